This is an optimization exercise on Yosys and OpenROAD, whose aim is small area and a short achievable clock period, not a production implementation.
RTL that was checked went through simulation tests only; none was proved equivalent to the original.
Runs are listed by start time; runs that overlapped did not see each other's results, and the first one shown may already differ from the original design.
The series may have gaps, and a smaller design here may also do less where the tests do not look.
For runs 1 and 5 to 8, only the layout was checked, not whether the RTL still works.
Power and IR drop assume default switching activity.

**flow/run.sh**
```bash
#!/bin/bash
# synth_recipe.tcl (not shown) runs the flow's synth.tcl, then flattens the netlist and writes it again
# the make line also repeats each setting of config.mk as NAME=value (left out here)
make -C /OpenROAD-flow-scripts/flow DESIGN_CONFIG=/design/flow/config.mk WORK_HOME=/design/flow/orfs CLKGATE_MAP_FILE= SYNTH_SCRIPT=/design/flow/synth_recipe.tcl finish
```
**flow/config.mk**
```make
export PLATFORM = sky130hd
export DESIGN_NAME = paintr_core
export DESIGN_NICKNAME = paintr_core
export VERILOG_FILES = /design/flow/design.v
export SDC_FILE = /design/flow/constraint.sdc
export NUM_CORES = 4
export LEC_CHECK = 0
export CAP_MARGIN = 20
export CORE_AREA = 5 5 475 475
export DIE_AREA = 0 0 480 480
export SLEW_MARGIN = 20
```
**flow/constraint.sdc**
```tcl
create_clock -name core_clock -period 6.5 [get_ports {clk}]
set_input_delay 1.3000 -clock core_clock [delete_from_list [all_inputs] [get_ports {clk}]]
set_output_delay 1.3000 -clock core_clock [all_outputs]
set_load 0.01 [all_outputs]
```
**flow/design.v**
```verilog
module paintr_core (
	input  logic         clk,
	input  logic         rst,
	input  logic         step,
	input  logic [7:0]   pos_x,
	input  logic [7:0]   pos_y,
	input  logic         sw_save,
	input  logic         sw_load,
	input  logic [639:0] ram_q,
	input  logic         fb_rdata,
	output logic [8:0]   ram_addr,
	output logic [639:0] ram_data,
	output logic         ram_wren,
	output logic [18:0]  fb_waddr,
	output logic         fb_wdata,
	output logic [18:0]  fb_raddr,
	output logic [7:0]   VGA_R,
	output logic [7:0]   VGA_G,
	output logic [7:0]   VGA_B,
	output logic         VGA_BLANK_N,
	output logic         VGA_CLK,
	output logic         VGA_HS,
	output logic         VGA_SYNC_N,
	output logic         VGA_VS
);
	logic [10:0] cx, cy;
	always_ff @(posedge clk) begin
		if (rst) begin
			cx <= 11'd0;
			cy <= 11'd0;
		end else if (step) begin
			if (pos_x > 8'h30) cx <= pos_x[7] ? cx - 11'd1 : cx + 11'd1;
			if (pos_y > 8'h30) cy <= pos_y[7] ? cy + 11'd1 : cy - 11'd1;
		end
	end
	logic [9:0] load_x;
	logic [8:0] load_y;
	logic       color, act, wrap;
	logic [639:0] q_sh;    
	assign q_sh = {1'b0, ram_q[639:1]};
	logic row_end, all_done, upd;
	assign row_end  = act & ~wrap & (load_x == 10'd638);          
	assign all_done = act & wrap & (load_y == 9'd478);            
	assign upd      = ~row_end & ~all_done;
	always_ff @(posedge clk) begin
		if (rst) begin
			load_x <= 10'd0;
			load_y <= 9'd0;
			color  <= 1'b0;
		end else if (sw_load & upd) begin
			load_x <= (act & ~wrap) ? load_x + 10'd1 : 10'd0;
			load_y <= act ? (wrap ? load_y + 9'd1 : load_y) : 9'd0;
			color  <= (act & ~wrap) ? q_sh[load_x] : ram_q[0];
		end
	end
	always_ff @(posedge clk) begin
		if (rst | ~sw_load) begin
			act  <= 1'b0;
			wrap <= 1'b0;
		end else begin
			act  <= 1'b1;
			if (row_end) wrap <= 1'b1;
			else if (upd) wrap <= 1'b0;
		end
	end
	logic [10:0] x, y;
	assign x = sw_load ? {1'b0, load_x} : cx;
	assign y = sw_load ? {2'b0, load_y} : cy;
	logic [8:0]   write_addr;
	logic [639:0] data;
	logic         eq_l, eq_c, en;
	assign eq_l = (write_addr == load_y);
	assign eq_c = ({2'b00, write_addr} == cy);
	assign en   = sw_save & ~rst & (sw_load ? eq_l : eq_c);
	logic [79:0] rsel;
	logic [7:0]  csel;
	always_comb begin
		for (int j = 0; j < 80; j++) rsel[j] = en & (x[10:3] == j);
		for (int k = 0; k < 8; k++)  csel[k] = (x[2:0] == k);
	end
	always_ff @(posedge clk) begin
		for (int i = 0; i < 640; i++)
			data[i] <= (data[i] & en) | (rsel[i >> 3] & csel[i & 7]);
	end
	always_ff @(posedge clk) begin
		if (rst | ~sw_save) write_addr <= 9'd0;
		else                write_addr <= y[8:0];
	end
	assign ram_data = data;
	assign ram_wren = sw_save;
	assign ram_addr = sw_load ? (act ? load_y : 9'd0) : (sw_save ? write_addr : 9'd500);
	logic [18:0] addr_c, addr_l;
	assign addr_c = {cx[10:7] + {cy, 2'b00} + cy, cx[6:0]};
	assign addr_l = {{2'b00, load_x[9:7]} + {1'b0, load_y, 2'b00} + {3'b000, load_y}, load_x[6:0]};
	assign fb_waddr = sw_load ? addr_l : addr_c;
	assign fb_wdata = sw_load ? color : 1'b1;
	logic [10:0] hcount;
	logic [9:0]  vcount;
	logic        eol, eof, blank, pixel;
	assign eol = (hcount == 11'd1599);
	assign eof = (vcount == 10'd524);
	always_ff @(posedge clk) begin
		if (rst | eol) hcount <= 11'd0;
		else           hcount <= hcount + 11'd1;
		if (rst) vcount <= 10'd0;
		else if (eol) vcount <= eof ? 10'd0 : vcount + 10'd1;
	end
	assign VGA_HS = !((hcount[10:7] == 4'b1010) & (hcount[6] | hcount[5]));
	assign VGA_VS = !(vcount[9:1] == 9'd245);
	assign VGA_SYNC_N = 1'b1;
	assign VGA_CLK = hcount[0];
	assign blank = (hcount[10] & (hcount[9] | hcount[8])) | vcount[9] | (vcount[8:5] == 4'b1111);
	assign fb_raddr = {{1'b0, hcount[10:8]} + {vcount, 2'b00} + {2'b00, vcount}, hcount[7:1]};
	always_ff @(posedge clk) begin
		if (rst) begin
			pixel <= 1'b0;
			VGA_BLANK_N <= 1'b0;
		end else if (hcount[0]) begin
			pixel <= fb_rdata;
			VGA_BLANK_N <= ~blank;
		end
	end
	assign VGA_R = {8{pixel}};
	assign VGA_G = {8{pixel}};
	assign VGA_B = {8{pixel}};
endmodule
```
==> impl_metrics.toml, run 1 <==
[status]
status = "complete, no violations"

[detailed_routing]
ant_nets = 0
avgRoutedWirePerCell_um = 29.1
vias = 30900
dr.first_iter.drc_count = 2073
finalWirelength_um = 209000
drc_errors = 0
drt_pass1_iterations = 5
viasPerCell = 4.30

[floorplanning]
die_h_um = 480
rows = 172
dieArea_um2 = 230000
core-area_um2 = 220000
num_io_pins = 1380
die_x_um = 480
initial_core_util = 0.144

[synth]
synth_top_area_cell = "dfxtp_1"
synthTopCellsByArea = "dfxtp_1 (45%), a22o_1 (18%), mux4_2 (10%), ha_1 (3.2%), nor2_1 (3.1%)"
synth_area_per_cell_um2 = 10.9
synthCells = 2886
synthAdderAreaFrac = 0.0374
ys_seq_elements = 716
synth_edf_count = 0
synth_xor_area_frac = 0.0202
synth_top_family_by_area = "compound AO/OA/AOI/OAI gates"
synth_cell_types = 68
yosys_most_used_dff = "dfxtp_1"
netlist.area_leader.share = 0.454
yosysWarnings = 1
synthMuxAreaShare = 0.124
syn-cell-area_um2 = 31600
async_flop_share = 0
seq_area_frac_synth = 0.454
synth_compound_area_frac = 0.232
synthSimpleGateAreaFrac = 0.0856

[worst_setup_path]
cp.arrival_ns = 4.40
r2r_end = "color"
r2r_cells = 9
start_kind = "flip-flop"
crit_start = "cy[0]"
reg2reg_slack_ns = 2.24
path_class = "reg -> out"
critPathMaxFanout = 5
setup.worst_path.end = "fb_waddr[18]"
crit_required_ns = 5.20
crit-reg2reg-launch = "load_x[0]"
setup.worst_path.end_class = "primary output"

[layout]
drive_gt1_frac = 0.102
post-route-cell-area_um2 = 51600
area_delta_synth_final_pct = 63.4
nNetsFinal = 4901

[clocking]
cts_sinks = 716
insertion_delay_ns = 0.70
cts_hold_buf = 0
clk_pin_slew_ns = 0.06
cts_root_buffer = "clkbuf_16"
cts_buffers = 83
h-tree-depth = 3
cts.path.max_buffers = 3
cts_tree = "done"
ctsResizeCount = 0
post_cts_buffers = 0

[timing]
hold_violations = 0
grt_setup_unrepaired = "no"
max_slew.worst_pin.slew_ns = 1.19
setup_viol = 0
relSlewSlack = 0.205
min_period_ns = 5.70
tns_ns = 0
fin_skew_ns = 0.0450
timing.final.crit_share = 0.876
fmax_mhz = 176
final_max_slew_viol_count = 0

[global_routing]
gr-usage-all-layers = 0.171
grt_pass1_vias = 31100
grt_max_degree = 200
use_met1 = 0.204
overflow = 0
grt_pass1_wl_um = 273000
met3_usage = 0.0378
busiest_layer = "met2"
use_met2 = 0.295
antenna_found_initial = 38

[job]
drv_cap = 0

[placement]
numPortBuffers = 1378
place_area_um2 = 48700
gp_congestion = 0.888
dp_hpwl_um = 170000

[power_and_ir_drop]
p_leak_nw = 18.4
power.density_nw_per_um2 = 209
vdd_ir_drop_max_v = 0.000209

[hold_path]
hold_path_class = "reg -> reg"
placed cells by master, fill, tap and decap left out, drive strengths merged, types with 15 or more instances in the layout:
cell type      netlist  routed
mux4               143     143
a22o               643     643
xnor2               42      42
nor2               270     270
nand2              111     111
xor2                31      31
clkdlybuf4s50        0    1376
nor2b               16      16
nand3               38      38
nor4                20      20
inv                 51      59
and3                16      16
dfxtp              716     716
o21ai               41      41
clkbuf             153     113
a21oi               79      79
a22oi               40      40
ha                  80      80
diode                0      15
nor3                16      16
buf                124      80
clkinv               3      22
mux2i               64      64
critical path, stage by stage, from the launching register on:
cell             delay, ns
dfxtp_1               0.47
inv_1                 0.13
fa_1                  0.52
inv_1                 0.07
fa_1                  0.41
a21o_1                0.19
a21oi_1               0.24
o21bai_1              0.11
a21oi_1               0.21
o21ai_0               0.18
a31oi_1               0.22
xnor2_1               0.10
o21ai_0               0.23
clkdlybuf4s50_1       0.59
worst min path at each step:
stage / start / end / slack, ns / depth (start not counted)
2_1_floorplan: cx[3] / cx[3] / 0.48 / 2
3_3_place_gp: data[244] / data[244] / 0.46 / 1
3_5_place_dp: data[114] / data[114] / 0.46 / 1
4_1_cts: data[165] / data[165] / 0.48 / 1
5_1_grt: data[354] / data[354] / 0.49 / 1
6_report: data[456] / data[456] / 0.48 / 1
kinds of logic after synthesis:
kind of cell	Yosys count
AOI/OAI and AO/OA	905
xor gates and xnor gates	73
adders and majority gates	89
buffers and inverters	331
DFF	716
muxes	211
other	1
and+or+nand+nor	560
metal layers:
layer  up-vias  share of wire  wire length, um
met3       282          0.078            16400
met1     15500           0.39            81900
li1      13600              -                -
met5         -       0.000053               11
met4         2          0.050            10600
met2      1528           0.48           100000
stage by stage:
| step | instances | setup WS (ns) | total power, mW | util | hold WS [ns] |
|---|---|---|---|---|---|
| after global placement | 7022 | 1.35 | 5.99 | 0.222 | 0.461 |
| final | 7190 | 0.804 | 10.8 | 0.235 | 0.477 |
| after global routing | 7178 | 0.479 | 11.2 | 0.235 | 0.485 |
| after detailed placement | 7023 | 1.31 | 6.01 | 0.222 | 0.463 |
| after CTS | 7175 | 0.672 | 11.0 | 0.235 | 0.479 |
| after floorplan | 2886 | 1.97 | 5.17 | - | 0.480 |
area by class of cell:
class / count / area (um2)
fill: 23500 / 168000
clock inverter: 39 / 460
inverter: 54 / 203
sequential: 716 / 14400
multi-input combinational: 1839 / 16000
tap: 2958 / 3700
antenna: 15 / 37.5
timing repair buffer: 1456 / 14500
clock buffer: 113 / 2400
state kept, by name, indices dropped and copies added (netlist names), 9 cells and up:
| register | count |
|---|---|
| cx | 11 |
| cy | 11 |
| data | 640 |
| hcount | 11 |
| load_x | 10 |
| load_y | 9 |
| vcount | 10 |
| write_addr | 9 |
synth_stat cells, drive strengths merged (10+ instances only):
master / count
a31oi: 11
nand3: 38
nor3: 16
o21bai: 14
xor2: 31
a21oi: 79
o21ai: 41
a21o: 11
ha: 80
and3: 16
buf: 124
nand4: 13
a22oi: 40
mux4: 143
xnor2: 42
or3: 10
nor2b: 16
dfxtp: 716
mux2i: 64
nand2: 111
nor4: 20
nor2: 270
clkbuf: 153
inv: 51
a22o: 643
power breakdown:
part / total [mW] / switching [mW] / internal (mW)
combinational: 1.44 / 0.742 / 0.700
sequential: 4.46 / 0.0481 / 4.41
clock: 4.90 / 2.08 / 2.83
total: 10.8 / 2.87 / 7.94
==> run 2: changes to the inputs <==
--- a/flow/design.v
+++ b/flow/design.v
@@ -39,4 +39,17 @@
 	logic [639:0] q_sh;    
 	assign q_sh = {1'b0, ram_q[639:1]};
+	logic [7:0]  s0, s1;
+	logic [9:0]  s2;
+	logic [79:0] g1;
+	logic [9:0]  g2;
+	logic        q_mux;
+	always_comb begin
+		for (int k = 0; k < 8; k++)  s0[k] = (load_x[2:0] == k);
+		for (int k = 0; k < 8; k++)  s1[k] = (load_x[5:3] == k);
+		for (int k = 0; k < 10; k++) s2[k] = (load_x[9:6] == k);
+		for (int h = 0; h < 80; h++) g1[h] = |(q_sh[8*h +: 8] & s0);
+		for (int m = 0; m < 10; m++) g2[m] = |(g1[8*m +: 8] & s1);
+		q_mux = |(g2 & s2);
+	end
 	logic row_end, all_done, upd;
 	assign row_end  = act & ~wrap & (load_x == 10'd638);          
@@ -51,5 +64,5 @@
 			load_x <= (act & ~wrap) ? load_x + 10'd1 : 10'd0;
 			load_y <= act ? (wrap ? load_y + 9'd1 : load_y) : 9'd0;
-			color  <= (act & ~wrap) ? q_sh[load_x] : ram_q[0];
+			color  <= (act & ~wrap) ? q_mux : ram_q[0];
 		end
 	end
@@ -90,8 +103,29 @@
 	assign ram_wren = sw_save;
 	assign ram_addr = sw_load ? (act ? load_y : 9'd0) : (sw_save ? write_addr : 9'd500);
-	logic [18:0] addr_c, addr_l;
-	assign addr_c = {cx[10:7] + {cy, 2'b00} + cy, cx[6:0]};
-	assign addr_l = {{2'b00, load_x[9:7]} + {1'b0, load_y, 2'b00} + {3'b000, load_y}, load_x[6:0]};
-	assign fb_waddr = sw_load ? addr_l : addr_c;
+	logic [11:0] ac, al;
+	logic        mx, my, cx_c;
+	assign mx   = step & (pos_x > 8'h30);
+	assign my   = step & (pos_y > 8'h30);
+	assign cx_c = mx & (pos_x[7] ? (cx[6:0] == 7'd0) : (cx[6:0] == 7'h7f));
+	logic [5:0]  dx, dy, dac;
+	logic        cy_w;
+	assign dx   = ~cx_c ? 6'd0 :
+	              pos_x[7] ? ((cx[10:7] == 4'd0)  ? 6'd15 : 6'h3f) :
+	                         ((cx[10:7] == 4'd15) ? 6'h31 : 6'd1);
+	assign dy   = ~my ? 6'd0 : pos_y[7] ? 6'd5 : 6'h3b;
+	assign cy_w = my & (pos_y[7] ? (cy == 11'h7ff) : (cy == 11'd0));
+	assign dac  = dx + dy;
+	always_ff @(posedge clk) begin
+		if (rst) ac <= 12'd0;
+		else     ac <= ac + {cy_w ^ dac[5], {5{dac[5]}}, dac};
+	end
+	always_ff @(posedge clk) begin
+		if (rst) al <= 12'd0;
+		else if (sw_load & upd) begin
+			if (~act) al <= 12'd0;
+			else if (wrap | (load_x[6:0] == 7'h7f)) al <= al + 12'd1;
+		end
+	end
+	assign fb_waddr = sw_load ? {al, load_x[6:0]} : {ac, cx[6:0]};
 	assign fb_wdata = sw_load ? color : 1'b1;
 	logic [10:0] hcount;
@@ -100,16 +134,32 @@
 	assign eol = (hcount == 11'd1599);
 	assign eof = (vcount == 10'd524);
+	logic [10:0] hnext;
+	logic [9:0]  vnext;
+	logic [11:0] ra;       
+	logic        hs, vs;
+	assign hnext = eol ? 11'd0 : hcount + 11'd1;
+	assign vnext = eol ? (eof ? 10'd0 : vcount + 10'd1) : vcount;
 	always_ff @(posedge clk) begin
-		if (rst | eol) hcount <= 11'd0;
-		else           hcount <= hcount + 11'd1;
-		if (rst) vcount <= 10'd0;
-		else if (eol) vcount <= eof ? 10'd0 : vcount + 10'd1;
+		if (rst) begin
+			hcount <= 11'd0;
+			vcount <= 10'd0;
+			ra     <= 12'd0;
+			hs     <= 1'b1;
+			vs     <= 1'b1;
+		end else begin
+			hcount <= hnext;
+			vcount <= vnext;
+			if (eol)                      ra <= eof ? 12'd0 : ra - 12'd1;
+			else if (hcount[7:0] == 8'hff) ra <= ra + 12'd1;
+			hs <= !((hnext[10:7] == 4'b1010) & (hnext[6] | hnext[5]));
+			vs <= !(vnext[9:1] == 9'd245);
+		end
 	end
-	assign VGA_HS = !((hcount[10:7] == 4'b1010) & (hcount[6] | hcount[5]));
-	assign VGA_VS = !(vcount[9:1] == 9'd245);
+	assign VGA_HS = hs;
+	assign VGA_VS = vs;
 	assign VGA_SYNC_N = 1'b1;
 	assign VGA_CLK = hcount[0];
 	assign blank = (hcount[10] & (hcount[9] | hcount[8])) | vcount[9] | (vcount[8:5] == 4'b1111);
-	assign fb_raddr = {{1'b0, hcount[10:8]} + {vcount, 2'b00} + {2'b00, vcount}, hcount[7:1]};
+	assign fb_raddr = {ra, hcount[7:1]};
 	always_ff @(posedge clk) begin
 		if (rst) begin
==> flow/flow/run.sh (new file) <==
#!/bin/bash
# Standard ORFS layout (standard.sh), with two layout choices added to
# config.mk: port buffers use the smallest buffer cell, and pins may sit on
# adjacent routing tracks so that a smaller die still holds all 1370 ports.
set -euo pipefail
cat flow/extra.mk >> config.mk
bash standard.sh > standard.log 2>&1
==> flow/flow/extra.mk (new file) <==
export BUFFER_PORTS_ARGS = -buffer_cell sky130_fd_sc_hd__buf_1
export PLACE_PINS_ARGS = -min_distance 1 -min_distance_in_tracks
==> flow/standard.sh (new file) <==
#!/bin/bash
# synth_recipe.tcl (not shown) runs the flow's synth.tcl, then flattens the netlist and writes it again
# the make line also repeats each setting of config.mk as NAME=value (left out here)
make -C /OpenROAD-flow-scripts/flow DESIGN_CONFIG=/design/flow/config.mk WORK_HOME=/design/flow/orfs CLKGATE_MAP_FILE= SYNTH_SCRIPT=/design/flow/synth_recipe.tcl "${@:-finish}"
--- a/flow/config.mk
+++ b/flow/config.mk
@@ -7,5 +7,7 @@
 export LEC_CHECK = 0
 export CAP_MARGIN = 20
-export CORE_AREA = 5 5 475 475
-export DIE_AREA = 0 0 480 480
+export CORE_AREA = 5 5 355 355
+export DIE_AREA = 0 0 360 360
 export SLEW_MARGIN = 20
+export BUFFER_PORTS_ARGS = -buffer_cell sky130_fd_sc_hd__buf_1
+export PLACE_PINS_ARGS = -min_distance 1 -min_distance_in_tracks
removed: flow/run.sh
==> impl_metrics.toml, run 2 <==
[status]
status = "complete, no violations"

[placement]
place_area_um2 = 37700
numPortBuffers = 1378
dp_cells = 5860
gp_congestion = 1.01
dp_hpwl_um = 125000

[clocking]
ctsResizeCount = 0
cts_buffers = 79
clk_pin_slew_ns = 0.05
cts_tree = "done"
insertion_delay_ns = 0.66
cts_sinks = 754
cts_root_buffer = "clkbuf_16"
cts.path.max_buffers = 3
h-tree-depth = 3
post_cts_buffers = 0
cts_hold_buf = 0

[synth]
yosys_most_used_dff = "dfxtp_1"
yosysWarnings = 1
seq_area_frac_synth = 0.483
ys_seq_elements = 754
synthCells = 3098
synth_edf_count = 0
synth_top_area_cell = "dfxtp_1"
synthTopCellsByArea = "dfxtp_1 (48%), a22o_1 (18%), a222oi_1 (6.7%), nor2_1 (3.4%), nand2_1 (2.6%)"
synth_cell_types = 71
synthTopCellsByCount = "dfxtp_1 (754), a22o_1 (641), nor2_1 (283)"
synth_most_common_cell = "dfxtp_1"
async_flop_share = 0
syn-cell-area_um2 = 31200
synth_area_per_cell_um2 = 10.1
netlist.area_leader.share = 0.483

[timing]
fmax_mhz = 213
max_slew.worst_pin.slew_ns = 1.08
fin_skew_ns = 0.0525
tns_ns = 0
min_period_ns = 4.70
relSlewSlack = 0.277
hold_violations = 0
grt_setup_unrepaired = "no"
setup_viol = 0
timing.final.crit_share = 0.723
final_max_slew_viol_count = 0

[power_and_ir_drop]
p_sw_frac = 0.261
power_frac_comb = 0.102
vdd_ir_drop_max_v = 0.000189
power_frac_clock = 0.442
intPower_mw = 7.65
p_switching_mw = 2.71
p_leak_nw = 14.7
seqPwrFrac = 0.456
power.density_nw_per_um2 = 256

[layout]
nNetsFinal = 5029
layout_commonest_cell = "buf_1"
drive_gt1_frac = 0.0631
fin_cells = 6025
layout_common_cells = "buf_1 (1376), dfxtp_1 (753), a22o_1 (641), nor2_1 (263), nand2_1 (214)"
finish.utilization = 0.332
largest_register_ffs = 640
area_delta_synth_final_pct = 29.4
regMostFlops = "data"
post-route-cell-area_um2 = 40400

[worst_setup_path]
crit_required_ns = 5.20
reg2reg_slack_ns = 1.90
cp.arrival_ns = 3.40
critPathMaxFanout = 33
setup.worst_path.end_class = "primary output"
start_kind = "input port"
crit-reg2reg-launch = "load_x[0]"
crit_start = "sw_load"
path_class = "in -> out"

[global_routing]
antenna_found_initial = 27
gr-usage-all-layers = 0.240
overflow = 0
grt_pass1_vias = 31500
grt_max_degree = 236
grt_pass1_wl_um = 232000

[detailed_routing]
drc_errors = 0
avgRoutedWirePerCell_um = 27.9
ant_nets = 0
dr.first_iter.drc_count = 4331
vias = 33400
viasPerCell = 5.55
drt_pass1_iterations = 14
finalWirelength_um = 168000

[floorplanning]
initial_core_util = 0.257
die_h_um = 360
die_x_um = 360
core-area_um2 = 122000
dieArea_um2 = 130000
rows = 128
num_io_pins = 1380

[hold_path]
hold_path_class = "reg -> reg"
hp-start = "data[201]"

[job]
drv_cap = 0
-- run 2: power by group through the flow --
stage                     Clock [mW]  Combinational (mW)  Sequential [mW]
after global placement             0                1.04             4.82
after global routing            4.85                1.15             4.73
after floorplan                    0               0.644             4.80
final                           4.58                1.06             4.72
after CTS                       4.67                1.05             4.72
after detailed placement           0                1.04             4.82
-- run 2: final cells by class --
class                      count  area [um2]
fill                       12900       81300
sequential                   754       15100
multi-input combinational   1995       14700
timing repair buffer        1445        5800
clock buffer                 113        2290
tap                         1625        2030
clock inverter                28         340
inverter                      41         154
antenna                       24        60.1
-- run 2: final timing paths --
kind	cells past startpoint	to
worst max-delay path	5	fb_waddr[2]
worst min-delay path	1	data[201]
worst max register to register	12	color
worst min register to register	1	data[201]
-- run 2: worst max-delay path, cell delays in order --
cell and delay (ns):
buf_2 0.57, buf_4 0.45, mux2i_1 0.58, inv_1 0.27, buf_1 0.19
-- run 2: kinds of logic (layout without fill, tap and decap cells) --
kind of cell | after synthesis | after routing | share of synthesized area
other cells | 1 | 25 | 0.000120
fa+ha+maj | 51 | 51 | 0.0214
compound gates | 1090 | 1090 | 0.296
buf+inv | 349 | 1627 | 0.0519
mux | 60 | 60 | 0.0206
flops | 754 | 754 | 0.483
simple gates | 714 | 714 | 0.104
xor+xnor | 79 | 79 | 0.0222
-- run 2: metal layers --
layer  up-vias  share of wire  GRT usage
li1      14400              -          -
met1     16100           0.39      0.294
met2      2153           0.40      0.336
met3       720           0.10     0.0812
met4        10           0.10      0.202
met5         -        0.00040          0
-- run 2: per-stage QoR --
stage / power, mW / worst slack [ns] / hold WS (ns)
3_3_place_gp: 5.86 / 1.35 / 0.459
2_1_floorplan: 5.45 / 1.64 / 0.471
4_1_cts: 10.4 / 1.83 / 0.478
6_report: 10.4 / 1.80 / 0.476
3_5_place_dp: 5.87 / 1.28 / 0.462
5_1_grt: 10.7 / 1.64 / 0.487
==> run 3: changes to the inputs <==
--- a/flow/config.mk
+++ b/flow/config.mk
@@ -8,4 +8,6 @@
 export CAP_MARGIN = 20
 export CORE_AREA = 5 5 355 355
+export CTS_BUF_LIST = sky130_fd_sc_hd__clkbuf_8
+export CTS_CLUSTER_SIZE = 24
 export DIE_AREA = 0 0 360 360
 export SLEW_MARGIN = 20
==> impl_metrics.toml, run 3 <==
[timing]
timing.final.crit_share = 0.718
worst_slack_ns = 1.84
final_max_slew_viol_count = 0
relSlewSlack = 0.245
max_slew.worst_pin.slew_ns = 1.13
tns_ns = 0
hold_violations = 0
fmax_mhz = 214
fin_skew_ns = 0.0596
grt_setup_unrepaired = "no"
setup_viol = 0
min_period_ns = 4.66

[worst_setup_path]
critPathMaxFanout = 33
start_kind = "input port"
cp.arrival_ns = 3.36
crit_start = "sw_load"
crit_required_ns = 5.20
path_class = "in -> out"
setup.worst_path.end_class = "primary output"
crit-reg2reg-launch = "load_x[0]"

[detailed_routing]
dr.first_iter.drc_count = 4284
drc_errors = 0
finalWirelength_um = 168000
avgRoutedWirePerCell_um = 27.6
ant_nets = 0
vias = 33800
viasPerCell = 5.54
drt_pass1_iterations = 13

[global_routing]
grt_pass1_wl_um = 233000
grt_pass1_vias = 31800
gr-usage-all-layers = 0.241
antenna_found_initial = 28
overflow = 0
grt_max_degree = 236

[power_and_ir_drop]
power.density_nw_per_um2 = 246
p_leak_nw = 14.8
p_total_mw = 9.88
vdd_ir_drop_max_v = 0.000169

[layout]
layout_common_cells = "buf_1 (1376), dfxtp_1 (753), a22o_1 (641), nor2_1 (263), nand2_1 (214)"
nNetsFinal = 5069
area_delta_synth_final_pct = 28.8
layout_commonest_cell = "buf_1"
largest_register_ffs = 640
drive_gt1_frac = 0.0735
finish.utilization = 0.331
regMostFlops = "data"

[floorplanning]
die_x_um = 360
die_h_um = 360
rows = 128
initial_core_util = 0.257
core-area_um2 = 122000
dieArea_um2 = 130000
num_io_pins = 1380

[placement]
place_ws_ns = 1.28
dp_hpwl_um = 125000
numPortBuffers = 1378
gp_congestion = 1.01

[clocking]
cts_hold_buf = 0
cts_buffers = 119
ctsResizeCount = 0
insertion_delay_ns = 0.79
clk_pin_slew_ns = 0.06
cts_tree = "done"
cts.path.max_buffers = 3
cts_sinks = 754
post_cts_buffers = 0
cts_root_buffer = "clkbuf_8"
h-tree-depth = 3

[synth]
seq_area_frac_synth = 0.483
netlist.area_leader.share = 0.483
synth_edf_count = 0
synthTopCellsByArea = "dfxtp_1 (48%), a22o_1 (18%), a222oi_1 (6.7%), nor2_1 (3.4%), nand2_1 (2.6%)"
synthTopCellsByCount = "dfxtp_1 (754), a22o_1 (641), nor2_1 (283)"
synth_top_area_cell = "dfxtp_1"
syn-cell-area_um2 = 31200
async_flop_share = 0
synthCells = 3098
synth_area_per_cell_um2 = 10.1
yosys_most_used_dff = "dfxtp_1"
synth_most_common_cell = "dfxtp_1"
synth_cell_types = 71
ys_seq_elements = 754
yosysWarnings = 1

[status]
status = "complete, no violations"

[hold_path]
hp-start = "data[365]"
hold_path_class = "reg -> reg"

[job]
drv_cap = 0
[run 3: cell counts after synthesis]
No cell type changed its count.
[run 3: layer usage]
metal,share of wire,vias to the layer above,GRT usage
li1,-,14600,-
met1,0.40,16300,0.292
met2,0.39,2200,0.333
met3,0.10,748,0.0890
met4,0.11,8,0.211
met5,0.00036,-,0
[run 3: power by group]
| part | leakage, nW | switching (mW) | internal [mW] |
|---|---|---|---|
| sequential | 6.08 | 0.0562 | 4.67 |
| clock | 1.40 | 1.97 | 2.13 |
| combinational | 7.33 | 0.675 | 0.381 |
| total | 14.8 | 2.70 | 7.18 |
[run 3: cell type report]
class / count / area (um2)
clock buffers: 144 / 1980
repair buffers: 1445 / 5800
clock inverters: 71 / 437
flip-flops and latches: 754 / 15100
fillers: 12900 / 81500
inverters: 41 / 154
multi-input cells: 1995 / 14700
well taps: 1625 / 2030
diodes: 29 / 72.6
[run 3: cell families (layout without fill, tap and decap cells)]
family                   after synthesis  count (layout)  synth area share
AO/OA/AOI/OAI                       1090            1090             0.296
XOR/XNOR                              79              79            0.0222
adder cells (fa/ha/maj)               51              51            0.0214
buffers and inverters                349            1701            0.0519
flip-flops                           754             754             0.483
multiplexers                          60              60            0.0206
other                                  1              30          0.000120
AND/OR/NAND/NOR                      714             714             0.104
[run 3: through the flow]
| step | hold WS [ns] | cell area, um2 | std cells |
|---|---|---|---|
| after global routing | 0.489 | 40200 | 6096 |
| final | 0.475 | 40200 | 6104 |
| after floorplan | 0.471 | 31200 | 3098 |
| after CTS | 0.480 | 40200 | 6075 |
| after global placement | 0.459 | 37700 | 5860 |
| after detailed placement | 0.462 | 37700 | 5860 |
[run 3: worst max-delay path, cell delays in order]
cell and delay [ns]:
buf_2 0.56, buf_4 0.46, mux2i_1 0.58, inv_1 0.24
buf_1 0.19
[run 3: worst paths after layout]
path                 end  slack [ns]  cells past startpoint
min reg2reg    data[365]        0.48                      1
max          fb_waddr[2]        1.84                      5
max reg2reg        color        1.97                     12
min            data[365]        0.48                      1
==> run 4: changes to the inputs <==
--- a/flow/config.mk
+++ b/flow/config.mk
@@ -11,4 +11,5 @@
 export CTS_CLUSTER_SIZE = 24
 export DIE_AREA = 0 0 360 360
+export SETUP_SLACK_MARGIN = 3.0
 export SLEW_MARGIN = 20
 export BUFFER_PORTS_ARGS = -buffer_cell sky130_fd_sc_hd__buf_1
==> impl_metrics.toml, run 4 <==
[worst_setup_path]
cp.arrival_ns = 4.33
reg2reg_slack_ns = 3.04
crit_required_ns = 7.18
crit_family = "compound AO/OA/AOI/OAI gates"
cp_common_cell = "a21o_1"
cp_num_buf_inv = 3
crit_chain = "buf_6 -> nor4_4 -> nor2_2 -> o31ai_4 -> clkinvlp_4 -> ha_4 -> inv_2 -> fa_2 -> xnor2_1 -> ha_1 -> a21o_1 -> a21o_1 -> a21o_1 -> a21oi_2 -> o21a_1 -> o21ai_1 -> xnor2_1 -> nor2_1"
path_class = "in -> reg"
start_kind = "input port"
slowest_stage = "ha_1"
critical-path-max-stage-delay_ns = 0.29
critPathMaxFanout = 3
setup.worst_path.end_class = "flip-flop"

[detailed_routing]
drt_pass1_iterations = 17
drc_errors = 0
finalWirelength_um = 177000
ant_nets = 0
avgRoutedWirePerCell_um = 28.5
vias = 34700
dr.first_iter.drc_count = 4911
viasPerCell = 5.60

[layout]
nNetsFinal = 5156
drive_gt1_frac = 0.113
regMostFlops = "data"
layout_common_cells = "buf_1 (1357), dfxtp_1 (746), a22o_1 (641), nor2_1 (258), nand2_1 (213)"
area_delta_synth_final_pct = 35.8
largest_register_ffs = 640
layout_commonest_cell = "buf_1"

[global_routing]
antenna_found_initial = 39
grt_pass1_wl_um = 241000
gr-usage-all-layers = 0.251
grt_pass1_vias = 32400
grt_max_degree = 214
overflow = 0

[power_and_ir_drop]
p_sw_frac = 0.273
power_frac_comb = 0.115
power_frac_clock = 0.435
vdd_ir_drop_max_v = 0.000189
p_total_mw = 10.5
p_leak_nw = 15.7
intPower_mw = 7.66
seqPwrFrac = 0.450
p_switching_mw = 2.87
power.density_nw_per_um2 = 248

[synth]
ys_seq_elements = 754
synthCells = 3098
synth_cell_types = 71
async_flop_share = 0
syn-cell-area_um2 = 31200
synth_edf_count = 0
synth_area_per_cell_um2 = 10.1
synthTopCellsByCount = "dfxtp_1 (754), a22o_1 (641), nor2_1 (283)"
yosys_most_used_dff = "dfxtp_1"
synthTopCellsByArea = "dfxtp_1 (48%), a22o_1 (18%), a222oi_1 (6.7%), nor2_1 (3.4%), nand2_1 (2.6%)"
yosysWarnings = 1
seq_area_frac_synth = 0.483
synth_most_common_cell = "dfxtp_1"
synth_top_area_cell = "dfxtp_1"
netlist.area_leader.share = 0.483

[floorplanning]
num_io_pins = 1380
die_x_um = 360
rows = 128
core-area_um2 = 122000
initial_core_util = 0.257
die_h_um = 360
dieArea_um2 = 130000

[timing]
timing.final.crit_share = 0.562
fmax_mhz = 274
relSlewSlack = 0.319
hold_violations = 0
max_slew.worst_pin.slew_ns = 1.02
tns_ns = 0
setup_viol = 0
final_max_slew_viol_count = 0
fin_skew_ns = 0.0479
min_period_ns = 3.66
grt_setup_unrepaired = "yes"

[clocking]
cts_tree = "done"
cts.path.max_buffers = 3
h-tree-depth = 4
cts_root_buffer = "clkbuf_8"
clk_pin_slew_ns = 0.05
cts_buffers = 131
insertion_delay_ns = 0.83
cts_sinks = 754

[placement]
numPortBuffers = 1378
dp_hpwl_um = 125000
gp_congestion = 0.999

[status]
status = "complete, no violations"

[job]
drv_cap = 0

[hold_path]
hold_path_class = "reg -> reg"
-- run 4: logic make-up after synthesis --
family,after synthesis,share of synthesized area
AOI/OAI and AO/OA,1090,0.296
DFF,754,0.483
and+or+nand+nor,714,0.104
buffers and inverters,349,0.0519
xor gates and xnor gates,79,0.0222
muxes,60,0.0206
adders and majority gates,51,0.0214
other,1,0.000120
-- run 4: worst paths after layout --
kind	from	endpoint	cells after the start
setup / recovery	pos_y[3]	ac[10]	18
hold / removal	data[309]	data[309]	1
setup reg to reg	cx[4]	ac[10]	15
hold reg to reg	data[309]	data[309]	1
-- run 4: power groups by stage --
stage               sequential, mW  combinational, mW  clock, mW
floorplan                     4.80              0.674          0
global placement              4.83               1.05          0
detailed placement            4.84               1.06          0
CTS                           4.74               1.14       4.69
global route                  4.74               1.31       4.91
finish                        4.74               1.22       4.58
-- run 4: cell type report --
type,count,area [um2]
fillers,12700,79300
multi-input cells,1996,15200
flip-flops and latches,754,15100
repair buffers,1519,7070
clock buffers,156,2150
well taps,1625,2030
clock inverters,71,591
inverters,41,171
diodes,34,85.1
-- run 4: per-layer routing --
metal | track usage | vias up | routed length [um] | share of wire
met5 | 0.00254 | - | 104 | 0.00059
met4 | 0.212 | 12 | 16300 | 0.092
met3 | 0.0864 | 709 | 18700 | 0.11
met2 | 0.347 | 2484 | 71700 | 0.41
met1 | 0.309 | 16700 | 70100 | 0.40
li1 | - | 14800 | - | -
-- run 4: through the flow --
stage / area (um2) / util / worst slack, ns / instances / hold slack, ns
CTS: 41700 / 0.342 / 2.89 / 6130 / 0.479
finish: 42400 / 0.349 / 2.84 / 6196 / 0.475
global route: 42400 / 0.348 / 2.71 / 6193 / 0.484
detailed placement: 38000 / 0.312 / 1.23 / 5860 / 0.462
floorplan: 31600 / - / 2.19 / 3098 / 0.472
global placement: 37900 / 0.312 / 1.28 / 5859 / 0.460
-- run 4: repair_timing --
| item | in CTS | in global routing |
|---|---|---|
| endpoints found under the setup margin | 682 | 513 |
| pin swaps | 21 | 33 |
| buffers inserted | 35 | 24 |
| gates resized for setup | 105 | 45 |
| hold buffers | 0 | 0 |
| cloned | 8 | 7 |
==> run 5: changes to the inputs <==
--- a/flow/design.v
+++ b/flow/design.v
@@ -86,13 +86,13 @@
 	assign eq_c = ({2'b00, write_addr} == cy);
 	assign en   = sw_save & ~rst & (sw_load ? eq_l : eq_c);
-	logic [79:0] rsel;
-	logic [7:0]  csel;
+	logic [19:0] rsel;
+	logic [31:0] csel;
 	always_comb begin
-		for (int j = 0; j < 80; j++) rsel[j] = en & (x[10:3] == j);
-		for (int k = 0; k < 8; k++)  csel[k] = (x[2:0] == k);
+		for (int j = 0; j < 20; j++) rsel[j] = en & (x[10:5] == j);
+		for (int k = 0; k < 32; k++) csel[k] = (x[4:0] == k);
 	end
 	always_ff @(posedge clk) begin
 		for (int i = 0; i < 640; i++)
-			data[i] <= (data[i] & en) | (rsel[i >> 3] & csel[i & 7]);
+			data[i] <= (data[i] & en) | (rsel[i >> 5] & csel[i & 31]);
 	end
 	always_ff @(posedge clk) begin
@@ -108,15 +108,36 @@
 	assign my   = step & (pos_y > 8'h30);
 	assign cx_c = mx & (pos_x[7] ? (cx[6:0] == 7'd0) : (cx[6:0] == 7'h7f));
-	logic [5:0]  dx, dy, dac;
+	logic [5:0]  dxr;      
 	logic        cy_w;
-	assign dx   = ~cx_c ? 6'd0 :
-	              pos_x[7] ? ((cx[10:7] == 4'd0)  ? 6'd15 : 6'h3f) :
-	                         ((cx[10:7] == 4'd15) ? 6'h31 : 6'd1);
-	assign dy   = ~my ? 6'd0 : pos_y[7] ? 6'd5 : 6'h3b;
+	assign dxr  = (cx[6:0] == 7'h7f) ? ((cx[10:7] == 4'd15) ? 6'h31 : 6'd1) :
+	              (cx[6:0] == 7'd0)  ? ((cx[10:7] == 4'd0)  ? 6'd15 : 6'h3f) : 6'd0;
 	assign cy_w = my & (pos_y[7] ? (cy == 11'h7ff) : (cy == 11'd0));
-	assign dac  = dx + dy;
+	logic [5:0]  kd [6];   
+	logic [6:0]  ks [6];
+	logic [5:0]  klo [6];
+	logic [5:0]  kup, kdn;
+	always_comb begin
+		kd[0] = 6'd0;        kd[1] = 6'd5;         kd[2] = 6'h3b;
+		kd[3] = dxr;         kd[4] = dxr + 6'd5;   kd[5] = dxr + 6'h3b;
+		for (int k = 0; k < 6; k++) begin
+			ks[k]  = {1'b0, ac[5:0]} + {1'b0, kd[k]};
+			klo[k] = ks[k][5:0];
+			kup[k] = ks[k][6] & ~kd[k][5];
+			kdn[k] = ~ks[k][6] & kd[k][5];
+		end
+	end
+	logic [2:0]  ksel;
+	assign ksel = (cx_c ? 3'd3 : 3'd0) + (~my ? 3'd0 : pos_y[7] ? 3'd1 : 3'd2);
+	logic [5:0]  ac_up, ac_dn, ac_hi, ac_lo;
+	logic        sel_up, sel_dn;
+	assign ac_up  = ac[11:6] + 6'd1;
+	assign ac_dn  = ac[11:6] - 6'd1;
+	assign ac_lo  = klo[ksel];
+	assign sel_up = kup[ksel];
+	assign sel_dn = kdn[ksel];
+	assign ac_hi  = sel_up ? ac_up : sel_dn ? ac_dn : ac[11:6];
 	always_ff @(posedge clk) begin
 		if (rst) ac <= 12'd0;
-		else     ac <= ac + {cy_w ^ dac[5], {5{dac[5]}}, dac};
+		else     ac <= {ac_hi[5] ^ cy_w, ac_hi[4:0], ac_lo};
 	end
 	always_ff @(posedge clk) begin
--- a/flow/config.mk
+++ b/flow/config.mk
@@ -7,8 +7,9 @@
 export LEC_CHECK = 0
 export CAP_MARGIN = 20
-export CORE_AREA = 5 5 355 355
-export CTS_BUF_LIST = sky130_fd_sc_hd__clkbuf_8
-export CTS_CLUSTER_SIZE = 24
-export DIE_AREA = 0 0 360 360
+export CORE_AREA = 12 12 368 368
+export CTS_BUF_LIST = sky130_fd_sc_hd__clkbuf_8 sky130_fd_sc_hd__clkbuf_16
+export CTS_CLUSTER_DIAMETER = 100
+export CTS_CLUSTER_SIZE = 30
+export DIE_AREA = 0 0 380 380
 export SETUP_SLACK_MARGIN = 3.0
 export SLEW_MARGIN = 20
==> impl_metrics.toml, run 5 <==
[synth]
netlist.area_leader.share = 0.469
synth_top_area_cell = "dfxtp_1"
yosysWarnings = 4
synthTopCellsByArea = "dfxtp_1 (47%), a22o_1 (14%), a222oi_1 (6.5%), nor2_1 (3.6%), a21oi_1 (3.0%)"
ys_seq_elements = 754
synth_area_per_cell_um2 = 9.79
seq_area_frac_synth = 0.469
synthCells = 3283
yosys_most_used_dff = "dfxtp_1"
synth_cell_types = 87
syn-cell-area_um2 = 32200
synthTopCellsByCount = "dfxtp_1 (754), a22o_1 (515), nor2_1 (305)"
async_flop_share = 0
synth_edf_count = 0
synth_most_common_cell = "dfxtp_1"

[timing]
hold_violations = 0
final_max_slew_viol_count = 0
setup_viol = 0
max_slew.worst_pin.slew_ns = 1.20
fin_skew_ns = 0.0483
fmax_mhz = 231
timing.final.crit_share = 0.666
tns_ns = 0
grt_setup_unrepaired = "yes"
relSlewSlack = 0.200
whs_ns = 0.479
min_period_ns = 4.33

[floorplanning]
die_h_um = 380
dieArea_um2 = 144000
die_x_um = 380
core-area_um2 = 126000
rows = 130
initial_core_util = 0.256
num_io_pins = 1380

[global_routing]
overflow = 0
use_met2 = 0.347
met3_usage = 0.0830
grt_max_degree = 222
grt_pass1_wl_um = 262000
grt_pass1_vias = 32600
busiest_layer = "met2"
gr-usage-all-layers = 0.247
antenna_found_initial = 29
use_met1 = 0.309

[worst_setup_path]
cp_common_cell = "a222oi_1"
cp_num_buf_inv = 1
crit_required_ns = 6.99
cp.arrival_ns = 4.82
crit_chain = "buf_1 -> a222oi_1 -> nand2_2 -> a222oi_1 -> o22ai_1 -> or4b_1 -> a311oi_2 -> a21oi_1"
crit_start = "ram_q[50]"
reg2reg_slack_ns = 2.17
crit_family = "compound AO/OA/AOI/OAI gates"
critPathMaxFanout = 1
setup.worst_path.end_class = "flip-flop"
path_class = "in -> reg"
r2r_cells = 9
critical-path-max-stage-delay_ns = 1.08
slowest_stage = "a222oi_1"
crit-reg2reg-launch = "load_x[1]"
r2r_end = "color"
start_kind = "input port"

[layout]
layout_commonest_cell = "buf_1"
area_delta_synth_final_pct = 30.6
fin_cells = 6205
drive_gt1_frac = 0.106
regMostFlops = "data"
fill_cells = 13200
post-route-cell-area_um2 = 42000
largest_register_ffs = 640
nNetsFinal = 5243
layout_common_cells = "buf_1 (1355), dfxtp_1 (746), a22o_1 (515), nor2_1 (264), a222oi_1 (209)"

[clocking]
h-tree-depth = 2
cts.path.max_buffers = 3
cts_sinks = 754
cts_tree = "done"
insertion_delay_ns = 0.62
clk_pin_slew_ns = 0.11
cts_buffers = 38
cts_root_buffer = "clkbuf_16"

[detailed_routing]
finalWirelength_um = 193000
ant_nets = 0
drt_pass1_iterations = 15
drc_errors = 0
avgRoutedWirePerCell_um = 31.1
vias = 35000
dr.first_iter.drc_count = 4576
viasPerCell = 5.64

[placement]
dp_cells = 5999
place_area_um2 = 38500
gp_congestion = 0.964
numPortBuffers = 1378
dp_hpwl_um = 136000

[power_and_ir_drop]
power.density_nw_per_um2 = 225
vdd_ir_drop_max_v = 0.000168
seqPwrFrac = 0.504
p_total_mw = 9.44
p_leak_nw = 14.6
intPower_mw = 6.58
p_sw_frac = 0.303
p_switching_mw = 2.86
power_frac_comb = 0.181
power_frac_clock = 0.315

[hold_path]
hold_path_class = "reg -> reg"
holdPathEnd = "data[89]"
hp-start = "data[89]"
holdPathStages = 2

[status]
status = "complete, no violations"

[job]
drv_cap = 0
## run 5: changes by cell type in the layout (fill, tap and decap cells not counted), sizes merged, moves of 13 or more
| cell | previous run | this run |
|---|---|---|
| and3 | 12 | 25 |
| inv | 84 | 55 |
| nor2 | 292 | 331 |
| a22o | 641 | 515 |
| a21oi | 75 | 193 |
| diode | 34 | 21 |
| buf | 1508 | 1539 |
| clkbuf | 165 | 46 |
## run 5: timing repair
item,CTS,global route
gates resized for setup,161,53
pin swaps,47,30
setup endpoints to repair,685,428
cloned,20,2
hold buffers,0,0
buffers inserted,75,34
## run 5: area by class of cell
| class | instances | area, um2 | share of cell area |
|---|---|---|---|
| clock inverters | 14 | 303 | 0.00721 |
| clock buffers | 40 | 990 | 0.0236 |
| repair buffers | 1547 | 7120 | 0.169 |
| inverters | 54 | 229 | 0.00545 |
| diodes | 21 | 52.6 | 0.00125 |
| multi-input cells | 2125 | 16100 | 0.384 |
| well taps | 1650 | 2060 | 0.0491 |
| flip-flops and latches | 754 | 15100 | 0.360 |
## run 5: kinds of logic after synthesis
group,Yosys count,share of synthesized area
adder cells (fa/ha/maj),61,0.0251
AO/OA/AOI/OAI,1137,0.284
other,1,0.000117
multiplexers,59,0.0195
flip-flops,754,0.469
AND/OR/NAND/NOR,773,0.113
buffers and inverters,421,0.0673
XOR/XNOR,77,0.0210
## run 5: worst max path at each step
stage                           end  slack [ns]  cells past startpoint
after floorplan               ac[8]        2.44                     14
after global placement    data[616]        1.38                      8
after detailed placement  data[617]        1.29                      8
after CTS                     color        2.31                      9
after global routing          color        2.23                      9
final                         color        2.17                      8
## run 5: through the flow
| step | util | setup WS, ns |
|---|---|---|
| after floorplan | - | 2.44 |
| after global placement | 0.306 | 1.38 |
| after detailed placement | 0.307 | 1.29 |
| after CTS | 0.329 | 2.31 |
| after global routing | 0.334 | 2.23 |
| final | 0.334 | 2.17 |
## run 5: worst reg2reg max path: cells and delay by family, from the launching register on
| kind | cells | cell delay, ns |
|---|---|---|
| AOI/OAI and AO/OA | 5 | 2.59 |
| buffers and inverters | 1 | 0.14 |
| DFF | 1 | 0.38 |
| and+or+nand+nor | 2 | 0.86 |
| adders and majority gates | 1 | 0.24 |
## run 5: power by group through the flow
stage | combinational (mW) | clock (mW) | sequential, mW
finish | 1.70 | 2.97 | 4.76
global route | 1.84 | 3.18 | 4.77
CTS | 1.60 | 3.03 | 4.76
detailed placement | 1.38 | 0 | 4.86
global placement | 1.36 | 0 | 4.86
floorplan | 0.934 | 0 | 4.82
## run 5: metal layers
layer,part of all wire,wire (um)
met1,0.41,78900
met2,0.40,76400
met3,0.11,20400
met4,0.087,16800
met5,0.0010,198
==> run 6: changes to the inputs <==
--- a/flow/design.v
+++ b/flow/design.v
@@ -127,13 +127,19 @@
 		end
 	end
-	logic [2:0]  ksel;
-	assign ksel = (cx_c ? 3'd3 : 3'd0) + (~my ? 3'd0 : pos_y[7] ? 3'd1 : 3'd2);
+	logic        yu, yd;
+	assign yu = my & pos_y[7];
+	assign yd = my & ~pos_y[7];
+	logic [7:0]  kv [6];   
+	logic [7:0]  kx, k0, kk;
+	always_comb
+		for (int k = 0; k < 6; k++) kv[k] = {klo[k], kup[k], kdn[k]};
+	assign k0 = yu ? kv[1] : yd ? kv[2] : kv[0];
+	assign kx = yu ? kv[4] : yd ? kv[5] : kv[3];
+	assign kk = cx_c ? kx : k0;
 	logic [5:0]  ac_up, ac_dn, ac_hi, ac_lo;
 	logic        sel_up, sel_dn;
 	assign ac_up  = ac[11:6] + 6'd1;
 	assign ac_dn  = ac[11:6] - 6'd1;
-	assign ac_lo  = klo[ksel];
-	assign sel_up = kup[ksel];
-	assign sel_dn = kdn[ksel];
+	assign {ac_lo, sel_up, sel_dn} = kk;
 	assign ac_hi  = sel_up ? ac_up : sel_dn ? ac_dn : ac[11:6];
 	always_ff @(posedge clk) begin
--- a/flow/config.mk
+++ b/flow/config.mk
@@ -7,9 +7,8 @@
 export LEC_CHECK = 0
 export CAP_MARGIN = 20
-export CORE_AREA = 12 12 368 368
-export CTS_BUF_LIST = sky130_fd_sc_hd__clkbuf_8 sky130_fd_sc_hd__clkbuf_16
-export CTS_CLUSTER_DIAMETER = 100
-export CTS_CLUSTER_SIZE = 30
-export DIE_AREA = 0 0 380 380
+export CORE_AREA = 5 5 355 355
+export CTS_BUF_LIST = sky130_fd_sc_hd__clkbuf_8
+export CTS_CLUSTER_SIZE = 24
+export DIE_AREA = 0 0 360 360
 export SETUP_SLACK_MARGIN = 3.0
 export SLEW_MARGIN = 20
==> impl_metrics.toml, run 6 <==
[global_routing]
antenna_found_initial = 75
grt_pass1_wl_um = 243000
use_met2 = 0.366
gr-usage-all-layers = 0.253
use_met1 = 0.306
busiest_layer = "met2"
overflow = 0
grt_max_degree = 233
met3_usage = 0.0921
grt_pass1_vias = 32400

[clocking]
cts_buffers = 121
cts_root_buffer = "clkbuf_8"
h-tree-depth = 3
cts_hold_buf = 0
insertion_delay_ns = 0.83
cts_tree = "done"
clk_pin_slew_ns = 0.06
cts.path.max_buffers = 3
cts_sinks = 754

[hold_path]
hold_path_class = "reg -> reg"
holdPathEnd = "hs"
holdPathStages = 1
hp-start = "hcount[10]"

[worst_setup_path]
critPathMaxFanout = 5
start_kind = "flip-flop"
crit_required_ns = 7.20
setup.worst_path.end_class = "flip-flop"
path_class = "reg -> reg"
crit-reg2reg-launch = "load_x[0]"
cp.arrival_ns = 4.68
r2r_cells = 12
r2r_end = "color"
reg2reg_slack_ns = 2.52

[placement]
place_ws_ns = 1.10
numPortBuffers = 1378
gp_congestion = 1.04
dp_hpwl_um = 123000

[timing]
worst_slack_ns = 2.52
min_period_ns = 3.98
hold_violations = 0
max_slew.worst_pin.slew_ns = 1.18
fmax_mhz = 251
timing.final.crit_share = 0.612
fin_skew_ns = 0.0572
setup_viol = 0
tns_ns = 0
grt_setup_unrepaired = "yes"
final_max_slew_viol_count = 0
whs_ns = 0.455
relSlewSlack = 0.210

[floorplanning]
initial_core_util = 0.257
die_x_um = 360
num_io_pins = 1380
rows = 128
dieArea_um2 = 130000
core-area_um2 = 122000
die_h_um = 360

[detailed_routing]
drt_pass1_iterations = 17
ant_nets = 0
avgRoutedWirePerCell_um = 28.3
finalWirelength_um = 179000
viasPerCell = 5.53
drc_errors = 0
vias = 35000
dr.first_iter.drc_count = 4689

[power_and_ir_drop]
vdd_ir_drop_max_v = 0.000201
power.density_nw_per_um2 = 244
p_leak_nw = 15.0

[synth]
synth_most_common_cell = "dfxtp_1"
synth_area_per_cell_um2 = 9.68
syn-cell-area_um2 = 31300
synthTopCellsByArea = "dfxtp_1 (48%), a22o_1 (14%), a222oi_1 (7.0%), nor2_1 (3.6%), clkbuf_1 (3.3%)"
synthTopCellsByCount = "dfxtp_1 (754), a22o_1 (514), nor2_1 (301)"
seq_area_frac_synth = 0.483
async_flop_share = 0
synth_top_area_cell = "dfxtp_1"
synth_edf_count = 0
synthCells = 3229
yosysWarnings = 5
netlist.area_leader.share = 0.483
synth_cell_types = 73
yosys_most_used_dff = "dfxtp_1"
ys_seq_elements = 754

[layout]
nNetsFinal = 5248
fill_cells = 12700
regMostFlops = "data"
largest_register_ffs = 640
area_delta_synth_final_pct = 34.7
layout_common_cells = "buf_1 (1358), dfxtp_1 (736), a22o_1 (514), nor2_1 (250), a222oi_1 (218)"
drive_gt1_frac = 0.114
layout_commonest_cell = "buf_1"

[job]
drv_cap = 0

[status]
status = "complete, no violations"
## run 6: cell count changes after synthesis, moves of 8 or more
cell,previous run,this run
a222oi_1,209,218
nor2_4,12,0
buf_2,92,17
buf_4,49,33
clkbuf_1,172,278
a21oi_1,193,201
buf_6,38,12
nor2b_1,22,14
or4_1,4,14
buf_1,16,26
## run 6: what timing repair did
action                                  in CTS  in global routing
gates cloned                                10                  6
gates resized for setup                     96                 95
pin swaps                                   32                 25
endpoints found under the setup margin     628                445
setup buffers                               61                 27
endpoints found under the hold margin        0                  0
## run 6: how the worst max path moves through the flow
stage / slack, ns / depth (start not counted) / startpoint / endpoint
floorplan: 2.93 / 6 / sw_load / fb_waddr[15]
global placement: 1.17 / 9 / sw_load / data[207]
detailed placement: 1.10 / 9 / sw_load / data[454]
CTS: 2.64 / 11 / load_x[0] / color
global route: 2.48 / 12 / load_x[0] / color
finish: 2.52 / 12 / load_x[0] / color
## run 6: power breakdown
group	internal, mW	switching (mW)	leakage (nW)
sequential	4.66	0.0789	6.09
combinational	0.538	0.799	7.51
clock	2.19	2.02	1.45
total	7.39	2.90	15.0
## run 6: logic make-up after synthesis
logic type / share of synthesized area
and+or+nand+nor: 0.103
AOI/OAI and AO/OA: 0.292
muxes: 0.0158
xor gates and xnor gates: 0.0244
DFF: 0.483
other: 0.000120
adders and majority gates: 0.0244
buffers and inverters: 0.0577
## run 6: worst max-delay path, stage by stage, from the launching register on
cell and delay (ns):
dfxtp_4 0.39, inv_4 0.06, ha_4 0.17, buf_12 0.14, buf_4 0.15, a222oi_1 0.64
nand2_1 0.14, a222oi_1 0.57, o22ai_1 0.14, or4_1 0.54, mux4_2 0.50, a311oi_2 0.26
o22ai_1 0.12
## run 6: area by class of cell
type	count	area [um2]	share of cell area
multi-input combinational	2070	15200	0.362
sequential	754	15100	0.359
timing repair buffer	1529	6860	0.163
tap	1625	2030	0.0483
clock buffer	144	1980	0.0470
clock inverter	74	493	0.0117
inverter	52	204	0.00484
antenna	75	188	0.00445
## run 6: per-stage QoR
step / power (mW) / cells / cell area, um2 / util
floorplan: 5.54 / 3230 / 31400 / -
global route: 10.7 / 6316 / 42100 / 0.346
CTS: 10.3 / 6214 / 41300 / 0.340
detailed placement: 5.99 / 5925 / 37800 / 0.310
global placement: 5.97 / 5923 / 37700 / 0.310
finish: 10.3 / 6323 / 42100 / 0.346
## run 6: routing by layer
metal,vias up,part of all wire
li1,15000,-
met5,-,0.00026
met1,16800,0.38
met4,8,0.090
met2,2418,0.42
met3,693,0.11
==> run 7: changes to the inputs <==
--- a/flow/config.mk
+++ b/flow/config.mk
@@ -8,8 +8,9 @@
 export CAP_MARGIN = 20
 export CORE_AREA = 5 5 355 355
-export CTS_BUF_LIST = sky130_fd_sc_hd__clkbuf_8
-export CTS_CLUSTER_SIZE = 24
+export CTS_BUF_LIST = sky130_fd_sc_hd__clkbuf_8 sky130_fd_sc_hd__clkbuf_16
+export CTS_CLUSTER_DIAMETER = 60
+export CTS_CLUSTER_SIZE = 20
 export DIE_AREA = 0 0 360 360
-export SETUP_SLACK_MARGIN = 3.0
+export SETUP_SLACK_MARGIN = 3.3
 export SLEW_MARGIN = 20
 export BUFFER_PORTS_ARGS = -buffer_cell sky130_fd_sc_hd__buf_1
==> impl_metrics.toml, run 7 <==
[detailed_routing]
avgRoutedWirePerCell_um = 28.4
drt_pass1_iterations = 14
finalWirelength_um = 175000
ant_nets = 0
viasPerCell = 5.63
vias = 34700
drc_errors = 0
dr.first_iter.drc_count = 5022

[power_and_ir_drop]
p_leak_nw = 15.0
power.density_nw_per_um2 = 237
p_total_mw = 10.1
vdd_ir_drop_max_v = 0.000260

[layout]
regMostFlops = "data"
largest_register_ffs = 640
layout_common_cells = "buf_1 (1350), dfxtp_1 (737), a22o_1 (514), nor2_1 (253), a222oi_1 (218)"
drive_gt1_frac = 0.115
layout_commonest_cell = "buf_1"
nNetsFinal = 5208
fill_cells = 12600
finish.utilization = 0.350
post-route-cell-area_um2 = 42600
area_delta_synth_final_pct = 36.2

[synth]
seq_area_frac_synth = 0.483
ys_seq_elements = 754
netlist.area_leader.share = 0.483
synthTopCellsByArea = "dfxtp_1 (48%), a22o_1 (14%), a222oi_1 (7.0%), nor2_1 (3.6%), clkbuf_1 (3.3%)"
synth_edf_count = 0
synth_cell_types = 73
synth_area_per_cell_um2 = 9.68
synthCells = 3229
yosysWarnings = 5
yosys_most_used_dff = "dfxtp_1"
synth_most_common_cell = "dfxtp_1"
synth_top_area_cell = "dfxtp_1"
syn-cell-area_um2 = 31300
async_flop_share = 0
synthTopCellsByCount = "dfxtp_1 (754), a22o_1 (514), nor2_1 (301)"

[worst_setup_path]
r2r_end = "ac[11]"
crit_chain = "nor4_4 -> nand2_2 -> a221o_2 -> inv_2 -> ha_4 -> inv_1 -> ha_4 -> o211a_1 -> o21ai_1 -> nand4_1 -> o21ai_2 -> o21ai_4 -> buf_6 -> or4_4 -> a21oi_2 -> nor3_2"
slowest_stage = "a221o_2"
start_kind = "flip-flop"
setup.worst_path.end = "ac[11]"
critPathMaxFanout = 4
critical-path-max-stage-delay_ns = 0.51
crit_start = "cx[6]"
path_class = "reg -> reg"
cp_common_cell = "ha_4"
crit_required_ns = 7.06
reg2reg_slack_ns = 2.85
r2r_cells = 16
cp.arrival_ns = 4.21
setup.worst_path.end_class = "flip-flop"
crit-reg2reg-launch = "cx[6]"

[timing]
fin_skew_ns = 0.0940
min_period_ns = 3.65
tns_ns = 0
fmax_mhz = 274
timing.final.crit_share = 0.561
setup_viol = 0
final_max_slew_viol_count = 0
max_slew.worst_pin.slew_ns = 1.22
relSlewSlack = 0.185
grt_setup_unrepaired = "yes"
whs_ns = 0.468
hold_violations = 0

[status]
status = "complete, no violations"

[global_routing]
grt_max_degree = 122
overflow = 0
antenna_found_initial = 9
grt_pass1_wl_um = 234000
grt_pass1_vias = 31800
gr-usage-all-layers = 0.243

[clocking]
clk_pin_slew_ns = 0.08
cts_hold_buf = 0
cts_sinks = 754
cts_root_buffer = "clkbuf_16"
cts_tree = "done"
cts.path.max_buffers = 3
h-tree-depth = 2
insertion_delay_ns = 0.74
cts_buffers = 61

[floorplanning]
num_io_pins = 1380
dieArea_um2 = 130000
die_x_um = 360
initial_core_util = 0.257
rows = 128
core-area_um2 = 122000
die_h_um = 360

[hold_path]
hold_path_class = "reg -> reg"
hp-start = "data[19]"

[placement]
place_area_um2 = 37900
dp_hpwl_um = 118000
numPortBuffers = 1378
gp_congestion = 0.974

[job]
drv_cap = 0
run 7: kinds of logic after synthesis:
family / synth area share
compound gates: 0.292
flops: 0.483
simple gates: 0.103
buf+inv: 0.0577
xor+xnor: 0.0244
fa+ha+maj: 0.0244
mux: 0.0158
other cells: 0.000120
run 7: metrics by stage:
step / setup WS (ns) / cells
floorplan: 2.93 / 3230
global placement: 1.36 / 5929
detailed placement: 1.36 / 5930
CTS: 2.95 / 6116
global route: 2.75 / 6156
finish: 2.85 / 6159
run 7: critical path, delay by kind of cell, from the launching register on:
kind / cells / cell delay [ns]
flops: 1 / 0.37
simple gates: 5 / 1.15
fa+ha+maj: 2 / 0.41
buf+inv: 3 / 0.31
compound gates: 6 / 1.25
run 7: cell type report:
| type | instances | area (um2) | area share |
|---|---|---|---|
| Clock inverter | 42 | 551 | 0.0129 |
| Inverter | 52 | 210 | 0.00493 |
| Multi-Input combinational cell | 2069 | 15500 | 0.364 |
| Sequential cell | 754 | 15100 | 0.355 |
| Timing Repair Buffer | 1550 | 7620 | 0.179 |
| Antenna cell | 4 | 10.0 | 0.000235 |
| Tap cell | 1625 | 2030 | 0.0477 |
| Clock buffer | 63 | 1550 | 0.0365 |
run 7: worst min-delay path by stage:
stage	endpoint	slack [ns]	cells past startpoint
CTS	hs	0.47	1
detailed placement	data[113]	0.45	2
floorplan	hs	0.40	1
finish	data[19]	0.47	2
global route	data[108]	0.49	2
global placement	data[10]	0.45	2
run 7: what timing repair did:
item | 4_1_cts | 5_1_grt
buffers inserted | 66 | 23
cloned | 15 | 16
resized for setup | 190 | 94
setup endpoints to repair | 713 | 536
pin swaps | 42 | 39
run 7: layer usage:
layer / wire, um / up-vias / global-route usage
li1: - / 14800 / -
met4: 17200 / 8 / 0.190
met2: 71500 / 2332 / 0.346
met5: 189 / - / 0.00944
met1: 67500 / 16800 / 0.300
met3: 18500 / 723 / 0.0785
run 7: report_power, final:
part | total, mW | internal, mW | leakage [nW] | switching (mW)
Sequential | 4.73 | 4.65 | 6.09 | 0.0805
Combinational | 1.40 | 0.583 | 7.91 | 0.814
Clock | 3.96 | 1.95 | 1.03 | 2.01
Total | 10.1 | 7.19 | 15.0 | 2.90
==> run 8: changes to the inputs <==
--- a/flow/design.v
+++ b/flow/design.v
@@ -34,4 +34,26 @@
 		end
 	end
+	logic f_l1, f_l0, f_h1, f_h0;
+	logic cx_inc, cx_dec;
+	assign cx_inc = step & (pos_x > 8'h30) & ~pos_x[7];
+	assign cx_dec = step & (pos_x > 8'h30) & pos_x[7];
+	always_ff @(posedge clk) begin
+		if (rst) begin
+			f_l1 <= 1'b0;
+			f_l0 <= 1'b1;
+			f_h1 <= 1'b0;
+			f_h0 <= 1'b1;
+		end else if (cx_inc) begin
+			f_l1 <= (cx[6:0] == 7'h7e);
+			f_l0 <= f_l1;
+			f_h1 <= f_l1 ? (cx[10:7] == 4'd14) : f_h1;
+			f_h0 <= f_l1 ? (cx[10:7] == 4'd15) : f_h0;
+		end else if (cx_dec) begin
+			f_l1 <= f_l0;
+			f_l0 <= (cx[6:0] == 7'd1);
+			f_h1 <= f_l0 ? (cx[10:7] == 4'd0) : f_h1;
+			f_h0 <= f_l0 ? (cx[10:7] == 4'd1) : f_h0;
+		end
+	end
 	logic [9:0] load_x;
 	logic [8:0] load_y;
@@ -107,9 +129,8 @@
 	assign mx   = step & (pos_x > 8'h30);
 	assign my   = step & (pos_y > 8'h30);
-	assign cx_c = mx & (pos_x[7] ? (cx[6:0] == 7'd0) : (cx[6:0] == 7'h7f));
+	assign cx_c = (cx_dec & f_l0) | (cx_inc & f_l1);
 	logic [5:0]  dxr;      
 	logic        cy_w;
-	assign dxr  = (cx[6:0] == 7'h7f) ? ((cx[10:7] == 4'd15) ? 6'h31 : 6'd1) :
-	              (cx[6:0] == 7'd0)  ? ((cx[10:7] == 4'd0)  ? 6'd15 : 6'h3f) : 6'd0;
+	assign dxr  = f_l1 ? (f_h1 ? 6'h31 : 6'd1) : f_l0 ? (f_h0 ? 6'd15 : 6'h3f) : 6'd0;
 	assign cy_w = my & (pos_y[7] ? (cy == 11'h7ff) : (cy == 11'd0));
 	logic [5:0]  kd [6];   
@@ -119,5 +140,7 @@
 	always_comb begin
 		kd[0] = 6'd0;        kd[1] = 6'd5;         kd[2] = 6'h3b;
-		kd[3] = dxr;         kd[4] = dxr + 6'd5;   kd[5] = dxr + 6'h3b;
+		kd[3] = dxr;
+		kd[4] = f_l1 ? (f_h1 ? 6'h36 : 6'd6)  : f_l0 ? (f_h0 ? 6'd20 : 6'd4)  : 6'd5;
+		kd[5] = f_l1 ? (f_h1 ? 6'h2c : 6'h3c) : f_l0 ? (f_h0 ? 6'd10 : 6'h3a) : 6'h3b;
 		for (int k = 0; k < 6; k++) begin
 			ks[k]  = {1'b0, ac[5:0]} + {1'b0, kd[k]};
==> impl_metrics.toml, run 8 <==
[status]
status = "complete, no violations"

[layout]
fin_cells = 6290
drive_gt1_frac = 0.117
largest_register_ffs = 640
regMostFlops = "data"
layout_common_cells = "buf_1 (1348), dfxtp_1 (751), a22o_1 (518), nor2_1 (261), a21oi_1 (202)"
area_delta_synth_final_pct = 34.9
post-route-cell-area_um2 = 43200
nNetsFinal = 5308
layout_commonest_cell = "buf_1"

[timing]
tns_ns = 0
grt_setup_unrepaired = "yes"
whs_ns = 0.468
hold_violations = 0
relSlewSlack = 0.362
final_max_slew_viol_count = 0
setup_viol = 0
fmax_mhz = 283
fin_skew_ns = 0.0386
min_period_ns = 3.54
timing.final.crit_share = 0.544
worst_slack_ns = 2.96
max_slew.worst_pin.slew_ns = 0.957

[detailed_routing]
viasPerCell = 5.65
drt_pass1_iterations = 13
drc_errors = 0
finalWirelength_um = 192000
dr.first_iter.drc_count = 5120
vias = 35500
avgRoutedWirePerCell_um = 30.5
ant_nets = 0

[floorplanning]
initial_core_util = 0.263
die_x_um = 360
rows = 128
dieArea_um2 = 130000
num_io_pins = 1380
core-area_um2 = 122000
die_h_um = 360

[synth]
synth_cell_types = 90
synth_area_per_cell_um2 = 9.77
synth_most_common_cell = "dfxtp_1"
seq_area_frac_synth = 0.474
async_flop_share = 0
synthTopCellsByCount = "dfxtp_1 (758), a22o_1 (518), nor2_1 (300)"
synth_edf_count = 0
syn-cell-area_um2 = 32000
yosysWarnings = 5
yosys_most_used_dff = "dfxtp_1"
ys_seq_elements = 758
synthCells = 3275
netlist.area_leader.share = 0.474
synthTopCellsByArea = "dfxtp_1 (47%), a22o_1 (14%), a222oi_1 (5.4%), nor2_1 (3.5%), a21oi_1 (3.2%)"
synth_top_area_cell = "dfxtp_1"

[placement]
place_ws_ns = 1.68
dp_cells = 5979
dp_hpwl_um = 128000
place_area_um2 = 38400
gp_congestion = 1.04
numPortBuffers = 1378

[worst_setup_path]
slowest_stage = "a31oi_1"
r2r_cells = 9
path_class = "reg -> reg"
crit_chain = "ha_1 -> ha_4 -> buf_4 -> a222oi_1 -> a31oi_1 -> nor3_1 -> a211oi_1 -> o31ai_1 -> nand4_1"
crit_required_ns = 7.08
reg2reg_slack_ns = 2.96
r2r_end = "color"
crit-reg2reg-launch = "load_x[0]"
crit_family = "compound AO/OA/AOI/OAI gates"
cp_num_buf_inv = 1
start_kind = "flip-flop"
cp.arrival_ns = 4.12
setup.worst_path.end_class = "flip-flop"
critPathMaxFanout = 52
critical-path-max-stage-delay_ns = 0.71

[hold_path]
hp-start = "data[21]"
holdPathStages = 2
holdPathEnd = "data[21]"
hold_path_class = "reg -> reg"

[clocking]
cts_sinks = 758
cts_hold_buf = 0
h-tree-depth = 2
cts.path.max_buffers = 3
clk_pin_slew_ns = 0.07
insertion_delay_ns = 0.65
cts_root_buffer = "clkbuf_16"
cts_tree = "done"
cts_buffers = 58

[global_routing]
grt_max_degree = 115
antenna_found_initial = 46
overflow = 0
grt_pass1_wl_um = 258000
gr-usage-all-layers = 0.272
grt_pass1_vias = 32600

[power_and_ir_drop]
p_leak_nw = 15.3
power.density_nw_per_um2 = 229
vdd_ir_drop_max_v = 0.000225

[job]
drv_cap = 0
-- run 8: cell types whose count changed in the layout (fill, tap and decap cells not counted), moves of 20 or more --
cell,change
nor2_4,+33
a221oi_1,+27
diode_2,+32
a222oi_1,-44
buf_4,+37
o22ai_1,-20
buf_12,+20
-- run 8: cells by family after synthesis --
family	share of synthesized area
mux	0.0210
other cells	0.000117
compound gates	0.291
flops	0.474
xor+xnor	0.0216
buf+inv	0.0632
simple gates	0.107
fa+ha+maj	0.0219
-- run 8: per-layer routing --
layer / track usage / vias to the layer above / part of all wire
li1: - / 15100 / -
met5: 0.00799 / - / 0.00087
met4: 0.202 / 8 / 0.091
met2: 0.392 / 2381 / 0.41
met1: 0.343 / 17400 / 0.39
met3: 0.0820 / 687 / 0.11
-- run 8: power by group --
part | switching (mW) | internal, mW
sequential | 0.0737 | 4.68
clock | 1.92 | 1.91
combinational | 0.792 | 0.520
total | 2.79 | 7.11
-- run 8: cell type report --
| cell class | instances | area (um2) |
|---|---|---|
| antenna | 36 | 90.1 |
| clock buffer | 61 | 1500 |
| clock inverter | 35 | 462 |
| fill | 12600 | 78500 |
| inverter | 61 | 246 |
| multi-input combinational | 2121 | 15800 |
| sequential | 758 | 15200 |
| tap | 1625 | 2030 |
| timing repair buffer | 1593 | 7870 |
-- run 8: how the worst max path moves through the flow --
| stage | slack [ns] | start | to | depth (start not counted) |
|---|---|---|---|---|
| finish | 2.96 | load_x[0] | color | 9 |
| global route | 2.99 | load_x[0] | color | 11 |
| CTS | 2.88 | load_x[1] | color | 10 |
| detailed placement | 1.68 | sw_load | data[476] | 9 |
| global placement | 1.68 | sw_load | data[476] | 9 |
| floorplan | 3.03 | sw_load | fb_waddr[12] | 5 |
-- run 8: per-stage QoR --
| step | power [mW] | utilization |
|---|---|---|
| floorplan | 5.53 | - |
| global placement | 5.95 | 0.316 |
| detailed placement | 5.96 | 0.316 |
| CTS | 9.88 | 0.349 |
| global route | 10.2 | 0.355 |
| finish | 9.90 | 0.355 |
-- run 8: what timing repair did --
| item | 4_1_cts | 5_1_grt |
|---|---|---|
| setup buffers | 95 | 41 |
| endpoints found under the setup margin | 691 | 620 |
| pin swaps | 59 | 35 |
| gates cloned | 39 | 2 |
| resized for setup | 159 | 51 |
-- run 8: tightest hold or removal path, cell delays in order (launching register included) --
cell	delay [ns]
dfxtp_1	0.32
a21oi_1	0.04
nor2_1	0.07
==> run 9: changes to the inputs <==
--- a/flow/design.v
+++ b/flow/design.v
@@ -67,5 +67,4 @@
 	logic        q_mux;
 	always_comb begin
-		for (int k = 0; k < 8; k++)  s0[k] = (load_x[2:0] == k);
 		for (int k = 0; k < 8; k++)  s1[k] = (load_x[5:3] == k);
 		for (int k = 0; k < 10; k++) s2[k] = (load_x[9:6] == k);
@@ -78,4 +77,8 @@
 	assign all_done = act & wrap & (load_y == 9'd478);            
 	assign upd      = ~row_end & ~all_done;
+	always_ff @(posedge clk) begin
+		if (rst) s0 <= 8'd1;
+		else if (sw_load & upd) s0 <= (act & ~wrap) ? {s0[6:0], s0[7]} : 8'd1;
+	end
 	always_ff @(posedge clk) begin
 		if (rst) begin
@@ -105,6 +108,13 @@
 	logic [639:0] data;
 	logic         eq_l, eq_c, en;
-	assign eq_l = (write_addr == load_y);
-	assign eq_c = ({2'b00, write_addr} == cy);
+	logic [8:0]   wa_nx, ly_nx;
+	logic [10:0]  cy_nx;
+	assign wa_nx = (rst | ~sw_save) ? 9'd0 : y[8:0];
+	assign ly_nx = rst ? 9'd0 : (sw_load & upd) ? (act ? (wrap ? load_y + 9'd1 : load_y) : 9'd0) : load_y;
+	assign cy_nx = rst ? 11'd0 : (step & (pos_y > 8'h30)) ? (pos_y[7] ? cy + 11'd1 : cy - 11'd1) : cy;
+	always_ff @(posedge clk) begin
+		eq_l <= (wa_nx == ly_nx);
+		eq_c <= ({2'b00, wa_nx} == cy_nx);
+	end
 	assign en   = sw_save & ~rst & (sw_load ? eq_l : eq_c);
 	logic [19:0] rsel;
==> impl_metrics.toml, run 9 <==
[status]
status = "complete, no violations"

[timing]
max_slew.worst_pin.slew_ns = 1.11
whs_ns = 0.454
setup_viol = 0
worst_slack_ns = 3.03
final_max_slew_viol_count = 0
tns_ns = 0
fmax_mhz = 288
fin_skew_ns = 0.0665
relSlewSlack = 0.258
timing.final.crit_share = 0.534
grt_setup_unrepaired = "yes"
hold_violations = 0
min_period_ns = 3.47

[global_routing]
grt_max_degree = 117
gr-usage-all-layers = 0.249
grt_pass1_wl_um = 240000
overflow = 0
antenna_found_initial = 51
grt_pass1_vias = 32800

[clocking]
cts_hold_buf = 0
cts_buffers = 72
cts_sinks = 768
clk_pin_slew_ns = 0.07
cts.path.max_buffers = 3
insertion_delay_ns = 0.66
cts_tree = "done"
cts_root_buffer = "clkbuf_16"
h-tree-depth = 3

[layout]
largest_register_ffs = 640
layout_common_cells = "buf_1 (1346), dfxtp_1 (756), a22o_1 (528), a22oi_1 (304), nand2_1 (276)"
layout_commonest_cell = "buf_1"
nNetsFinal = 5353
drive_gt1_frac = 0.100
fin_cells = 6374
area_delta_synth_final_pct = 34.8
finish.utilization = 0.354
regMostFlops = "data"
post-route-cell-area_um2 = 43100

[floorplanning]
dieArea_um2 = 130000
die_h_um = 360
core-area_um2 = 122000
initial_core_util = 0.263
die_x_um = 360
num_io_pins = 1380
rows = 128

[worst_setup_path]
crit_chain = "clkbuf_16 -> buf_12 -> buf_16 -> a32o_2 -> buf_6"
path_class = "in -> out"
critPathMaxFanout = 8
r2r_end = "color"
start_kind = "input port"
cp.arrival_ns = 2.17
crit_family = "buffers and inverters"
slowest_stage = "a32o_2"
cp_num_buf_inv = 4
setup.worst_path.end_class = "primary output"
critical-path-max-stage-delay_ns = 0.27
reg2reg_slack_ns = 3.40
crit_required_ns = 5.20
crit-reg2reg-launch = "s0[3]"
r2r_cells = 8

[synth]
yosysWarnings = 5
synth_xor_area_frac = 0.0221
synth_edf_count = 0
synth_compound_area_frac = 0.305
synthSimpleGateAreaFrac = 0.111
synth_cell_types = 81
async_flop_share = 0
syn-cell-area_um2 = 32000
synthTopCellsByArea = "dfxtp_1 (48%), a22o_1 (14%), a22oi_1 (7.2%), nand2_1 (3.4%), clkbuf_1 (2.9%)"
synthAdderAreaFrac = 0.0203
synth_most_common_cell = "dfxtp_1"
ys_seq_elements = 768
synthCells = 3380
synth_area_per_cell_um2 = 9.47
synth_top_family_by_area = "compound AO/OA/AOI/OAI gates"
synthTopCellsByCount = "dfxtp_1 (768), a22o_1 (528), a22oi_1 (306)"
yosys_most_used_dff = "dfxtp_1"
seq_area_frac_synth = 0.480
synthMuxAreaShare = 0.0107
netlist.area_leader.share = 0.480
synth_top_area_cell = "dfxtp_1"

[placement]
dp_cells = 6115
place_ws_ns = 1.93
numPortBuffers = 1378
dp_hpwl_um = 126000
gp_congestion = 1.03
place_area_um2 = 38700

[detailed_routing]
ant_nets = 0
vias = 35000
dr.first_iter.drc_count = 3667
viasPerCell = 5.50
avgRoutedWirePerCell_um = 27.5
drt_pass1_iterations = 6
drc_errors = 0
finalWirelength_um = 175000

[hold_path]
holdPathStages = 2
holdPathEnd = "data[444]"
hold_path_class = "reg -> reg"
hp-start = "data[444]"

[power_and_ir_drop]
power.density_nw_per_um2 = 246
p_total_mw = 10.6
p_leak_nw = 15.0
vdd_ir_drop_max_v = 0.000264

[job]
drv_cap = 0
-- run 9: cell count changes after synthesis, moves of 38 or more --
cell,change
a21oi_1,-114
a222oi_1,-170
a22oi_1,+287
buf_2,-38
clkbuf_1,+52
nand2_1,+89
nand4_1,+59
nor2_1,-83
o21ai_0,+136
-- run 9: cell families (layout without fill, tap and decap cells) --
kind of cell | Yosys count | after routing
xor gates and xnor gates | 80 | 80
DFF | 768 | 768
muxes | 33 | 33
buffers and inverters | 384 | 1695
and+or+nand+nor | 777 | 786
other | 1 | 49
adders and majority gates | 49 | 49
AOI/OAI and AO/OA | 1288 | 1289
-- run 9: cell type report --
type,count,area [um2]
clock buffers,75,1840
diodes,48,120
fillers,12700,78600
flip-flops and latches,768,15400
multi-input cells,2238,15900
inverters,57,248
clock inverters,58,796
repair buffers,1505,6790
well taps,1625,2030
-- run 9: layer usage --
metal,share of wire,track usage
met2,0.43,0.374
met3,0.085,0.0686
met4,0.091,0.197
met1,0.39,0.300
met5,0.00031,0
-- run 9: tightest hold or removal path, stage by stage (launching register included) --
cell and delay [ns]:
dfxtp_1 0.33, nand2_1 0.04, o21ai_0 0.05
-- run 9: power breakdown --
group	internal (mW)	total, mW	leakage, nW	switching, mW
clock	2.52	4.67	1.28	2.15
combinational	0.446	1.13	7.49	0.680
sequential	4.74	4.83	6.20	0.0871
-- run 9: what timing repair did --
item	4_1_cts	5_1_grt
hold endpoints to repair	0	0
setup buffers	20	38
cloned	15	4
endpoints found under the setup margin	606	428
pin swaps	13	22
resized for setup	151	69
-- run 9: how the worst max path moves through the flow --
| stage | start | endpoint | slack, ns | depth (start not counted) |
|---|---|---|---|---|
| floorplan | sw_load | fb_waddr[15] | 2.90 | 6 |
| global placement | sw_load | data[196] | 1.91 | 8 |
| detailed placement | sw_load | data[132] | 1.93 | 8 |
| CTS | sw_load | ram_addr[0] | 3.02 | 5 |
| global route | sw_load | ram_addr[3] | 3.01 | 5 |
| finish | sw_load | ram_addr[3] | 3.03 | 5 |
==> run 10: changes to the inputs <==
--- a/flow/config.mk
+++ b/flow/config.mk
@@ -8,5 +8,5 @@
 export CAP_MARGIN = 20
 export CORE_AREA = 5 5 355 355
-export CTS_BUF_LIST = sky130_fd_sc_hd__clkbuf_8 sky130_fd_sc_hd__clkbuf_16
+export CTS_BUF_LIST = sky130_fd_sc_hd__clkbuf_8
 export CTS_CLUSTER_DIAMETER = 60
 export CTS_CLUSTER_SIZE = 20
==> impl_metrics.toml, run 10 <==
[placement]
gp_congestion = 1.03
dp_hpwl_um = 126000
numPortBuffers = 1378

[synth]
synth_edf_count = 0
netlist.area_leader.share = 0.480
seq_area_frac_synth = 0.480
synthTopCellsByCount = "dfxtp_1 (768), a22o_1 (528), a22oi_1 (306)"
synth_most_common_cell = "dfxtp_1"
synthCells = 3380
syn-cell-area_um2 = 32000
async_flop_share = 0
synth_area_per_cell_um2 = 9.47
synthTopCellsByArea = "dfxtp_1 (48%), a22o_1 (14%), a22oi_1 (7.2%), nand2_1 (3.4%), clkbuf_1 (2.9%)"
ys_seq_elements = 768
yosysWarnings = 5
synth_cell_types = 81
yosys_most_used_dff = "dfxtp_1"
synth_top_area_cell = "dfxtp_1"

[layout]
regMostFlops = "data"
seqCellArea_um2 = 15400
layout_commonest_cell = "buf_1"
largest_register_ffs = 640
multi_input_area_um2 = 15900
fill_cells = 12800
area_delta_synth_final_pct = 31.5
nNetsFinal = 5333
layout_common_cells = "buf_1 (1346), dfxtp_1 (752), a22o_1 (528), a22oi_1 (305), nand2_1 (278)"
drive_gt1_frac = 0.0963

[floorplanning]
die_h_um = 360
dieArea_um2 = 130000
num_io_pins = 1380
rows = 128
initial_core_util = 0.263
core-area_um2 = 122000
die_x_um = 360

[clocking]
cts_sinks = 768
cts.path.max_buffers = 3
cts_tree = "done"
cts_root_buffer = "clkbuf_8"
insertion_delay_ns = 0.76
clk_pin_slew_ns = 0.06
cts_buffers = 72
h-tree-depth = 3

[timing]
fin_skew_ns = 0.0970
tns_ns = 0
grt_setup_unrepaired = "yes"
hold_violations = 0
relSlewSlack = 0.156
setup_viol = 0
final_max_slew_viol_count = 0
timing.final.crit_share = 0.534
max_slew.worst_pin.slew_ns = 1.26
min_period_ns = 3.47
fmax_mhz = 288
whs_ns = 0.459

[global_routing]
antenna_found_initial = 51
grt_max_degree = 232
grt_pass1_wl_um = 238000
gr-usage-all-layers = 0.246
overflow = 0
grt_pass1_vias = 32600

[status]
status = "complete, no violations"

[worst_setup_path]
critPathMaxFanout = 8
path_class = "in -> out"
start_kind = "input port"
crit_required_ns = 5.20
cp.arrival_ns = 2.17
setup.worst_path.end_class = "primary output"

[power_and_ir_drop]
vdd_ir_drop_max_v = 0.000140
p_leak_nw = 14.5
power.density_nw_per_um2 = 225

[detailed_routing]
ant_nets = 0
drt_pass1_iterations = 6
viasPerCell = 5.51
dr.first_iter.drc_count = 3545
vias = 35000
finalWirelength_um = 175000
avgRoutedWirePerCell_um = 27.6
drc_errors = 0

[job]
drv_cap = 0

[hold_path]
hold_path_class = "reg -> reg"
-- run 10: cell counts after synthesis --
Identical to the previous run, type by type.
-- run 10: path summary, 6_finish.rpt --
check | slack, ns | end | from | cells past startpoint
setup / recovery | 3.03 | ram_addr[3] | sw_load | 5
hold / removal | 0.46 | data[506] | data[506] | 2
setup reg to reg | 3.39 | color | s0[0] | 8
hold reg to reg | 0.46 | data[506] | data[506] | 2
-- run 10: final cells by class --
| cell class | instances | share of cell area |
|---|---|---|
| Clock buffer | 75 | 0.0245 |
| Tap cell | 1625 | 0.0483 |
| Clock inverter | 58 | 0.0177 |
| Antenna cell | 46 | 0.00274 |
| Sequential cell | 768 | 0.366 |
| Multi-Input combinational cell | 2238 | 0.377 |
| Timing Repair Buffer | 1485 | 0.157 |
| Inverter | 57 | 0.00592 |
-- run 10: logic make-up (layout without fill, tap and decap cells) --
| group | Yosys count | count (layout) | share of synthesized area |
|---|---|---|---|
| compound gates | 1288 | 1289 | 0.305 |
| xor+xnor | 80 | 80 | 0.0221 |
| fa+ha+maj | 49 | 49 | 0.0203 |
| buf+inv | 384 | 1675 | 0.0500 |
| flops | 768 | 768 | 0.480 |
| mux | 33 | 33 | 0.0107 |
| other cells | 1 | 47 | 0.000117 |
| simple gates | 777 | 786 | 0.111 |
-- run 10: report_power, final --
part,switching (mW),internal [mW],leakage [nW]
Combinational,0.673,0.437,7.38
Sequential,0.0869,4.74,6.20
Clock,1.99,1.54,0.887
-- run 10: through the flow --
stage               worst slack [ns]  instance area (um2)  instances  power [mW]  utilization
floorplan                       2.90                32300       3380        5.53            -
global placement                1.91                38700       6114        5.90        0.318
detailed placement              1.93                38700       6115        5.91        0.318
CTS                             3.03                41300       6276        9.49        0.339
global route                    3.01                42100       6345        9.83        0.346
finish                          3.03                42100       6352        9.47        0.346
-- run 10: critical path, cell delays in order --
cell and delay, ns:
clkbuf_16 0.18, buf_12 0.15, buf_16 0.13, a32o_2 0.27, buf_6 0.13
-- run 10: metal layers --
metal / track usage / wire, um / up-vias
met5: 0 / 51 / -
met4: 0.194 / 15900 / 8
met3: 0.0677 / 15900 / 680
met2: 0.368 / 74900 / 2183
met1: 0.298 / 68800 / 16900
li1: - / - / 15200
-- run 10: what timing repair did --
item,CTS,global route
endpoints found under the setup margin,582,510
resized for setup,129,76
pin swaps,9,15
hold buffers,0,0
buffers inserted,18,20
cloned,10,9
==> run 11: changes to the inputs <==
--- a/flow/config.mk
+++ b/flow/config.mk
@@ -7,9 +7,9 @@
 export LEC_CHECK = 0
 export CAP_MARGIN = 20
-export CORE_AREA = 5 5 355 355
-export CTS_BUF_LIST = sky130_fd_sc_hd__clkbuf_8
+export CORE_AREA = 5 5 325 325
+export CTS_BUF_LIST = sky130_fd_sc_hd__clkbuf_8 sky130_fd_sc_hd__clkbuf_16
 export CTS_CLUSTER_DIAMETER = 60
 export CTS_CLUSTER_SIZE = 20
-export DIE_AREA = 0 0 360 360
+export DIE_AREA = 0 0 330 330
 export SETUP_SLACK_MARGIN = 3.3
 export SLEW_MARGIN = 20
==> impl_metrics.toml, run 11 <==
[timing]
setup_viol = 0
relSlewSlack = 0.245
timing.final.crit_share = 0.521
tns_ns = 0
final_max_slew_viol_count = 0
fin_skew_ns = 0.0496
fmax_mhz = 295
max_slew.worst_pin.slew_ns = 1.13
min_period_ns = 3.39
grt_setup_unrepaired = "yes"
hold_violations = 0

[layout]
drive_gt1_frac = 0.0933
layout_common_cells = "buf_1 (1346), dfxtp_1 (754), a22o_1 (528), a22oi_1 (305), nand2_1 (274)"
nNetsFinal = 5321
regMostFlops = "data"
area_delta_synth_final_pct = 32.3
largest_register_ffs = 640
layout_commonest_cell = "buf_1"
finish.utilization = 0.416
post-route-cell-area_um2 = 42400

[detailed_routing]
avgRoutedWirePerCell_um = 27.8
vias = 35100
viasPerCell = 5.75
drc_errors = 0
ant_nets = 0
dr.first_iter.drc_count = 3376
finalWirelength_um = 169000
drt_pass1_iterations = 6

[clocking]
insertion_delay_ns = 0.67
cts_tree = "done"
cts_sinks = 768
cts_hold_buf = 0
cts.path.max_buffers = 3
clk_pin_slew_ns = 0.06
cts_buffers = 73
cts_root_buffer = "clkbuf_16"
h-tree-depth = 3

[placement]
place_area_um2 = 38400
gp_congestion = 1.09
dp_hpwl_um = 123000
numPortBuffers = 1378

[global_routing]
gr-usage-all-layers = 0.287
antenna_found_initial = 66
overflow = 0
grt_max_degree = 182
grt_pass1_wl_um = 232000
grt_pass1_vias = 32600

[worst_setup_path]
critPathMaxFanout = 7
crit_family = "buffers and inverters"
reg2reg_slack_ns = 3.33
start_kind = "input port"
setup.worst_path.end_class = "primary output"
crit_chain = "clkbuf_16 -> buf_16 -> mux2_4 -> buf_6"
cp_num_buf_inv = 3
cp.arrival_ns = 2.09
crit_required_ns = 5.20
critical-path-max-stage-delay_ns = 0.32
path_class = "in -> out"
slowest_stage = "mux2_4"

[power_and_ir_drop]
power.density_nw_per_um2 = 248
vdd_ir_drop_max_v = 0.000210
p_leak_nw = 14.8

[floorplanning]
die_x_um = 330
core-area_um2 = 102000
rows = 117
initial_core_util = 0.315
die_h_um = 330
dieArea_um2 = 109000
num_io_pins = 1380

[status]
status = "complete, no violations"

[job]
drv_cap = 0

[synth]
synth_edf_count = 0
synth_most_common_cell = "dfxtp_1"
synth_top_area_cell = "dfxtp_1"
async_flop_share = 0
yosysWarnings = 5
synthCells = 3380
netlist.area_leader.share = 0.480
syn-cell-area_um2 = 32000
yosys_most_used_dff = "dfxtp_1"
ys_seq_elements = 768
synth_cell_types = 81
synth_area_per_cell_um2 = 9.47
synthTopCellsByCount = "dfxtp_1 (768), a22o_1 (528), a22oi_1 (306)"
seq_area_frac_synth = 0.480
synthTopCellsByArea = "dfxtp_1 (48%), a22o_1 (14%), a22oi_1 (7.2%), nand2_1 (3.4%), clkbuf_1 (2.9%)"

[hold_path]
hold_path_class = "reg -> reg"
run 11: what timing repair did:
action	in CTS	in global routing
resized for setup	144	66
gates cloned	8	3
buffers inserted	19	13
setup endpoints to repair	661	497
pin swaps	5	14
run 11: where the power goes:
part	switching [mW]	total, mW	internal, mW	leakage, nW
clock	2.19	4.57	2.38	1.24
sequential	0.0811	4.82	4.74	6.20
combinational	0.659	1.10	0.440	7.34
run 11: cell type report:
type	count	area, um2
Multi-Input combinational cell	2229	15700
Clock buffer	76	1880
Tap cell	1368	1710
Fill cell	10300	59400
Timing Repair Buffer	1481	6550
Sequential cell	768	15400
Inverter	57	249
Clock inverter	53	706
Antenna cell	64	160
run 11: worst paths after layout:
check                 start            to  depth (start not counted)
setup / recovery    sw_load  fb_waddr[17]                          4
hold / removal    data[486]     data[486]                          2
setup reg to reg      s0[1]         color                          9
hold reg to reg   data[486]     data[486]                          2
run 11: cells by family after synthesis:
logic type / synth area share
simple gates: 0.111
other cells: 0.000117
mux: 0.0107
flops: 0.480
buf+inv: 0.0500
xor+xnor: 0.0221
compound gates: 0.305
fa+ha+maj: 0.0203
run 11: per-stage QoR:
stage          instances  total power, mW  setup WS [ns]  hold slack (ns)
2_1_floorplan       3380             5.53           2.90            0.406
3_3_place_gp        5858             5.89           1.94            0.433
3_5_place_dp        5860             5.91           1.89            0.440
4_1_cts             6016             10.5           3.12            0.457
5_1_grt             6084             10.9           3.11            0.475
6_report            6096             10.5           3.11            0.450
run 11: routing by layer:
metal | global-route usage | share of wire | up-vias
met1 | 0.336 | 0.37 | 16800
met3 | 0.0898 | 0.097 | 759
met4 | 0.250 | 0.10 | 14
met5 | 0.00710 | 0.00052 | -
met2 | 0.423 | 0.43 | 2247
li1 | - | - | 15300
run 11: worst reg2reg max path, stage by stage, from the launching register on:
cell and delay [ns]:
dfxtp_2 0.45, buf_4 0.30, a22oi_1 0.81, nand4_1 0.51, nand2_1 0.21, a41oi_1 0.14
o21bai_1 0.16, nor3_1 0.06, a32oi_1 0.25, o32ai_1 0.14
==> run 12: changes to the inputs <==
--- a/flow/config.mk
+++ b/flow/config.mk
@@ -7,9 +7,9 @@
 export LEC_CHECK = 0
 export CAP_MARGIN = 20
-export CORE_AREA = 5 5 325 325
+export CORE_AREA = 5 5 295 295
 export CTS_BUF_LIST = sky130_fd_sc_hd__clkbuf_8 sky130_fd_sc_hd__clkbuf_16
 export CTS_CLUSTER_DIAMETER = 60
 export CTS_CLUSTER_SIZE = 20
-export DIE_AREA = 0 0 330 330
+export DIE_AREA = 0 0 300 300
 export SETUP_SLACK_MARGIN = 3.3
 export SLEW_MARGIN = 20
==> impl_metrics.toml, run 12 <==
[status]
status = "complete, no violations"

[synth]
synth_most_common_cell = "dfxtp_1"
syn-cell-area_um2 = 32000
ys_seq_elements = 768
netlist.area_leader.share = 0.480
synth_area_per_cell_um2 = 9.47
synthMuxAreaShare = 0.0107
synthTopCellsByCount = "dfxtp_1 (768), a22o_1 (528), a22oi_1 (306)"
seq_area_frac_synth = 0.480
synthAdderAreaFrac = 0.0203
yosysWarnings = 5
synth_top_area_cell = "dfxtp_1"
synthCells = 3380
yosys_most_used_dff = "dfxtp_1"
synth_edf_count = 0
synth_top_family_by_area = "compound AO/OA/AOI/OAI gates"
synthTopCellsByArea = "dfxtp_1 (48%), a22o_1 (14%), a22oi_1 (7.2%), nand2_1 (3.4%), clkbuf_1 (2.9%)"
synthSimpleGateAreaFrac = 0.111
synth_xor_area_frac = 0.0221
synth_cell_types = 81
synth_compound_area_frac = 0.305
async_flop_share = 0

[placement]
gp_congestion = 1.11
dp_hpwl_um = 114000
dp_cells = 5567
numPortBuffers = 1378
place_ws_ns = 2.08
place_area_um2 = 38000

[worst_setup_path]
critPathMaxFanout = 7
setup.worst_path.end_class = "primary output"
slowest_stage = "a21boi_4"
critical-path-max-stage-delay_ns = 0.22
path_class = "in -> out"
start_kind = "input port"
crit_required_ns = 5.20
r2r_cells = 9
cp.arrival_ns = 2.13
crit_chain = "clkbuf_16 -> buf_4 -> clkinv_8 -> a21boi_4 -> inv_2 -> buf_6"

[floorplanning]
dieArea_um2 = 90000
rows = 106
initial_core_util = 0.383
num_io_pins = 1380
die_x_um = 300
core-area_um2 = 83600
die_h_um = 300

[layout]
post-route-cell-area_um2 = 41600
layout_commonest_cell = "buf_1"
finish.utilization = 0.498
drive_gt1_frac = 0.0895
area_delta_synth_final_pct = 30.1
regMostFlops = "data"
fin_cells = 5775
nNetsFinal = 5331
layout_common_cells = "buf_1 (1346), dfxtp_1 (753), a22o_1 (528), a22oi_1 (305), nand2_1 (277)"
largest_register_ffs = 640

[hold_path]
holdPathStages = 2
hold_path_class = "reg -> reg"

[detailed_routing]
drt_pass1_iterations = 8
drc_errors = 0
ant_nets = 0
dr.first_iter.drc_count = 3520
finalWirelength_um = 156000
avgRoutedWirePerCell_um = 27.1
vias = 34300
viasPerCell = 5.94

[power_and_ir_drop]
seqPwrFrac = 0.485
p_sw_frac = 0.271
p_switching_mw = 2.70
intPower_mw = 7.26
vdd_ir_drop_max_v = 0.000168
power_frac_clock = 0.405
p_total_mw = 9.96
power.density_nw_per_um2 = 239
p_leak_nw = 14.7
power_frac_comb = 0.110

[timing]
fmax_mhz = 292
setup_viol = 0
timing.final.crit_share = 0.527
fin_skew_ns = 0.0531
max_slew.worst_pin.slew_ns = 1.12
min_period_ns = 3.43
worst_slack_ns = 3.07
tns_ns = 0
final_max_slew_viol_count = 0
relSlewSlack = 0.249
hold_violations = 0
whs_ns = 0.454
grt_setup_unrepaired = "yes"

[global_routing]
gr-usage-all-layers = 0.318
antenna_found_initial = 46
grt_max_degree = 219
grt_pass1_wl_um = 219000
grt_pass1_vias = 31500
overflow = 0

[clocking]
cts_hold_buf = 0
cts_sinks = 768
insertion_delay_ns = 0.66
cts_buffers = 59
cts.path.max_buffers = 3
cts_tree = "done"
clk_pin_slew_ns = 0.07
cts_root_buffer = "clkbuf_16"
h-tree-depth = 2

[job]
drv_cap = 0
run 12: power groups by stage:
stage                     sequential, mW  combinational, mW  clock [mW]
after floorplan                     4.89              0.630           0
after global placement              4.93              0.946           0
after detailed placement            4.93              0.952           0
after CTS                           4.82               1.03        4.09
after global routing                4.84               1.19        4.27
final                               4.83               1.10        4.04
run 12: layout make-up:
class | count | area [um2]
flip-flops and latches | 768 | 15400
fillers | 8027 | 41900
repair buffers | 1504 | 6740
diodes | 38 | 95.1
multi-input cells | 2230 | 15700
clock inverters | 36 | 597
clock buffers | 62 | 1520
well taps | 1080 | 1350
inverters | 57 | 253
run 12: cell families (layout without fill, tap and decap cells):
kind of cell	Yosys count	in the layout
compound gates	1288	1288
simple gates	777	779
flops	768	768
buf+inv	384	1659
xor+xnor	80	80
fa+ha+maj	49	49
mux	33	33
other cells	1	39
run 12: final timing paths:
| kind | startpoint | endpoint | slack, ns |
|---|---|---|---|
| min | data[441] | data[441] | 0.45 |
| max reg2reg | s0[6] | color | 3.26 |
| min reg2reg | data[441] | data[441] | 0.45 |
| max | sw_load | fb_waddr[0] | 3.07 |
run 12: layer usage:
| metal | vias up | GRT usage | routed length [um] |
|---|---|---|---|
| met4 | 18 | 0.203 | 12200 |
| li1 | 15300 | - | - |
| met3 | 585 | 0.115 | 18900 |
| met1 | 16100 | 0.404 | 61500 |
| met2 | 2285 | 0.457 | 63500 |
| met5 | - | 0.00758 | 171 |
run 12: critical path, delay by kind of cell:
| family | cells | cell delay, ns |
|---|---|---|
| buffers and inverters | 5 | 0.60 |
| AO/OA/AOI/OAI | 1 | 0.22 |
run 12: what timing repair did:
action	in CTS	in global routing
resized for setup	120	72
setup buffers	30	31
cloned	10	1
pin swaps	17	27
endpoints found under the setup margin	539	465
==> run 13: changes to the inputs <==
--- a/flow/config.mk
+++ b/flow/config.mk
@@ -7,11 +7,12 @@
 export LEC_CHECK = 0
 export CAP_MARGIN = 20
-export CORE_AREA = 5 5 295 295
+export CORE_AREA = 5 5 325 325
 export CTS_BUF_LIST = sky130_fd_sc_hd__clkbuf_8 sky130_fd_sc_hd__clkbuf_16
 export CTS_CLUSTER_DIAMETER = 60
 export CTS_CLUSTER_SIZE = 20
-export DIE_AREA = 0 0 300 300
+export DIE_AREA = 0 0 330 330
 export SETUP_SLACK_MARGIN = 3.3
 export SLEW_MARGIN = 20
+export TNS_END_PERCENT = 5
 export BUFFER_PORTS_ARGS = -buffer_cell sky130_fd_sc_hd__buf_1
 export PLACE_PINS_ARGS = -min_distance 1 -min_distance_in_tracks
==> impl_metrics.toml, run 13 <==
[worst_setup_path]
crit_required_ns = 5.20
critPathMaxFanout = 6
crit-reg2reg-launch = "s0[7]"
slowest_stage = "a21boi_4"
cp.arrival_ns = 2.10
critical-path-max-stage-delay_ns = 0.22
cp_num_buf_inv = 4
start_kind = "input port"
r2r_cells = 8
setup.worst_path.end_class = "primary output"
path_class = "in -> out"
crit_chain = "clkbuf_16 -> nand2_1 -> a21boi_4 -> buf_6 -> inv_2 -> buf_6"
crit_family = "buffers and inverters"
reg2reg_slack_ns = 3.31
r2r_end = "color"
cp_common_cell = "buf_6"

[floorplanning]
rows = 117
die_h_um = 330
dieArea_um2 = 109000
core-area_um2 = 102000
die_x_um = 330
num_io_pins = 1380
initial_core_util = 0.315

[power_and_ir_drop]
intPower_mw = 7.13
p_sw_frac = 0.277
power_frac_clock = 0.401
power_frac_comb = 0.109
p_leak_nw = 14.4
p_switching_mw = 2.73
power.density_nw_per_um2 = 237
seqPwrFrac = 0.490
p_total_mw = 9.86
vdd_ir_drop_max_v = 0.000226

[detailed_routing]
ant_nets = 0
dr.first_iter.drc_count = 3387
avgRoutedWirePerCell_um = 29.2
drc_errors = 0
viasPerCell = 5.73
vias = 34800
finalWirelength_um = 177000
drt_pass1_iterations = 8

[timing]
timing.final.crit_share = 0.523
max_slew.worst_pin.slew_ns = 1.20
whs_ns = 0.453
final_max_slew_viol_count = 0
fmax_mhz = 294
min_period_ns = 3.40
relSlewSlack = 0.199
tns_ns = 0
worst_slack_ns = 3.10
setup_viol = 0
grt_setup_unrepaired = "yes"
fin_skew_ns = 0.0667
hold_violations = 0

[placement]
dp_cells = 5857
gp_congestion = 1.05
dp_hpwl_um = 131000
place_area_um2 = 38300
numPortBuffers = 1378
place_ws_ns = 1.79

[clocking]
clk_pin_slew_ns = 0.07
cts_root_buffer = "clkbuf_16"
cts_tree = "done"
cts_hold_buf = 0
cts.path.max_buffers = 3
insertion_delay_ns = 0.70
cts_sinks = 768
h-tree-depth = 2
cts_buffers = 61

[global_routing]
grt_max_degree = 237
grt_pass1_vias = 32300
grt_pass1_wl_um = 240000
antenna_found_initial = 65
overflow = 0
gr-usage-all-layers = 0.301

[status]
status = "complete, no violations"

[layout]
post-route-cell-area_um2 = 41500
drive_gt1_frac = 0.0806
largest_register_ffs = 640
regMostFlops = "data"
layout_commonest_cell = "buf_1"
fill_cells = 10400
multi_input_area_um2 = 15600
seqCellArea_um2 = 15400
fin_cells = 6063
area_delta_synth_final_pct = 29.8
layout_common_cells = "buf_1 (1347), dfxtp_1 (757), a22o_1 (528), a22oi_1 (305), nand2_1 (278)"
finish.utilization = 0.408
nNetsFinal = 5309

[synth]
synth_cell_types = 81
synth_top_area_cell = "dfxtp_1"
yosys_most_used_dff = "dfxtp_1"
async_flop_share = 0
synth_edf_count = 0
seq_area_frac_synth = 0.480
synth_area_per_cell_um2 = 9.47
synthCells = 3380
syn-cell-area_um2 = 32000
ys_seq_elements = 768
synthTopCellsByCount = "dfxtp_1 (768), a22o_1 (528), a22oi_1 (306)"
yosysWarnings = 5
netlist.area_leader.share = 0.480
synthTopCellsByArea = "dfxtp_1 (48%), a22o_1 (14%), a22oi_1 (7.2%), nand2_1 (3.4%), clkbuf_1 (2.9%)"
synth_most_common_cell = "dfxtp_1"

[job]
drv_cap = 0

[hold_path]
hp-start = "data[432]"
hold_path_class = "reg -> reg"
holdPathStages = 2
holdPathEnd = "data[432]"
==> run 13: cell counts after synthesis <==
No cell type changed its count.
==> run 13: metal layers <==
layer  vias up  global-route usage  wire (um)
met4        18               0.286      20600
met5         -                   0        131
li1      15200                   -          -
met2      2039               0.438      74400
met3       787              0.0790      15200
met1     16700               0.357      66900
==> run 13: layout make-up <==
cell class,count,share of cell area
clock buffers,64,0.0377
diodes,55,0.00331
well taps,1368,0.0412
multi-input cells,2231,0.375
inverters,57,0.00602
repair buffers,1479,0.152
flip-flops and latches,768,0.371
clock inverters,41,0.0132
==> run 13: how the worst max path moves through the flow <==
stage,endpoint,slack [ns],start,depth (start not counted)
2_1_floorplan,fb_waddr[15],2.90,sw_load,6
3_3_place_gp,data[369],1.79,sw_load,7
3_5_place_dp,data[625],1.79,sw_load,7
4_1_cts,fb_waddr[11],3.13,sw_load,4
5_1_grt,fb_waddr[0],3.08,sw_load,6
6_report,fb_waddr[0],3.10,sw_load,6
==> run 13: kinds of logic (layout without fill, tap and decap cells) <==
kind of cell	Yosys count	after routing	synth area share
buffers and inverters	384	1641	0.0500
other	1	56	0.000117
xor gates and xnor gates	80	80	0.0221
and+or+nand+nor	777	779	0.111
AOI/OAI and AO/OA	1288	1289	0.305
muxes	33	33	0.0107
adders and majority gates	49	49	0.0203
DFF	768	768	0.480
==> run 13: worst reg2reg max path: cells and delay by family, from the launching register on <==
| kind | cells | cell delay, ns |
|---|---|---|
| AO/OA/AOI/OAI | 5 | 1.71 |
| AND/OR/NAND/NOR | 3 | 0.79 |
| flip-flops | 1 | 0.55 |
==> run 13: repair_timing <==
action	CTS	global route
endpoints found under the setup margin	623	406
pin swaps	9	16
buffers inserted	16	21
cloned	7	1
gates resized for setup	128	42
==> run 13: power groups by stage <==
stage	Sequential (mW)	Clock, mW	Combinational (mW)
after floorplan	4.89	0	0.616
after global placement	4.93	0	0.957
after detailed placement	4.93	0	0.963
after CTS	4.83	4.03	1.03
after global routing	4.84	4.21	1.17
final	4.83	3.95	1.08
==> run 14: changes to the inputs <==
--- a/flow/config.mk
+++ b/flow/config.mk
@@ -12,5 +12,5 @@
 export CTS_CLUSTER_SIZE = 20
 export DIE_AREA = 0 0 330 330
-export SETUP_SLACK_MARGIN = 3.3
+export SETUP_SLACK_MARGIN = 3.5
 export SLEW_MARGIN = 20
 export TNS_END_PERCENT = 5
==> impl_metrics.toml, run 14 <==
[status]
status = "complete, no violations"

[timing]
timing.final.crit_share = 0.523
fmax_mhz = 294
tns_ns = 0
setup_viol = 0
final_max_slew_viol_count = 0
min_period_ns = 3.40
grt_setup_unrepaired = "yes"
relSlewSlack = 0.0586
hold_violations = 0
fin_skew_ns = 0.0610
max_slew.worst_pin.slew_ns = 1.40

[synth]
synth_xor_area_frac = 0.0221
synth_most_common_cell = "dfxtp_1"
synth_top_family_by_area = "compound AO/OA/AOI/OAI gates"
synthTopCellsByArea = "dfxtp_1 (48%), a22o_1 (14%), a22oi_1 (7.2%), nand2_1 (3.4%), clkbuf_1 (2.9%)"
synthMuxAreaShare = 0.0107
yosys_most_used_dff = "dfxtp_1"
yosysWarnings = 5
synth_area_per_cell_um2 = 9.47
netlist.area_leader.share = 0.480
synth_edf_count = 0
synthAdderAreaFrac = 0.0203
synth_top_area_cell = "dfxtp_1"
seq_area_frac_synth = 0.480
synth_cell_types = 81
synthCells = 3380
synth_compound_area_frac = 0.305
async_flop_share = 0
synthTopCellsByCount = "dfxtp_1 (768), a22o_1 (528), a22oi_1 (306)"
synthSimpleGateAreaFrac = 0.111
ys_seq_elements = 768
syn-cell-area_um2 = 32000

[detailed_routing]
ant_nets = 0
dr.first_iter.drc_count = 3499
avgRoutedWirePerCell_um = 27.7
drt_pass1_iterations = 8
vias = 35000
drc_errors = 0
finalWirelength_um = 169000
viasPerCell = 5.74

[worst_setup_path]
path_class = "in -> out"
setup.worst_path.end_class = "primary output"
reg2reg_slack_ns = 3.39
r2r_cells = 9
start_kind = "input port"
crit-reg2reg-launch = "load_y[0]"
critPathMaxFanout = 8
crit_start = "sw_load"
crit_required_ns = 5.20
setup.worst_path.end = "ram_addr[3]"
r2r_end = "al[10]"
cp.arrival_ns = 2.10

[floorplanning]
core-area_um2 = 102000
num_io_pins = 1380
initial_core_util = 0.315
dieArea_um2 = 109000
die_h_um = 330
rows = 117
die_x_um = 330

[layout]
largest_register_ffs = 640
fill_cells = 10200
regMostFlops = "data"
layout_commonest_cell = "buf_1"
multi_input_area_um2 = 16000
fin_cells = 6086
nNetsFinal = 5365
drive_gt1_frac = 0.0994
area_delta_synth_final_pct = 32.9
seqCellArea_um2 = 15400
layout_common_cells = "buf_1 (1345), dfxtp_1 (756), a22o_1 (528), a22oi_1 (303), nand2_1 (272)"

[clocking]
cts_buffers = 66
insertion_delay_ns = 0.66
cts_tree = "done"
cts_root_buffer = "clkbuf_16"
cts_hold_buf = 0
clk_pin_slew_ns = 0.07
h-tree-depth = 3
cts_sinks = 768
cts.path.max_buffers = 3

[global_routing]
overflow = 0
gr-usage-all-layers = 0.281
antenna_found_initial = 21
grt_pass1_wl_um = 228000
grt_max_degree = 215
grt_pass1_vias = 31800

[power_and_ir_drop]
p_switching_mw = 2.78
p_sw_frac = 0.274
power_frac_clock = 0.411
seqPwrFrac = 0.476
power.density_nw_per_um2 = 239
p_leak_nw = 14.9
intPower_mw = 7.37
vdd_ir_drop_max_v = 0.000222
power_frac_comb = 0.113

[job]
drv_cap = 0

[placement]
gp_congestion = 1.03
dp_hpwl_um = 121000
numPortBuffers = 1378
dp_cells = 5865

[hold_path]
hold_path_class = "reg -> reg"
[run 14: cell counts after synthesis]
Identical to the previous run, type by type.
[run 14: how the worst min path moves through the flow]
stage	startpoint	end	slack, ns	depth (start not counted)
floorplan	hcount[10]	hs	0.41	1
global placement	data[402]	data[402]	0.43	2
detailed placement	data[399]	data[399]	0.44	2
CTS	data[429]	data[429]	0.46	2
global route	data[476]	data[476]	0.48	2
finish	data[432]	data[432]	0.45	2
[run 14: area by class of cell]
type                    instances  area share
well taps                    1368      0.0402
multi-input cells            2236       0.375
repair buffers               1525       0.162
flip-flops and latches        768       0.362
inverters                      57     0.00618
clock inverters                40      0.0119
clock buffers                  72      0.0413
diodes                         20     0.00118
[run 14: per-stage QoR]
| step | hold slack (ns) | total power, mW | setup WS (ns) | area, um2 | util |
|---|---|---|---|---|---|
| 3_3_place_gp | 0.432 | 5.90 | 1.92 | 38400 | 0.377 |
| 3_5_place_dp | 0.440 | 5.91 | 1.89 | 38400 | 0.377 |
| 5_1_grt | 0.476 | 10.5 | 3.08 | 42500 | 0.418 |
| 6_report | 0.452 | 10.1 | 3.10 | 42500 | 0.418 |
| 4_1_cts | 0.458 | 10.1 | 3.02 | 41600 | 0.409 |
| 2_1_floorplan | 0.406 | 5.53 | 2.90 | 32300 | - |
[run 14: logic make-up after synthesis]
logic type / count (synthesis)
compound gates: 1288
simple gates: 777
flops: 768
buf+inv: 384
xor+xnor: 80
fa+ha+maj: 49
mux: 33
other cells: 1
[run 14: power groups by stage]
stage / clock network [mW] / registers [mW] / logic (mW)
after CTS: 4.23 / 4.83 / 1.06
after global routing: 4.43 / 4.84 / 1.24
final: 4.17 / 4.83 / 1.15
after detailed placement: 0 / 4.93 / 0.980
after floorplan: 0 / 4.89 / 0.631
after global placement: 0 / 4.93 / 0.969
[run 14: what timing repair did]
| item | in CTS | in global routing |
|---|---|---|
| setup buffers | 24 | 48 |
| pin swaps | 11 | 44 |
| setup endpoints to repair | 705 | 689 |
| gates cloned | 10 | 7 |
| gates resized for setup | 127 | 108 |
[run 14: per-layer routing]
layer | up-vias | part of all wire | track usage
met1 | 16800 | 0.39 | 0.349
li1 | 15300 | - | -
met4 | 14 | 0.11 | 0.248
met2 | 2094 | 0.41 | 0.397
met3 | 767 | 0.094 | 0.0763
met5 | - | 0.00056 | 0.0182
[run 14: worst max-delay path, stage by stage]
cell	delay, ns
clkbuf_16	0.15
buf_12	0.13
buf_16	0.14
a32o_1	0.24
buf_2	0.14
==> run 15: changes to the inputs <==
--- a/flow/config.mk
+++ b/flow/config.mk
@@ -12,5 +12,5 @@
 export CTS_CLUSTER_SIZE = 20
 export DIE_AREA = 0 0 330 330
-export SETUP_SLACK_MARGIN = 3.5
+export SETUP_SLACK_MARGIN = 3.1
 export SLEW_MARGIN = 20
 export TNS_END_PERCENT = 5
==> impl_metrics.toml, run 15 <==
[clocking]
clk_pin_slew_ns = 0.08
h-tree-depth = 2
cts.path.max_buffers = 3
cts_buffers = 60
insertion_delay_ns = 0.69
cts_hold_buf = 0
cts_sinks = 768
cts_root_buffer = "clkbuf_16"
cts_tree = "done"

[placement]
place_area_um2 = 38200
numPortBuffers = 1378
dp_hpwl_um = 128000
gp_congestion = 1.04

[synth]
synth_area_per_cell_um2 = 9.47
synthTopCellsByArea = "dfxtp_1 (48%), a22o_1 (14%), a22oi_1 (7.2%), nand2_1 (3.4%), clkbuf_1 (2.9%)"
synthCells = 3380
ys_seq_elements = 768
seq_area_frac_synth = 0.480
netlist.area_leader.share = 0.480
yosysWarnings = 5
syn-cell-area_um2 = 32000
async_flop_share = 0
synth_top_area_cell = "dfxtp_1"
synth_cell_types = 81
synthTopCellsByCount = "dfxtp_1 (768), a22o_1 (528), a22oi_1 (306)"
synth_edf_count = 0
yosys_most_used_dff = "dfxtp_1"
synth_most_common_cell = "dfxtp_1"

[status]
status = "complete, no violations"

[layout]
drive_gt1_frac = 0.0634
fill_cells = 10600
nNetsFinal = 5272
regMostFlops = "data"
largest_register_ffs = 640
area_delta_synth_final_pct = 27.2
layout_common_cells = "buf_1 (1357), dfxtp_1 (758), a22o_1 (528), a22oi_1 (305), nand2_1 (284)"
layout_commonest_cell = "buf_1"
post-route-cell-area_um2 = 40700

[worst_setup_path]
setup.worst_path.end_class = "flip-flop"
cp_num_buf_inv = 3
r2r_cells = 8
critPathMaxFanout = 32
start_kind = "input port"
crit-reg2reg-launch = "load_x[3]"
r2r_end = "al[4]"
crit_required_ns = 7.12
cp.arrival_ns = 4.20
critical-path-max-stage-delay_ns = 0.83
slowest_stage = "nor2_4"
reg2reg_slack_ns = 3.21
path_class = "in -> reg"
crit_family = "simple AND/OR/NAND/NOR gates"
crit_chain = "clkbuf_2 -> clkinv_1 -> buf_4 -> nand2_1 -> nor2_4 -> o21a_1 -> o21ai_0 -> nor2_4 -> a22o_1"
cp_common_cell = "nor2_4"

[power_and_ir_drop]
vdd_ir_drop_max_v = 0.000256
p_total_mw = 9.71
power.density_nw_per_um2 = 239
p_leak_nw = 14.0

[floorplanning]
die_h_um = 330
dieArea_um2 = 109000
die_x_um = 330
initial_core_util = 0.315
core-area_um2 = 102000
rows = 117
num_io_pins = 1380

[timing]
final_max_slew_viol_count = 0
hold_violations = 0
grt_setup_unrepaired = "yes"
relSlewSlack = 0.220
tns_ns = 0
timing.final.crit_share = 0.551
fin_skew_ns = 0.0654
max_slew.worst_pin.slew_ns = 1.17
min_period_ns = 3.58
fmax_mhz = 279
setup_viol = 0

[detailed_routing]
wl_met1_um = 64200
avgRoutedWirePerCell_um = 28.6
finalWirelength_um = 173000
viasPerCell = 5.74
drc_errors = 0
vias = 34600
dr_wl_met2_um = 71700
wl_met3_um = 15800
drt_pass1_iterations = 7
ant_nets = 0
dr.first_iter.drc_count = 3325
top_layer = "met5"

[global_routing]
gr-usage-all-layers = 0.293
grt_max_degree = 251
grt_pass1_vias = 31800
overflow = 0
antenna_found_initial = 57
grt_pass1_wl_um = 235000

[job]
drv_cap = 0

[hold_path]
hp-start = "data[438]"
holdPathEnd = "data[438]"
hold_path_class = "reg -> reg"
holdPathStages = 2
-- run 15: kinds of logic (layout without fill, tap and decap cells) --
group,Yosys count,count (layout),synth area share
xor+xnor,80,80,0.0221
buf+inv,384,1605,0.0500
simple gates,777,779,0.111
other cells,1,55,0.000117
flops,768,768,0.480
mux,33,33,0.0107
compound gates,1288,1289,0.305
fa+ha+maj,49,49,0.0203
-- run 15: final cells by class --
class                   count  area [um2]  area share
clock inverters            43         532      0.0131
multi-input cells        2231       15300       0.377
flip-flops and latches    768       15400       0.378
repair buffers           1443        5820       0.143
inverters                  57         239     0.00587
clock buffers              62        1530      0.0376
well taps                1368        1710      0.0420
diodes                     54         135     0.00332
-- run 15: worst max-delay path by stage --
stage	cells after the start	from	endpoint	slack [ns]
3_3_place_gp	8	sw_load	data[13]	1.95
3_5_place_dp	8	sw_load	data[353]	1.95
4_1_cts	9	pos_x[0]	ac[9]	2.94
6_report	9	rst	data[321]	2.92
2_1_floorplan	6	sw_load	fb_waddr[15]	2.90
5_1_grt	9	rst	data[363]	2.75
-- run 15: power breakdown --
| part | leakage [nW] | internal [mW] | switching [mW] | total, mW |
|---|---|---|---|---|
| sequential | 6.20 | 4.74 | 0.0865 | 4.82 |
| clock | 1.00 | 1.89 | 1.99 | 3.88 |
| combinational | 6.85 | 0.382 | 0.627 | 1.01 |
| total | 14.0 | 7.01 | 2.70 | 9.71 |
-- run 15: metrics by stage --
stage	std cells	hold slack, ns	setup slack, ns	util
4_1_cts	5967	0.456	2.94	0.398
3_3_place_gp	5852	0.434	1.95	0.375
5_1_grt	6018	0.475	2.75	0.400
2_1_floorplan	3380	0.406	2.90	-
6_report	6026	0.453	2.92	0.400
3_5_place_dp	5852	0.440	1.95	0.375
-- run 15: worst register-to-register path, delay by kind of cell, from the launching register on --
family                 cells  cell delay (ns)
AOI/OAI and AO/OA          3             0.92
and+or+nand+nor            4             1.38
buffers and inverters      1             0.40
DFF                        1             0.52
-- run 15: timing repair --
item / CTS / global route
pin swaps: 2 / 3
setup buffers: 6 / 4
cloned: 4 / 1
setup endpoints to repair: 659 / 408
resized for setup: 62 / 10
-- run 15: layer usage --
| layer | global-route usage | vias up |
|---|---|---|
| met4 | 0.286 | 6 |
| li1 | - | 15100 |
| met3 | 0.0854 | 784 |
| met1 | 0.345 | 16600 |
| met5 | 0.00710 | - |
| met2 | 0.420 | 2097 |
==> run 16: changes to the inputs <==
--- a/flow/config.mk
+++ b/flow/config.mk
@@ -7,10 +7,10 @@
 export LEC_CHECK = 0
 export CAP_MARGIN = 20
-export CORE_AREA = 5 5 325 325
+export CORE_AREA = 5 5 295 295
 export CTS_BUF_LIST = sky130_fd_sc_hd__clkbuf_8 sky130_fd_sc_hd__clkbuf_16
 export CTS_CLUSTER_DIAMETER = 60
 export CTS_CLUSTER_SIZE = 20
-export DIE_AREA = 0 0 330 330
-export SETUP_SLACK_MARGIN = 3.1
+export DIE_AREA = 0 0 300 300
+export SETUP_SLACK_MARGIN = 3.3
 export SLEW_MARGIN = 20
 export TNS_END_PERCENT = 5
==> impl_metrics.toml, run 16 <==
[layout]
fill_cells = 8161
layout_commonest_cell = "buf_1"
drive_gt1_frac = 0.0774
regMostFlops = "data"
layout_common_cells = "buf_1 (1364), dfxtp_1 (755), a22o_1 (528), a22oi_1 (305), nand2_1 (281)"
nNetsFinal = 5318
largest_register_ffs = 640
area_delta_synth_final_pct = 29.0

[synth]
synthMuxAreaShare = 0.0107
synth_compound_area_frac = 0.305
synth_cell_types = 81
syn-cell-area_um2 = 32000
ys_seq_elements = 768
synth_xor_area_frac = 0.0221
async_flop_share = 0
synth_top_family_by_area = "compound AO/OA/AOI/OAI gates"
synth_area_per_cell_um2 = 9.47
yosysWarnings = 5
yosys_most_used_dff = "dfxtp_1"
synthCells = 3380
synth_most_common_cell = "dfxtp_1"
synthTopCellsByCount = "dfxtp_1 (768), a22o_1 (528), a22oi_1 (306)"
synth_edf_count = 0
synthTopCellsByArea = "dfxtp_1 (48%), a22o_1 (14%), a22oi_1 (7.2%), nand2_1 (3.4%), clkbuf_1 (2.9%)"
netlist.area_leader.share = 0.480
synthSimpleGateAreaFrac = 0.111
seq_area_frac_synth = 0.480
synth_top_area_cell = "dfxtp_1"
synthAdderAreaFrac = 0.0203

[global_routing]
grt_max_degree = 222
overflow = 0
grt_pass1_wl_um = 227000
antenna_found_initial = 31
gr-usage-all-layers = 0.335
grt_pass1_vias = 32000

[clocking]
cts_tree = "done"
clk_pin_slew_ns = 0.06
cts_sinks = 768
h-tree-depth = 3
cts_root_buffer = "clkbuf_16"
cts.path.max_buffers = 3
cts_buffers = 67
insertion_delay_ns = 0.67

[floorplanning]
initial_core_util = 0.383
num_io_pins = 1380
die_h_um = 300
core-area_um2 = 83600
die_x_um = 300
rows = 106
dieArea_um2 = 90000

[worst_setup_path]
path_class = "in -> out"
r2r_cells = 13
cp.arrival_ns = 2.18
setup.worst_path.end_class = "primary output"
critPathMaxFanout = 6
crit_required_ns = 5.20
start_kind = "input port"

[hold_path]
holdPathStages = 2
hold_path_class = "reg -> reg"

[power_and_ir_drop]
power.density_nw_per_um2 = 246
vdd_ir_drop_max_v = 0.000221
p_leak_nw = 14.5

[timing]
hold_violations = 0
relSlewSlack = 0.247
grt_setup_unrepaired = "yes"
min_period_ns = 3.48
final_max_slew_viol_count = 0
setup_viol = 0
max_slew.worst_pin.slew_ns = 1.12
worst_slack_ns = 3.02
tns_ns = 0
fin_skew_ns = 0.0650
fmax_mhz = 287
timing.final.crit_share = 0.536

[detailed_routing]
avgRoutedWirePerCell_um = 28.5
ant_nets = 0
dr.first_iter.drc_count = 3736
viasPerCell = 6.06
drc_errors = 0
vias = 34900
finalWirelength_um = 164000
drt_pass1_iterations = 6

[placement]
numPortBuffers = 1378
gp_congestion = 1.00
dp_hpwl_um = 118000
place_ws_ns = 1.88

[job]
drv_cap = 0

[status]
status = "complete, no violations"
-- run 16: changes by cell type in the layout (fill, tap and decap cells not counted), moves of 5 or more --
cell       before   now
nor2_2         33    23
o21ai_2         2    10
clkbuf_16      60    69
buf_6           3    14
buf_12          2    12
buf_1        1357  1364
o21ai_0       173   167
buf_4          59    76
diode_2        54    26
o21ai_1        13     8
nor2_4          9    18
dfxtp_2         1     8
buf_2          17     2
-- run 16: worst paths after layout --
| kind | startpoint | to | slack [ns] |
|---|---|---|---|
| setup reg to reg | f_l1 | ac[9] | 3.29 |
| setup / recovery | sw_load | fb_waddr[1] | 3.02 |
| hold reg to reg | data[458] | data[458] | 0.46 |
| hold / removal | data[458] | data[458] | 0.46 |
-- run 16: through the flow --
| step | utilization | instance area (um2) | power [mW] | std cells | hold WS, ns |
|---|---|---|---|---|---|
| after floorplan | - | 32200 | 5.51 | 3380 | 0.406 |
| after global placement | 0.454 | 37900 | 5.89 | 5569 | 0.432 |
| after detailed placement | 0.454 | 38000 | 5.89 | 5570 | 0.441 |
| after CTS | 0.489 | 40900 | 10.2 | 5709 | 0.457 |
| after global routing | 0.494 | 41300 | 10.5 | 5753 | 0.479 |
| final | 0.494 | 41300 | 10.2 | 5757 | 0.456 |
-- run 16: per-layer routing --
layer / vias up / GRT usage / part of all wire
li1: 15200 / - / -
met5: - / 0 / 0.00040
met2: 2262 / 0.456 / 0.39
met1: 16800 / 0.436 / 0.40
met3: 631 / 0.117 / 0.12
met4: 10 / 0.247 / 0.088
-- run 16: worst max-delay path, stage by stage --
cell	delay (ns)
clkbuf_16	0.15
buf_16	0.16
nand2_4	0.06
a21boi_4	0.18
buf_6	0.14
inv_6	0.04
buf_8	0.13
-- run 16: timing repair --
action | in CTS | in global routing
setup endpoints to repair | 673 | 632
cloned | 7 | 3
pin swaps | 10 | 16
resized for setup | 90 | 43
setup buffers | 19 | 19
hold buffers | 0 | 0
-- run 16: final cells by class --
class	instances	area [um2]	area share
multi-input combinational	2234	15500	0.376
sequential	768	15400	0.373
timing repair buffer	1479	6330	0.153
clock buffer	69	1700	0.0413
tap	1080	1350	0.0327
clock inverter	44	651	0.0158
inverter	57	245	0.00594
antenna	26	65.1	0.00158
-- run 16: cells by family (layout without fill, tap and decap cells) --
logic type | after synthesis | count (layout)
xor gates and xnor gates | 80 | 80
and+or+nand+nor | 777 | 782
other | 1 | 27
adders and majority gates | 49 | 49
muxes | 33 | 33
DFF | 768 | 768
buffers and inverters | 384 | 1649
AOI/OAI and AO/OA | 1288 | 1289
-- run 16: report_power, final --
part           leakage, nW  internal (mW)  switching [mW]
Sequential            6.20           4.74          0.0851
Clock                 1.12           2.14            2.13
Combinational         7.13          0.413           0.647
Total                 14.5           7.29            2.86
==> run 17: changes to the inputs <==
--- a/flow/config.mk
+++ b/flow/config.mk
@@ -7,9 +7,9 @@
 export LEC_CHECK = 0
 export CAP_MARGIN = 20
-export CORE_AREA = 5 5 295 295
-export CTS_BUF_LIST = sky130_fd_sc_hd__clkbuf_8 sky130_fd_sc_hd__clkbuf_16
+export CORE_AREA = 5 5 325 325
+export CTS_BUF_LIST = sky130_fd_sc_hd__clkbuf_8
 export CTS_CLUSTER_DIAMETER = 60
 export CTS_CLUSTER_SIZE = 20
-export DIE_AREA = 0 0 300 300
+export DIE_AREA = 0 0 330 330
 export SETUP_SLACK_MARGIN = 3.3
 export SLEW_MARGIN = 20
==> impl_metrics.toml, run 17 <==
[synth]
yosysWarnings = 5
synthSimpleGateAreaFrac = 0.111
synth_top_area_cell = "dfxtp_1"
synth_cell_types = 81
synth_top_family_by_area = "compound AO/OA/AOI/OAI gates"
synthTopCellsByArea = "dfxtp_1 (48%), a22o_1 (14%), a22oi_1 (7.2%), nand2_1 (3.4%), clkbuf_1 (2.9%)"
synth_xor_area_frac = 0.0221
netlist.area_leader.share = 0.480
synthAdderAreaFrac = 0.0203
ys_seq_elements = 768
syn-cell-area_um2 = 32000
synth_edf_count = 0
synthTopCellsByCount = "dfxtp_1 (768), a22o_1 (528), a22oi_1 (306)"
synthMuxAreaShare = 0.0107
synthCells = 3380
synth_most_common_cell = "dfxtp_1"
synth_area_per_cell_um2 = 9.47
yosys_most_used_dff = "dfxtp_1"
seq_area_frac_synth = 0.480
synth_compound_area_frac = 0.305
async_flop_share = 0

[worst_setup_path]
start_kind = "input port"
cp_common_cell = "buf_6"
crit-reg2reg-launch = "s0[7]"
crit_chain = "buf_4 -> buf_6 -> nor2b_4 -> a32o_2 -> buf_6"
slowest_stage = "a32o_2"
cp.arrival_ns = 2.08
crit_family = "buffers and inverters"
cp_num_buf_inv = 3
critPathMaxFanout = 8
crit_cells = 5
crit_required_ns = 5.20
reg2reg_slack_ns = 3.28
setup.worst_path.end_class = "primary output"
r2r_cells = 8
critical-path-max-stage-delay_ns = 0.23
path_class = "in -> out"
r2r_end = "color"

[global_routing]
grt_max_degree = 237
gr-usage-all-layers = 0.300
grt_pass1_vias = 32200
antenna_found_initial = 64
grt_pass1_wl_um = 240000
overflow = 0

[floorplanning]
initial_core_util = 0.315
die_h_um = 330
dieArea_um2 = 109000
die_x_um = 330
num_io_pins = 1380
core-area_um2 = 102000
rows = 117

[timing]
timing.final.crit_share = 0.520
fin_skew_ns = 0.0911
fmax_mhz = 296
setup_viol = 0
tns_ns = 0
min_period_ns = 3.38
hold_violations = 0
relSlewSlack = 0.231
final_max_slew_viol_count = 0
max_slew.worst_pin.slew_ns = 1.15
grt_setup_unrepaired = "yes"

[layout]
drive_gt1_frac = 0.0805
largest_register_ffs = 640
fin_cells = 6057
regMostFlops = "data"
layout_common_cells = "buf_1 (1347), dfxtp_1 (753), a22o_1 (528), a22oi_1 (305), nand2_1 (277)"
layout_commonest_cell = "buf_1"
nNetsFinal = 5305
area_delta_synth_final_pct = 27.3
fill_cells = 10500

[hold_path]
holdPathStages = 2
holdPathEnd = "data[427]"
hold_path_class = "reg -> reg"
hp-start = "data[427]"

[placement]
numPortBuffers = 1378
dp_cells = 5857
dp_hpwl_um = 131000
gp_congestion = 1.05

[power_and_ir_drop]
power_frac_clock = 0.338
p_switching_mw = 2.60
power_frac_comb = 0.120
p_sw_frac = 0.292
seqPwrFrac = 0.542
power.density_nw_per_um2 = 219
vdd_ir_drop_max_v = 0.000181
p_leak_nw = 14.1
intPower_mw = 6.32

[clocking]
cts_tree = "done"
h-tree-depth = 2
cts_hold_buf = 0
cts_buffers = 61
cts_sinks = 768
insertion_delay_ns = 0.81
cts.path.max_buffers = 3
clk_pin_slew_ns = 0.09
cts_root_buffer = "clkbuf_8"

[job]
drv_cap = 0

[detailed_routing]
drt_pass1_iterations = 10
dr.first_iter.drc_count = 3338
avgRoutedWirePerCell_um = 29.1
drc_errors = 0
vias = 34700
ant_nets = 0
finalWirelength_um = 176000
viasPerCell = 5.73

[status]
status = "complete, no violations"
==> run 17: kinds of logic after synthesis <==
kind of cell	Yosys count
fa+ha+maj	49
buf+inv	384
simple gates	777
other cells	1
compound gates	1288
mux	33
flops	768
xor+xnor	80
==> run 17: worst max path at each step <==
stage | startpoint | to | slack [ns]
2_1_floorplan | sw_load | fb_waddr[15] | 2.90
3_3_place_gp | sw_load | data[369] | 1.79
3_5_place_dp | sw_load | data[625] | 1.79
4_1_cts | sw_load | fb_waddr[0] | 3.13
5_1_grt | pos_y[7] | eq_c | 3.08
6_report | sw_save | ram_addr[3] | 3.12
==> run 17: power by group through the flow <==
stage / sequential [mW] / clock (mW) / combinational, mW
floorplan: 4.89 / 0 / 0.616
global placement: 4.93 / 0 / 0.957
detailed placement: 4.93 / 0 / 0.963
CTS: 4.83 / 3.09 / 1.03
global route: 4.84 / 3.27 / 1.17
finish: 4.83 / 3.01 / 1.07
==> run 17: layout make-up <==
class / count / area [um2] / share of cell area
Sequential cell: 768 / 15400 / 0.378
Inverter: 57 / 244 / 0.00599
Multi-Input combinational cell: 2230 / 15500 / 0.381
Clock inverter: 41 / 509 / 0.0125
Antenna cell: 53 / 133 / 0.00325
Tap cell: 1368 / 1710 / 0.0420
Clock buffer: 64 / 881 / 0.0216
Timing Repair Buffer: 1476 / 6330 / 0.155
==> run 17: stage by stage <==
stage                     area [um2]  utilization  hold WS [ns]  setup slack (ns)  total power [mW]
after floorplan                32200            -         0.406              2.90              5.51
after global placement         38200        0.376         0.432              1.79              5.89
after detailed placement       38300        0.376         0.440              1.79              5.90
after CTS                      40400        0.397         0.464              3.13              8.95
after global routing           40800        0.401         0.490              3.08              9.28
final                          40800        0.401         0.460              3.12              8.92
==> run 17: worst register-to-register path, cell delays in order (launching register included) <==
cell and delay, ns:
dfxtp_4 0.56, a22o_1 0.34, a221oi_1 0.76, nand4_1 0.37, nand4_1 0.20, o211ai_1 0.11, and3_1 0.22, a32oi_1 0.38
o32ai_1 0.15
==> run 17: what timing repair did <==
item                       in CTS  in global routing
buffers inserted               22                 12
setup endpoints to repair     452                188
cloned                          6                  1
resized for setup             132                 29
pin swaps                       8                  6
==> run 17: per-layer routing <==
layer  GRT usage  vias to the layer above  wire (um)
li1            -                    15200          -
met1       0.355                    16600      65900
met2       0.437                     2117      73900
met3      0.0794                      806      15400
met4       0.287                       16      20800
met5           0                        -        138

[afterwards: timing with drivers on the ports]
The results above use ideal ports. As a check the final layouts listed here were re-extracted and re-timed, cells and wires unchanged.
Step 1 (the two cells are an assumption about what drives the block):
set clk [get_ports {clk}]
set_driving_cell -lib_cell sky130_fd_sc_hd__clkbuf_16 $clk
set_driving_cell -lib_cell sky130_fd_sc_hd__buf_2 [delete_from_list [all_inputs] $clk]
Step 2 moves the port delays by t, midway between the first and last clock arrival at a register: inputs arrive t later, outputs are due t later. That takes back most of the time a late clock gives input paths.
Slacks: ideal ports / drivers / drivers and shift; pairs: ideal ports / drivers.
| run | t (ns) | setup slack, ns | worst setup path after step 2 | worst slew at a driven data input, ns |
|---|---|---|---|---|
| run 1 | 0.752 | 0.804 / 0.729 / 1.034 | input to register | 0.56 |
| run 2 | 0.694 | 1.801 / 1.723 / 1.122 | input to register | 0.20 |
| run 3 | 0.812 | 1.836 / 1.760 / 1.076 | input to register | 0.21 |
| run 4 | 0.874 | 2.844 / 2.783 / 1.965 | input to register | 0.21 |
| run 5 | 0.663 | 2.170 / 2.173 / 1.517 | input to register | 0.27 |
| run 6 | 0.865 | 2.522 / 2.522 / 1.900 | input to register | 0.19 |
| run 7 | 0.750 | 2.850 / 2.709 / 2.004 | input to register | 0.33 |
| run 8 | 0.694 | 2.961 / 2.644 / 2.444 | input to register | 0.34 |
| run 9 | 0.689 | 3.030 / 2.821 / 2.434 | input to register | 0.24 |
| run 10 | 0.773 | 3.029 / 2.816 / 2.317 | input to register | 0.25 |
| run 11 | 0.709 | 3.113 / 2.869 / 2.415 | input to register | 0.25 |
| run 12 | 0.705 | 3.072 / 2.795 / 2.450 | input to register | 0.29 |
| run 13 | 0.728 | 3.098 / 2.907 / 2.400 | input to register | 0.24 |
| run 14 | 0.686 | 3.098 / 2.931 / 2.470 | input to register | 0.26 |
| run 15 | 0.720 | 2.916 / 2.816 / 2.234 | input to register | 0.26 |
| run 16 | 0.698 | 3.017 / 2.918 / 2.473 | input to register | 0.26 |
| run 17 | 0.826 | 3.122 / 2.940 / 2.377 | input to register | 0.22 |
After both steps setup and hold are still met in every run listed. For run 4, which loses most, drivers alone change the setup slack by -0.061 ns; drivers and shift together by -0.879 ns.
